From an optimization exercise on the open Yosys and OpenROAD flow, aimed at a short achievable clock period and few clock cycles; shortcuts taken in it are not production practice.
RTL that was checked went through simulation tests only; none was proved equivalent to the original.
Runs are listed by start time; runs that overlapped did not see each other's results, and the first one shown may already differ from the original design.
Some runs may be left out. An edit can pass the tests and still lose a function that they never use.
No functional check of the RTL was part of runs 3 to 5.
The flow treats the clock pin as an ideal source, which a real chip does not have.
Power figures rest on the tool's default switching activity, not on a simulated workload.

**run.sh**
```bash
#!/bin/bash
# synth_recipe.tcl (not shown) runs the flow's synth.tcl, then flattens the netlist and writes it again
# the make line also repeats each setting of config.mk as NAME=value (left out here)
make -C /OpenROAD-flow-scripts/flow DESIGN_CONFIG=/design/flow/config.mk WORK_HOME=/design/flow/orfs CLKGATE_MAP_FILE= SYNTH_SCRIPT=/design/flow/synth_recipe.tcl finish
```
**config.mk**
```make
export PLATFORM = sky130hd
export DESIGN_NAME = SingleCycleProc
export DESIGN_NICKNAME = SingleCycleProc
export VERILOG_FILES = /design/flow/design.v
export SDC_FILE = /design/flow/constraint.sdc
export NUM_CORES = 4
export LEC_CHECK = 0
export CAP_MARGIN = 20
export CORE_MARGIN = 2
export CORE_UTILIZATION = 35
export PLACE_DENSITY = 0.5
export SETUP_SLACK_MARGIN = 1.0
export SLEW_MARGIN = 20
```
**constraint.sdc**
```tcl
create_clock -name core_clock -period 17.0 [get_ports {CLK}]
set_input_delay 3.4000 -clock core_clock [delete_from_list [all_inputs] [get_ports {CLK}]]
set_output_delay 3.4000 -clock core_clock [all_outputs]
set_load 0.01 [all_outputs]
```
**design.v**
```verilog
module SingleCycleControl(Reg2Loc, ALUSrc, MemToReg, RegWrite, MemRead, MemWrite, Branch, Uncondbranch, ALUOp, Opcode);
   input [10:0] Opcode;
   output 	Reg2Loc;
   output 	ALUSrc;
   output 	MemToReg;
   output 	RegWrite;
   output 	MemRead;
   output 	MemWrite;
   output 	Branch;
   output 	Uncondbranch;
   output [1:0] ALUOp;
   reg 		Reg2Loc, ALUSrc, MemToReg, RegWrite, MemRead, MemWrite, Branch, Uncondbranch;
   reg [1:0] 	ALUOp;
   always @ (*) begin
     casez(Opcode)
       11'b11111000010: begin
         Reg2Loc = 1'b0;
         Uncondbranch = 1'b0;
         Branch = 1'b0;
         MemRead = 1'b1;
         MemToReg = 1'b1;
         MemWrite = 1'b0;
         ALUSrc = 1'b1;
         RegWrite = 1'b1;
         ALUOp = 2'b00;
       end
       11'b11111000000: begin
         Reg2Loc = 1'b1;
         Uncondbranch = 1'b0;
         Branch = 1'b0;
         MemRead = 1'b0;
         MemToReg = 1'b0;
         MemWrite = 1'b1;
         ALUSrc = 1'b1;
         RegWrite = 1'b0;
         ALUOp = 2'b00;
       end
       11'b10001011000: begin
         Reg2Loc = 1'b0;
         Uncondbranch = 1'b0;
         Branch = 1'b0;
         MemRead = 1'b0;
         MemToReg = 1'b0;
         MemWrite = 1'b0;
         ALUSrc = 1'b0;
         RegWrite = 1'b1;
         ALUOp = 2'b10;
       end
       11'b11001011000: begin
         Reg2Loc = 1'b0;
         Uncondbranch = 1'b0;
         Branch = 1'b0;
         MemRead = 1'b0;
         MemToReg = 1'b0;
         MemWrite = 1'b0;
         ALUSrc = 1'b0;
         RegWrite = 1'b1;
         ALUOp = 2'b10;
       end
       11'b10001010000: begin
         Reg2Loc = 1'b0;
         Uncondbranch = 1'b0;
         Branch = 1'b0;
         MemRead = 1'b0;
         MemToReg = 1'b0;
         MemWrite = 1'b0;
         ALUSrc = 1'b0;
         RegWrite = 1'b1;
         ALUOp = 2'b10;
       end
       11'b10101010000: begin
         Reg2Loc = 1'b0;
         Uncondbranch = 1'b0;
         Branch = 1'b0;
         MemRead = 1'b0;
         MemToReg = 1'b0;
         MemWrite = 1'b0;
         ALUSrc = 1'b0;
         RegWrite = 1'b1;
         ALUOp = 2'b10;
       end
       11'b10110100???: begin
         Reg2Loc = 1'b1;
         Uncondbranch = 1'b0;
         Branch = 1'b1;
         MemRead = 1'b0;
         MemToReg = 1'b0;
         MemWrite = 1'b0;
         ALUSrc = 1'b0;
         RegWrite = 1'b0;
         ALUOp = 2'b01;
       end
       11'b000101?????: begin
         Reg2Loc = 1'b0;
         Uncondbranch = 1'b1;
         Branch = 1'b0;
         MemRead = 1'b0;
         MemToReg = 1'b0;
         MemWrite = 1'b0;
         ALUSrc = 1'b0;
         RegWrite = 1'b0;
         ALUOp = 2'b01;
       end
        default: begin
           Reg2Loc = 1'b0;
           Uncondbranch = 1'b0;
           ALUSrc = 1'b0;
           MemToReg = 1'b0;
           RegWrite = 1'b0;
           MemRead = 1'b0;
           MemWrite = 1'b0;
           Branch = 1'b0;
           ALUOp = 2'b00;
        end
      endcase
   end
endmodule
`timescale 1ns / 1ps
module ALUControl(ALUCtrl, ALUop, Opcode); 
  input [1:0] ALUop; 
  input [10:0] Opcode; 
  output reg [3:0] ALUCtrl; 
  always @(*) begin  
    ALUCtrl = 4'b0010;
    case(ALUop)
      2'b00: begin  
        ALUCtrl = 4'b0010;
      end
      2'b01: begin  
        ALUCtrl = 4'b0111;
      end
      2'b10: begin  
        if(Opcode == 11'b10001011000)
          ALUCtrl = 4'b0010;
        else if(Opcode == 11'b11001011000)
          ALUCtrl = 4'b0110;
        else if(Opcode == 11'b10001010000)
          ALUCtrl = 4'b0000;
        else if(Opcode == 11'b10101010000)
          ALUCtrl = 4'b0001;
      end
      default: ;
    endcase
  end
endmodule
`timescale 1ns / 1ps
module ALU(BusW, Zero, BusA, BusB, ALUCtrl);
  output  [63:0] BusW;
  input   [63:0] BusA, BusB;
  input   [3:0] ALUCtrl;
  output reg  Zero;
  reg     [63:0] BusW;
  always @(*) begin
    case(ALUCtrl)
      4'b0000: begin
        BusW = (BusA & BusB);
      end
      4'b0001: begin
        BusW = (BusA | BusB);
      end
      4'b0010: begin
        BusW = (BusA + BusB);
      end
      4'b0110: begin
        BusW = (BusA - BusB);
      end
      4'b0111: begin
        BusW = BusB;
      end
      default: begin
        BusW = 64'd0;
      end
    endcase
  end
  always@(*)
    begin
      if(BusW == 0)
        Zero = 1;
      else
        Zero = 0;
    end
endmodule
`timescale 1ns / 1ps
module NextPClogic(NextPC, CurrentPC, SignExtImm64, Branch, ALUZero, UCbranch); 
  input [63:0] CurrentPC, SignExtImm64; 
  input Branch, ALUZero, UCbranch; 
  output reg [63:0] NextPC;
  reg [63:0]SignExtImm64SL;
  always @ (*) begin
    SignExtImm64SL = SignExtImm64 << 2;
  	if(UCbranch)
  		NextPC = CurrentPC + SignExtImm64SL;
    else if(Branch && ALUZero)
    	NextPC = CurrentPC + SignExtImm64SL;
    else 
    	NextPC = CurrentPC + 4;
  end
endmodule
`timescale 1ns / 1ps
module SignExtender(BusImm, Imm32); 
  output reg [63:0] BusImm; 
  input [31:0] Imm32; 
  always @(*) begin
    if (Imm32[31:26] == 6'b000101)
      BusImm = {{38{Imm32[25]}}, Imm32[25:0]};
    else if (Imm32[31:24] == 8'b10110100)
      BusImm = {{45{Imm32[23]}}, Imm32[23:5]};
    else
      BusImm = {{55{Imm32[20]}}, Imm32[20:12]};
  end
endmodule
`timescale 1ns / 1ps
module RegisterFile(BusA, BusB, BusW, RA, RB, RW, RegWr, Clk);
  output [63:0] BusA;
  output [63:0] BusB;
  input [63:0] BusW;
  input [4:0]RW;
  input [4:0]RA;
  input [4:0]RB;
  input RegWr;
  input Clk;
  reg [63:0] registers [30:0];
  assign BusA = (RA == 5'd31) ? 64'd0 : registers[RA];
  assign BusB = (RB == 5'd31) ? 64'd0 : registers[RB];
  always@(posedge Clk) 
    begin
      if(RegWr) 
        if(RW != 5'd31) 
          registers[RW] <= BusW;
    end
endmodule
module SingleCycleProc(CLK, Reset_L, startPC, currentPC, instruction, dMemAddr, dMemWriteData, dMemWrite, dMemOut);
   input CLK;
   input Reset_L;
   input [63:0] startPC;
   output [63:0] currentPC;
   input [31:0] instruction;    
   output [63:0] dMemAddr;      
   output [63:0] dMemWriteData;
   output 	 dMemWrite;
   input [63:0]  dMemOut;       
   wire [63:0] 	 nextPC;
   reg [63:0] 	 currentPC;
   wire [31:0] 	 currentInstruction;
   wire [10:0] 	 opcode;
   wire [4:0] 	 rm,rn,rd;
   wire [5:0] 	 shamt;
   assign currentInstruction = instruction;
   assign {opcode, rm, shamt, rn, rd} = currentInstruction;
   wire [63:0] 	 busA, busB, busW;  
   wire [4:0] 	 rB;  
   wire 	 Reg2Loc, ALUSrc, MemToReg, RegWrite, MemRead, MemWrite, Branch, Uncondbranch;
   wire [1:0] 	 ALUOp;
   wire [3:0] 	 ALUCtrl;
   wire [63:0] 	 signExtImm64;
   wire [63:0] ALUImmRegChoice;
   wire [63:0] 	 ALUResult;
   wire 	 ALUZero;
   NextPClogic next(nextPC, currentPC, signExtImm64, Branch, ALUZero, Uncondbranch);
   always @ (posedge CLK) begin
      if(~Reset_L)
	      currentPC <= startPC;
      else
	      currentPC <= nextPC;
   end
   SingleCycleControl control(Reg2Loc, ALUSrc, MemToReg, RegWrite, MemRead, MemWrite, Branch, Uncondbranch, ALUOp, opcode);
   assign rB = Reg2Loc ? rd : rm;
   RegisterFile registers(busA, busB, busW, rn, rB, rd, RegWrite & Reset_L, CLK);
   SignExtender sgnext(signExtImm64, currentInstruction);
   ALUControl ALUCont(ALUCtrl, ALUOp, opcode);
   assign ALUImmRegChoice = ALUSrc ? signExtImm64 : busB;
   ALU mainALU(ALUResult, ALUZero, busA, ALUImmRegChoice, ALUCtrl);
   assign dMemAddr = ALUResult;
   assign dMemWriteData = busB;
   assign dMemWrite = MemWrite & Reset_L;
   assign busW = MemToReg ? dMemOut : ALUResult;
endmodule
```
==> impl_results.md, run 1 <==
* Status: complete, no violations
* Yosys top cell area share at 0.521
* Crit end category: output port
* Top post-synthesis cells by area: edfxtp_1 (52%), mux4_2 (12%), nand2_1 (3.5%)
* Synth Instances at 9410
* Final HPWL DP at 391000 µm
* Clk sinks at 2048
* Core Rows at 210
* Prevailing post-synth register cell: edfxtp_1
* Total grt overflow at 0
* Pleak at 46.9 nW
* Worst hold slack at 0.675 ns
* Slowest stage cell, crit path: or4_4
* Drt drc at 0
* Commonest non-fill, non-tap cell in the layout: edfxtp_1
* Vias in the first global route at 92072
* Pwr Total at 15.7 mW
* Via count at 98268
* Gr usage total at 0.345
* CTS H-tree lvls at 4
* CTS tree: done
* Core box area at 327000 µm²
* Routed length per instance at 40.6 µm
* Power per cell area at 115 nW/µm²
* Fillers at 30345
* Worst slew pin tran at 1.35 ns
* F_max at 62.9 MHz
* Unique masters post-synth at 118
* Most used cell, CP: buf_4
* Layout area overhead at 18.7%
* Post-synth top area cell: edfxtp_1
* Clock Pin Slew Worst Setup and Hold Paths at 0.05 ns
* GP Congestion at 0.975
* Crit path max fanout at 60
* Final setup vio count at 0
* Largest family of logic cells by synthesized area: multiplexers
* Hold_buf cts at 0
* Worst Hold Class: reg2reg
* FF+latch count, synth at 2048
* Syn Area/Cell at 12.2 µm²
* Fin crit period at 15.89 ns
* Final worst-path cycle share at 0.934
* CP required at 13.60 ns
* Layout cells sized above 1 at 0.203
* I/O Buffers at 354
* Starting Density at 0.351
* Nets at 10356
* Syn_nets at 9707
* Hold Vio Cnt, Final at 0
* Die ar. at 332000 µm²
* Synthesized-area fraction occupied by adder cells at 0.0155
* Total CTS buffers at 227
* Post-Route WL at 593000 µm
* Ports at 355
* Die H at 576 µm
* Syn. warnings at 7
* Most frequent cells in the layout: edfxtp_1 (1986), nand2_1 (1075), buf_4 (747), mux4_2 (597), o21ai_0 (535)
* Initial antenna violation count at 78
* Clock Path Buffers at 4
* Post-synthesis compound-gate area fraction at 0.137
* Max_cap viols at 0
* Post-synth ARST share at 0
* Worst-Skew Late Latency at 0.97 ns
* First-pass GRT wire length at 792000 µm
* Cell Area, Synth at 115000 µm²
* Mux contribution to synthesized area at 0.153
* Worst endpoint data arrival time at 12.49 ns
* Post-synthesis simple-gate area fraction at 0.113
* Vias per inst at 6.72
* RSZ-0062 raised after global routing: true
* Pre-Repair DR Iteration Count at 8
* CP Launch Type: primary input
* EDFF count, synth at 1986
* Final Max Slew Viols at 0
* Die Span X at 576 µm
* Clk root buf: clkbuf_16
* Largest net degree at the start of global routing at 114
* Detailed Route Iter0 Violations at 17350
* Clk_skew at 0.127 ns
* Kind of critical path: in2out
* Post-Synth XOR/XNOR Area at 0.0168
* Detail Route Antenna Nets at 0
* Sequential area share after synthesis at 0.531
* Slowest stage delay, CP at 0.59 ns
* Maximum vdd drop at 92.1 µV
* Max-slew headroom at 0.0954
==> sequential cells by signal, indices dropped and copies added, names as in the netlist <==
register             cells
registers.registers   1984
currentPC               64
==> area by class of cell <==
| type | instances | area, µm² | area share |
|---|---|---|---|
| antenna | 27 | 67.6 | 0.000497 |
| clock buffer | 275 | 5890 | 0.0433 |
| clock inverter | 145 | 1620 | 0.0119 |
| inverter | 94 | 359 | 0.00264 |
| multi-input combinational | 6516 | 51200 | 0.377 |
| sequential | 2048 | 60900 | 0.448 |
| tap | 4346 | 5440 | 0.0400 |
| timing repair buffer | 1172 | 10500 | 0.0769 |
==> per-layer routing <==
layer,track usage,vias to the layer above,wire [µm]
met5,0.00100,-,365
met4,0.175,52,35300
met3,0.123,1577,85100
met2,0.505,7928,251000
met1,0.451,50175,222000
li1,-,38536,-
==> path summary, 6_finish.rpt <==
check,depth (start not counted),endpoint,start,slack (ns)
setup / recovery,39,dMemAddr[58],instruction[24],1.11
hold / removal,2,currentPC[30]$_DFF_P_,currentPC[30]$_DFF_P_,0.67
setup reg to reg,42,currentPC[43]$_DFF_P_,registers.registers[28][1]$_DFFE_PP_,6.90
hold reg to reg,2,currentPC[30]$_DFF_P_,currentPC[30]$_DFF_P_,0.67
==> critical path, delay by kind of cell <==
family          cells  cell delay, ns
buf+inv            13            3.07
xor+xnor            1            0.17
compound gates     14            2.86
simple gates       10            2.60
fa+ha+maj           1            0.31
==> synthesized netlist by cell type, types with 133 or more instances <==
library cell / instances
a211oi_1: 295
edfxtp_1: 1986
clkbuf_1: 413
nor2_1: 578
a21oi_1: 409
a31oi_1: 138
buf_2: 165
mux2i_1: 369
nand2_1: 1082
nand3_1: 447
and3_1: 216
mux4_2: 597
ha_1: 133
o21ai_0: 549
xnor2_1: 140
==> power breakdown <==
| group | switching (mW) | leakage (nW) | internal [mW] |
|---|---|---|---|
| Sequential | 0.0298 | 18.4 | 6.37 |
| Clock | 2.18 | 3.67 | 2.95 |
| Combinational | 2.89 | 24.8 | 1.25 |
| Total | 5.10 | 46.9 | 10.6 |
==> metrics by stage <==
stage                     TNS (ns)  utilization  setup slack [ns]  area (µm²)  cells
after global placement      -0.244        0.389            -0.244      127000  14119
after CTS                        0        0.413             0.728      135000  14556
after floorplan                  0            -              2.39      115000   9410
after detailed placement         0        0.389            0.0445      127000  14119
after global routing             0        0.416             0.892      136000  14598
final                            0        0.416              1.11      136000  14623
==> cell families (layout without fill, tap and decap cells) <==
group,after synthesis,in the layout
XOR/XNOR,220,220
multiplexers,996,996
buffers and inverters,848,1686
other,0,27
adder cells (fa/ha/maj),142,142
AND/OR/NAND/NOR,2814,2814
flip-flops,2048,2048
AO/OA/AOI/OAI,2342,2344
==> timing repair <==
item,in CTS,in global routing
buffers inserted,13,35
setup endpoints to repair,20,17
cloned,4,4
gates resized for setup,31,108
pin swaps,14,30
Testbench counts, summed over its fixed seeds: cycles 51,124.
==> run 2: changes to the inputs <==
==> design.v (replaced) <==
module SingleCycleControl(IsLd, IsSt, IsAdd, IsSub, IsAnd, IsOrr, IsCBZ, IsB, Opcode);
   input [10:0] Opcode;
   output IsLd, IsSt, IsAdd, IsSub, IsAnd, IsOrr, IsCBZ, IsB;
   assign IsLd  = Opcode == 11'b11111000010;
   assign IsSt  = Opcode == 11'b11111000000;
   assign IsAdd = Opcode == 11'b10001011000;
   assign IsSub = Opcode == 11'b11001011000;
   assign IsAnd = Opcode == 11'b10001010000;
   assign IsOrr = Opcode == 11'b10101010000;
   assign IsCBZ = Opcode[10:3] == 8'b10110100;
   assign IsB   = Opcode[10:5] == 6'b000101;
endmodule
`timescale 1ns / 1ps
module ALUControl(ALUCtrl, ALUop, Opcode); 
  input [1:0] ALUop; 
  input [10:0] Opcode; 
  output reg [3:0] ALUCtrl; 
  always @(*) begin  
    ALUCtrl = 4'b0010;
    case(ALUop)
      2'b00: begin  
        ALUCtrl = 4'b0010;
      end
      2'b01: begin  
        ALUCtrl = 4'b0111;
      end
      2'b10: begin  
        if(Opcode == 11'b10001011000)
          ALUCtrl = 4'b0010;
        else if(Opcode == 11'b11001011000)
          ALUCtrl = 4'b0110;
        else if(Opcode == 11'b10001010000)
          ALUCtrl = 4'b0000;
        else if(Opcode == 11'b10101010000)
          ALUCtrl = 4'b0001;
      end
      default: ;
    endcase
  end
endmodule
`timescale 1ns / 1ps
module ALU(BusW, Zero, BusA, BusB, Cin, Logic, OrSel);
  output [63:0] BusW;
  output        Zero;
  input  [63:0] BusA, BusB;
  input         Cin;      
  input         Logic;    
  input         OrSel;    
  wire [63:0] sum  = BusA + BusB + {63'd0, Cin};
  wire [63:0] land = BusA & BusB;
  wire [63:0] lor  = BusA | BusB;
  assign BusW = Logic ? (OrSel ? lor : land) : sum;
  wire [63:0] p = BusA ^ BusB;
  wire [63:0] c = {BusA[62:0] | BusB[62:0], Cin};
  wire sumZero  = ~|(p ^ c);
  assign Zero = Logic ? (OrSel ? ~|lor : ~|land) : sumZero;
endmodule
`timescale 1ns / 1ps
module NextPClogic(BTarget, CTarget, PCPlus4, CurrentPC, Instr);
  output [63:0] BTarget, CTarget, PCPlus4;
  input  [63:0] CurrentPC;
  input  [31:0] Instr;
  assign PCPlus4 = CurrentPC + 64'd4;
  wire [28:0] blo = {1'b0, CurrentPC[27:0]} + {1'b0, Instr[25:0], 2'b00};
  wire [35:0] bhi  = CurrentPC[63:28];
  wire [35:0] bhi1 = bhi + 36'd1;
  wire [35:0] bhim = bhi - 36'd1;
  wire bs = Instr[25];
  assign BTarget = {(bs == blo[28]) ? bhi : (blo[28] ? bhi1 : bhim), blo[27:0]};
  wire [21:0] clo = {1'b0, CurrentPC[20:0]} + {1'b0, Instr[23:5], 2'b00};
  wire [42:0] chi  = CurrentPC[63:21];
  wire [42:0] chi1 = chi + 43'd1;
  wire [42:0] chim = chi - 43'd1;
  wire cs = Instr[23];
  assign CTarget = {(cs == clo[21]) ? chi : (clo[21] ? chi1 : chim), clo[20:0]};
endmodule
`timescale 1ns / 1ps
module SignExtender(BusImm, Imm32); 
  output reg [63:0] BusImm; 
  input [31:0] Imm32; 
  always @(*) begin
    if (Imm32[31:26] == 6'b000101)
      BusImm = {{38{Imm32[25]}}, Imm32[25:0]};
    else if (Imm32[31:24] == 8'b10110100)
      BusImm = {{45{Imm32[23]}}, Imm32[23:5]};
    else
      BusImm = {{55{Imm32[20]}}, Imm32[20:12]};
  end
endmodule
`timescale 1ns / 1ps
module RegisterFile(BusA, BusB, BusC, ZeroC, BusW, ZeroW, RA, RB, RC, RW, RegWr, Clk);
  output [63:0] BusA;
  output [63:0] BusB;
  output [63:0] BusC;
  output        ZeroC;
  input  [63:0] BusW;
  input         ZeroW;
  input  [4:0]  RA;
  input  [4:0]  RB;
  input  [4:0]  RC;
  input  [4:0]  RW;
  input         RegWr;
  input         Clk;
  reg [63:0] registers [30:0];
  reg [30:0] zflags;
  assign BusA  = (RA == 5'd31) ? 64'd0 : registers[RA];
  assign BusB  = (RB == 5'd31) ? 64'd0 : registers[RB];
  assign BusC  = (RC == 5'd31) ? 64'd0 : registers[RC];
  assign ZeroC = (RC == 5'd31) ? 1'b1  : zflags[RC];
  always @(posedge Clk)
    if (RegWr && RW != 5'd31) begin
      registers[RW] <= BusW;
      zflags[RW]    <= ZeroW;
    end
endmodule
module SingleCycleProc(CLK, Reset_L, startPC, currentPC, instruction, dMemAddr, dMemWriteData, dMemWrite, dMemOut);
   input CLK;
   input Reset_L;
   input [63:0] startPC;
   output [63:0] currentPC;
   input [31:0] instruction;    
   output [63:0] dMemAddr;      
   output [63:0] dMemWriteData;
   output 	 dMemWrite;
   input [63:0]  dMemOut;       
   reg [63:0] pcF;
   reg        xValid;           
   reg        xWr;              
   reg        xLd, xSt;
   reg        xCin, xLogic, xOr;
   reg [4:0]  xRd;
   reg [63:0] xA, xB, xSD;      
   assign currentPC = pcF;
   wire [4:0] rm = instruction[20:16];
   wire [4:0] rn = instruction[9:5];
   wire [4:0] rt = instruction[4:0];
   wire isLd, isSt, isAdd, isSub, isAnd, isOrr, isCBZ, isB;
   SingleCycleControl control(isLd, isSt, isAdd, isSub, isAnd, isOrr, isCBZ, isB, instruction[31:21]);
   wire isR = isAdd | isSub | isAnd | isOrr;
   wire [63:0] aluRes;
   wire        aluZero;
   ALU mainALU(aluRes, aluZero, xA, xB, xCin, xLogic, xOr);
   wire [63:0] wData = xLd ? dMemOut : aluRes;
   wire        wZero = xLd ? ~|dMemOut : aluZero;
   wire        wEn   = xValid & xWr & Reset_L;
   assign dMemAddr      = aluRes;
   assign dMemWriteData = xSD;
   assign dMemWrite     = xValid & xSt & Reset_L;
   wire [63:0] rfA, rfB, rfC;
   wire        rfCZero;
   RegisterFile registers(rfA, rfB, rfC, rfCZero, wData, wZero, rn, rm, rt, xRd, wEn, CLK);
   wire fwd  = xValid & xWr;
   wire fwdA = fwd & (xRd == rn);
   wire fwdB = fwd & (xRd == rm);
   wire fwdC = fwd & (xRd == rt);
   wire [63:0] valA = fwdA ? wData : rfA;
   wire [63:0] valB = fwdB ? wData : rfB;
   wire [63:0] valC = fwdC ? wData : rfC;
   wire        zeroC = fwdC ? wZero : rfCZero;
   wire [63:0] bTarget, cTarget, pcPlus4;
   NextPClogic next(bTarget, cTarget, pcPlus4, pcF, instruction);
   wire cbzTaken = isCBZ & zeroC;
   wire [63:0] nextPC = isB ? bTarget : (cbzTaken ? cTarget : pcPlus4);
   wire capture = (pcF == startPC);
   wire runF    = Reset_L | capture;
   wire [63:0] dImm = {{55{instruction[20]}}, instruction[20:12]};
   always @(posedge CLK) begin
      pcF    <= runF ? nextPC : startPC;
      xValid <= runF;
      xWr    <= (isR | isLd) & (rt != 5'd31);
      xLd    <= isLd;
      xSt    <= isSt;
      xCin   <= isSub;
      xLogic <= isAnd | isOrr;
      xOr    <= isOrr;
      xRd    <= rt;
      xA     <= valA;
      xB     <= (isLd | isSt) ? dImm : (isSub ? ~valB : valB);
      xSD    <= valC;
   end
endmodule
--- a/config.mk
+++ b/config.mk
@@ -7,2 +7,3 @@
 export LEC_CHECK = 0
+export ABC_CLOCK_PERIOD_IN_PS = 4000
 export CAP_MARGIN = 20
==> run 2 against run 1 <==
Effect of this change: largest power group unchanged; hold slack got worse by 0.095 ns; non-clock buffer count shrank 537; total power up 12%; sequential share of layout area down 2.2 points; sequential cell count increased by 235; synthesized cell count is 0.92% lower; worst setup slack better by 6.0 ns; combinational power up 5.3%; sequential power up about 10%; critical path depth fell by 15; largest cell class is now multi-input gates; fmax is 60% higher.
==> impl_results.md, run 2 <==
* Routed length per instance at 37.4 µm
* Layout area overhead at 14.2%
* Pleak at 51.7 nW
* Fin crit period at 9.91 ns
* Register with the most flip-flops: registers.registers
* Via count at 96635
* Layout cells sized above 1 at 0.252
* Die Span X at 628 µm
* FF/Latch Area at 66300 µm²
* GP Congestion at 0.952
* Prevailing post-synth register cell: edfxtp_1
* Vias in the first global route at 94332
* Max_cap viols at 0
* Worst Hold Class: reg2reg
* Cell breakdown of the critical path: buf_8 -> ha_1 -> fa_1 -> a211o_1 -> a211oi_1 -> nor3_1 -> o21ai_0 -> o211ai_1 -> a41oi_1 -> o21ai_0 -> a31oi_4 -> buf_4 -> ha_1 -> nor2b_1 -> o21ai_1 -> a21oi_1 -> o31ai_1 -> o22ai_1 -> o221ai_1 -> o211ai_1 -> o41ai_1 -> o21ai_0 -> xor2_1 -> a221o_1
* Commonest non-fill, non-tap cell in the layout: edfxtp_1
* Detail Route Antenna Nets at 0
* Die H at 628 µm
* R2r worst-path depth at 23
* Max-slew headroom at 0.107
* CP startpoint: instruction[0]
* Detailed Route Iter0 Violations at 13969
* EDFF count, synth at 2060
* Total grt overflow at 0
* Drt drc at 0
* Post-Route Setup TNS at 0 ns
* Most frequent cells in the layout: edfxtp_1 (2060), mux4_2 (1580), nand2_1 (592), mux2i_1 (585), o21ai_0 (484)
* Worst-Skew Late Latency at 0.98 ns
* Fillers at 35602
* Syn_nets at 9744
* Unique masters post-synth at 95
* Max FFs per register at 1984
* Cell Area, Synth at 136000 µm²
* Hold_buf cts at 0
* R2r setup slk at 9.33 ns
* RSZ-0062 raised after global routing: false
* First-pass GRT wire length at 768000 µm
* Pre-Repair DR Iteration Count at 8
* Setup bufs post-CTS at 0
* FF+latch count, synth at 2283
* Multi-input logic area at 66300 µm²
* Clk_skew at 0.124 ns
* Sequential area share after synthesis at 0.486
* Clock Pin Slew Worst Setup and Hold Paths at 0.06 ns
* Total CTS buffers at 282
* Ports at 355
* Final setup vio count at 0
* Syn Area/Cell at 14.6 µm²
* F_max at 101 MHz
* CP required at 17.64 ns
* Syn. warnings at 2
* CTS H-tree lvls at 5
* Worst hold start: registers.zflags[29]$_DFFE_PP_
* Slowest stage cell, crit path: o31ai_1
* R2R Path End: pcF[62]$_DFFE_PP_
* Clock Path Buffers at 4
* CTS tree: done
* Worst endpoint data arrival time at 10.55 ns
* Clk root buf: clkbuf_16
* Nets at 9934
* Inst Count DP at 14424
* Core box area at 389000 µm²
* Post-synth ARST share at 0
* Final HPWL DP at 355000 µm
* Maximum vdd drop at 92.8 µV
* Crit path max fanout at 37
* Die ar. at 395000 µm²
* Post-Route WL at 559000 µm
* Vias per inst at 6.47
* Worst slew pin tran at 1.30 ns
* Final worst-path cycle share at 0.583
* Clk sinks at 2283
* Initial antenna violation count at 31
* Commonest cells post-synth: edfxtp_1 (2060), mux4_2 (1580), mux2i_1 (604)
* Starting Density at 0.351
* Status: complete, no violations
* Slowest stage delay, CP at 0.76 ns
* Count leader, synth: edfxtp_1
* Yosys top cell area share at 0.454
* Final cell count without fillers at 14945
* Final Max Slew Viols at 0
* Post-synth top area cell: edfxtp_1
* Largest net degree at the start of global routing at 116
* Crit end category: flip-flop
* I/O Buffers at 354
* Gr usage total at 0.275
* Kind of critical path: in2reg
* Cell depth of the worst min-delay path at 2
* Power per cell area at 113 nW/µm²
* Hold Path Sink: registers.zflags[29]$_DFFE_PP_
* Synth Instances at 9323
* CP Launch Type: primary input
* Hold Vio Cnt, Final at 0
* Most used cell, CP: o21ai_0
* Core Rows at 229
* Critical R2R Launch: pcF[2]$_DFF_P_
* Post-CTS sizing at 0
* Top post-synthesis cells by area: edfxtp_1 (45%), mux4_2 (26%), mux2i_1 (4.4%)
==> run 2: cell count changes after synthesis, sizes merged, moves of 103 or more <==
cell    previous run  this run
ha               133       253
o22ai             77       203
a22oi            131         8
inv               91       330
a31oi            138        35
nand3            447        91
mux2i            369       604
nor2             580       320
mux4             598      1580
nand2           1086       595
and3             217        25
a211oi           302       115
dfxtp             62       223
==> run 2: critical path, delay by kind of cell <==
| kind | cells | cell delay (ns) |
|---|---|---|
| adder cells (fa/ha/maj) | 3 | 1.09 |
| buffers and inverters | 2 | 0.62 |
| XOR/XNOR | 1 | 0.17 |
| AND/OR/NAND/NOR | 2 | 0.32 |
| AO/OA/AOI/OAI | 16 | 4.85 |
==> run 2: final cells by class <==
cell class                 count  area share
clock inverter               146      0.0103
tap                         5197      0.0418
multi-input combinational   5981       0.426
inverter                     330     0.00801
sequential                  2283       0.426
timing repair buffer         635      0.0379
antenna                       19    0.000305
clock buffer                 354      0.0493
==> run 2: logic make-up (layout without fill, tap and decap cells) <==
logic type,count (synthesis),after routing,share of synthesized area
other cells,0,19,0
flops,2283,2283,0.486
fa+ha+maj,259,259,0.0241
mux,2229,2229,0.309
compound gates,1729,1729,0.0799
simple gates,1411,1411,0.0474
xor+xnor,353,353,0.0228
buf+inv,1059,1465,0.0303
==> run 2: where the power goes <==
group	total (mW)	switching, mW	internal (mW)
Sequential	7.05	0.110	6.94
Clock	6.20	2.55	3.65
Combinational	4.36	2.96	1.39
Total	17.6	5.62	12.0
==> run 2: per-stage QoR <==
| step | power (mW) | worst slack (ns) | util | hold WS, ns | area, µm² |
|---|---|---|---|---|---|
| after CTS | 17.6 | 7.16 | 0.400 | 0.583 | 156000 |
| after global routing | 18.1 | 6.71 | 0.401 | 0.596 | 156000 |
| final | 17.6 | 7.09 | 0.401 | 0.579 | 156000 |
| after detailed placement | 11.4 | 6.20 | 0.376 | 0.569 | 146000 |
| after floorplan | 9.42 | 7.22 | - | 0.537 | 136000 |
| after global placement | 11.4 | 6.07 | 0.376 | 0.557 | 146000 |
==> run 2: worst max path at each step <==
stage / end
after CTS: pcF[62]$_DFFE_PP_
after floorplan: pcF[28]$_DFFE_PP_
after global placement: pcF[62]$_DFFE_PP_
after global routing: pcF[62]$_DFFE_PP_
final: pcF[62]$_DFFE_PP_
after detailed placement: pcF[62]$_DFFE_PP_
==> run 2: layer usage <==
layer | track usage | share of wire | wire length (µm) | vias up
li1 | - | - | - | 38721
met1 | 0.380 | 0.41 | 227000 | 51124
met2 | 0.422 | 0.45 | 251000 | 5776
met3 | 0.0668 | 0.10 | 58500 | 1008
met4 | 0.0969 | 0.040 | 22400 | 6
met5 | 0 | 0.000063 | 35 | -
Testbench counts for the RTL of run 2, summed over its fixed seeds: cycles 51,124.
==> run 3: changes to the inputs <==
--- a/design.v
+++ b/design.v
@@ -65,4 +65,4 @@
   wire [35:0] bhi  = CurrentPC[63:28];
-  wire [35:0] bhi1 = bhi + 36'd1;
-  wire [35:0] bhim = bhi - 36'd1;
+  wire [35:0] bhi1, bhim;
+  IncDec #(36) bid(bhi1, bhim, bhi);
   wire bs = Instr[25];
@@ -71,6 +71,23 @@
   wire [42:0] chi  = CurrentPC[63:21];
-  wire [42:0] chi1 = chi + 43'd1;
-  wire [42:0] chim = chi - 43'd1;
+  wire [42:0] chi1, chim;
+  IncDec #(43) cid(chi1, chim, chi);
   wire cs = Instr[23];
   assign CTarget = {(cs == clo[21]) ? chi : (clo[21] ? chi1 : chim), clo[20:0]};
+endmodule
+module IncDec(Inc, Dec, X);
+  parameter W = 8;
+  output [W-1:0] Inc, Dec;
+  input  [W-1:0] X;
+  genvar i;
+  generate
+    for (i = 0; i < W; i = i + 1) begin : g_bit
+      if (i == 0) begin : b0
+        assign Inc[0] = ~X[0];
+        assign Dec[0] = ~X[0];
+      end else begin : bn
+        assign Inc[i] = X[i] ^ (&X[i-1:0]);
+        assign Dec[i] = X[i] ^ ~(|X[i-1:0]);
+      end
+    end
+  endgenerate
 endmodule
@@ -132,2 +149,9 @@
    reg [63:0] xA, xB, xSD;      
+   reg [8:0]  xImm;             
+   reg        btbV;             
+   reg [61:0] btbPC, btbTgt;
+   reg        cbzV;             
+   reg [61:0] cbzPC, cbzPC1;    
+   reg [61:0] cbzTgt;
+   reg [4:0]  cbzRt;
    assign currentPC = pcF;
@@ -145,3 +169,7 @@
    wire        wEn   = xValid & xWr & Reset_L;
-   assign dMemAddr      = aluRes;
+   wire [9:0]  aLo = {1'b0, xA[8:0]} + {1'b0, xImm};
+   wire [54:0] aHi = xA[63:9];
+   wire [54:0] aHiInc, aHiDec;
+   IncDec #(55) aid(aHiInc, aHiDec, aHi);
+   assign dMemAddr      = {(xImm[8] == aLo[9]) ? aHi : (aLo[9] ? aHiInc : aHiDec), aLo[8:0]};
    assign dMemWriteData = xSD;
@@ -162,6 +190,15 @@
    wire cbzTaken = isCBZ & zeroC;
-   wire [63:0] nextPC = isB ? bTarget : (cbzTaken ? cTarget : pcPlus4);
+   wire btbHit = Reset_L & btbV & (pcPlus4[63:2] == btbPC);
+   wire [63:0] fallPC = btbHit ? {btbTgt, 2'b00} : pcPlus4;
+   wire cHit = Reset_L & cbzV & (pcPlus4[63:2] == cbzPC) & isR & (rt == cbzRt);
+   wire [61:0] cFall = (btbV & (btbPC == cbzPC1)) ? btbTgt : cbzPC1;
+   wire [63:0] fzC = {valA[62:0] | valB[62:0], 1'b0};
+   wire fZero = isSub ? (valA == valB) :
+                isAnd ? ~|(valA & valB) :
+                isOrr ? ~|(valA | valB) :
+                        ~|(valA ^ valB ^ fzC);
+   wire [63:0] cNext = {(fZero ? cbzTgt : cFall), 2'b00};
+   wire [63:0] nextPC = isB ? bTarget : (cbzTaken ? cTarget : (cHit ? cNext : fallPC));
    wire capture = (pcF == startPC);
    wire runF    = Reset_L | capture;
-   wire [63:0] dImm = {{55{instruction[20]}}, instruction[20:12]};
    always @(posedge CLK) begin
@@ -177,4 +214,21 @@
       xA     <= valA;
-      xB     <= (isLd | isSt) ? dImm : (isSub ? ~valB : valB);
+      xB     <= isSub ? ~valB : valB;
+      xImm   <= instruction[20:12];
       xSD    <= valC;
+      if (!Reset_L)
+        cbzV <= 1'b0;
+      else if (isCBZ & (rt != 5'd31)) begin
+        cbzV   <= 1'b1;
+        cbzPC  <= pcF[63:2];
+        cbzPC1 <= pcPlus4[63:2];
+        cbzTgt <= cTarget[63:2];
+        cbzRt  <= rt;
+      end
+      if (!Reset_L)
+        btbV <= 1'b0;
+      else if (isB) begin
+        btbV   <= 1'b1;
+        btbPC  <= pcF[63:2];
+        btbTgt <= bTarget[63:2];
+      end
    end
==> flow/run.sh (new file) <==
#!/bin/bash
# The standard layout (standard.sh, unchanged synthesis and steps),
# with ORFS's repair_timing asked for a larger setup margin, so that the
# resizer keeps working on paths well inside the design's clock period.
# The clock period and constraints are the design's own (constraint.sdc).
set -euo pipefail
bash standard.sh SETUP_SLACK_MARGIN=10.5 finish > standard_flow.log 2>&1
==> standard.sh (new file) <==
#!/bin/bash
# synth_recipe.tcl (not shown) runs the flow's synth.tcl, then flattens the netlist and writes it again
# the make line also repeats each setting of config.mk as NAME=value (left out here)
make -C /OpenROAD-flow-scripts/flow DESIGN_CONFIG=/design/flow/config.mk WORK_HOME=/design/flow/orfs CLKGATE_MAP_FILE= SYNTH_SCRIPT=/design/flow/synth_recipe.tcl "${@:-finish}"
--- a/config.mk
+++ b/config.mk
@@ -12,3 +12,2 @@
 export PLACE_DENSITY = 0.5
-export SETUP_SLACK_MARGIN = 1.0
 export SLEW_MARGIN = 20
removed: run.sh
==> run 3 against run 2 <==
Effect of this change: critical path depth fell by 11; global-route usage rose by 5.2 points; wire length rose by 35%; die area rose by 14%; largest power group unchanged; utilization rose by 2.4 points; non-clock buffer count rose by 461; final area rose by 21%; clock power rose by 12%; combinational power rose by 15%; fmax rose by 22%; first-iteration DRC count rose by 30%.
==> impl_results.md, run 3 <==
* Clock Path Buffers at 4
* Hold_buf cts at 0
* Vias in the first global route at 113506
* Kind of critical path: reg2out
* Prevailing post-synth register cell: edfxtp_1
* Largest net degree at the start of global routing at 84
* Worst slew pin tran at 1.24 ns
* Via count at 116795
* Logic pwr share at 0.252
* Hold Vio Cnt, Final at 0
* Cell Area, Synth at 155000 µm²
* Die ar. at 449000 µm²
* I/O Buffers at 354
* Final worst-path cycle share at 0.480
* Yosys top cell area share at 0.450
* Internal power at 13.4 mW
* Initial antenna violation count at 60
* EDFF count, synth at 2332
* Most used cell, CP: or3_4
* Register with the most flip-flops: registers.registers
* Core box area at 442000 µm²
* R2r worst-path depth at 29
* Cell breakdown of the critical path: or3_4 -> nand2b_4 -> or3_4 -> or4_4 -> or3_4 -> or3_4 -> or4_4 -> nor3_4 -> nand3_1 -> nor2_1 -> a41oi_1 -> xnor2_1 -> buf_2
* Unique masters post-synth at 107
* Total grt overflow at 0
* Synth Instances at 10767
* Max-slew headroom at 0.174
* Pwr Total at 19.9 mW
* FF+latch count, synth at 2609
* Crit path max fanout at 3
* Layout cells sized above 1 at 0.319
* Count leader, synth: edfxtp_1
* RSZ-0062 raised after global routing: true
* Routed length per instance at 43.0 µm
* Fin crit period at 8.15 ns
* Top post-synthesis cells by area: edfxtp_1 (45%), mux4_2 (25%), dfxtp_1 (3.6%)
* Sequential area share after synthesis at 0.486
* Die H at 670 µm
* Clk_skew at 0.0945 ns
* Switch share at 0.328
* Post-synth top area cell: edfxtp_1
* GP Congestion at 0.979
* Most frequent cells in the layout: edfxtp_1 (2332), mux4_2 (1719), nand2_1 (606), buf_4 (446), o21ai_0 (414)
* Max_cap viols at 0
* Starting Density at 0.352
* Commonest non-fill, non-tap cell in the layout: edfxtp_1
* Clock share of power at 0.349
* Post-Route Setup TNS at 0 ns
* Detailed Route Iter0 Violations at 18180
* Nets at 11848
* Syn. warnings at 2
* Worst endpoint data arrival time at 4.75 ns
* Total CTS buffers at 315
* Final setup vio count at 0
* Worst hold slack at 0.453 ns
* CP Launch Type: flip-flop
* First-pass GRT wire length at 1010000 µm
* Vias per inst at 6.65
* Detail Route Antenna Nets at 0
* Power per cell area at 106 nW/µm²
* Clk root buf: clkbuf_16
* Pleak at 63.5 nW
* CTS tree: done
* Critical R2R Launch: xA[18]$_DFF_P_
* F_max at 123 MHz
* Core Rows at 244
* Post-synth ARST share at 0
* Clk sinks at 2609
* Ports at 355
* Syn_nets at 11249
* Slowest stage delay, CP at 0.51 ns
* Crit end category: output port
* Final HPWL DP at 468000 µm
* Max FFs per register at 1984
* CP required at 13.60 ns
* R2r setup slk at 9.09 ns
* Worst Hold Class: reg2reg
* Sequential share of power at 0.399
* Die Span X at 670 µm
* Hold Path Sink: cbzV$_SDFFE_PN0P_
* Maximum vdd drop at 78.7 µV
* Worst-Skew Late Latency at 1.02 ns
* Status: complete, no violations
* Gr usage total at 0.327
* R2R Path End: pcF[36]$_DFF_P_
* CTS H-tree lvls at 5
* Sw Pwr at 6.53 mW
* Worst hold start: cbzV$_SDFFE_PN0P_
* Slowest stage cell, crit path: or4_4
* Clock Pin Slew Worst Setup and Hold Paths at 0.09 ns
* Post-Route WL at 756000 µm
* Drt drc at 0
* Pre-Repair DR Iteration Count at 6
* Layout area overhead at 20.9%
* Syn Area/Cell at 14.4 µm²
* Fillers at 39773
* Commonest cells post-synth: edfxtp_1 (2332), mux4_2 (1719), nand2_1 (617)
* Cell depth of the worst min-delay path at 1
* Final Max Slew Viols at 0
-- run 3: changes by cell type after synthesis, sizes merged, moves of 73 or more --
cell    before   now
xnor2      237   404
mux2i      604   461
inv        330   432
mux4      1580  1719
nor4        59   174
o21ai      540   467
o221ai     102    20
o22ai      203    92
xor2       115   264
a211oi     115    34
edfxtp    2060  2332
nand4       88   193
-- run 3: how the worst max path moves through the flow --
stage,start,end,slack [ns]
floorplan,instruction[5],pcF[53]$_DFF_P_,9.39
global placement,instruction[6],pcF[44]$_DFF_P_,5.25
detailed placement,instruction[6],pcF[44]$_DFF_P_,5.33
CTS,xA[27]$_DFF_P_,dMemAddr[44],8.80
global route,xA[41]$_DFF_P_,dMemAddr[63],8.80
finish,xA[41]$_DFF_P_,dMemAddr[63],8.85
-- run 3: kinds of logic (layout without fill, tap and decap cells) --
group	Yosys count	in the layout	share of synthesized area
flops	2609	2609	0.486
compound gates	1605	1607	0.0667
buf+inv	1262	2113	0.0311
other cells	0	44	0
mux	2274	2274	0.286
simple gates	2018	2022	0.0652
xor+xnor	678	678	0.0392
fa+ha+maj	321	321	0.0261
-- run 3: per-stage QoR --
| step | cells | setup WS, ns | utilization | cell area [µm²] |
|---|---|---|---|---|
| 4_1_cts | 17471 | 8.80 | 0.422 | 186000 |
| 2_1_floorplan | 10767 | 9.39 | - | 157000 |
| 5_1_grt | 17560 | 8.80 | 0.425 | 188000 |
| 3_3_place_gp | 16549 | 5.25 | 0.378 | 167000 |
| 6_report | 17572 | 8.85 | 0.425 | 188000 |
| 3_5_place_dp | 16555 | 5.33 | 0.378 | 167000 |
-- run 3: critical path, delay by kind of cell, from the launching register on --
kind	cells	cell delay (ns)
buffers and inverters	1	0.18
and+or+nand+nor	10	2.86
xor gates and xnor gates	1	0.27
DFF	1	0.37
AOI/OAI and AO/OA	1	0.06
-- run 3: layout make-up --
cell class,instances,area [µm²],share of cell area
tap,5904,7390,0.0393
sequential,2609,75600,0.402
clock buffer,416,8620,0.0459
antenna,44,110,0.000586
timing repair buffer,1096,13600,0.0725
clock inverter,159,1720,0.00917
inverter,433,1690,0.00898
multi-input combinational,6902,79100,0.421
timing repair inverter,9,45.0,0.000240
-- run 3: timing repair --
action / in CTS / in global routing
gates cloned: 112 / 5
pin swaps: 106 / 92
resized for setup: 975 / 249
setup buffers: 229 / 51
endpoints found under the setup margin: 1129 / 297
-- run 3: routing by layer --
metal / up-vias / track usage / wire [µm]
met2: 8456 / 0.492 / 330000
li1: 44991 / - / -
met5: - / 0 / 309
met4: 30 / 0.161 / 46300
met1: 61662 / 0.435 / 289000
met3: 1656 / 0.0925 / 91000
-- run 3: power by group through the flow --
stage                     logic (mW)  registers, mW  clock network [mW]
after floorplan                 2.31           8.02                   0
after global placement          4.34           8.08                   0
after detailed placement        4.38           8.09                   0
after CTS                       4.79           7.95                7.02
after global routing            5.18           7.96                7.27
final                           5.02           7.96                6.95
==> run 4: changes to the inputs <==
--- a/design.v
+++ b/design.v
@@ -80,11 +80,24 @@
   input  [W-1:0] X;
-  genvar i;
+  wire [W-1:0] ones, zeros;
+  PrefixAnd #(W) po(ones, X);
+  PrefixAnd #(W) pz(zeros, ~X);
+  assign Inc = X ^ {ones[W-2:0], 1'b1};
+  assign Dec = X ^ {zeros[W-2:0], 1'b1};
+endmodule
+module PrefixAnd(P, X);
+  parameter W = 8;
+  localparam L = $clog2(W);
+  output [W-1:0] P;
+  input  [W-1:0] X;
+  wire [(L+1)*W-1:0] s;
+  assign s[W-1:0] = X;
+  genvar l, i;
   generate
-    for (i = 0; i < W; i = i + 1) begin : g_bit
-      if (i == 0) begin : b0
-        assign Inc[0] = ~X[0];
-        assign Dec[0] = ~X[0];
-      end else begin : bn
-        assign Inc[i] = X[i] ^ (&X[i-1:0]);
-        assign Dec[i] = X[i] ^ ~(|X[i-1:0]);
+    for (l = 0; l < L; l = l + 1) begin : g_lvl
+      for (i = 0; i < W; i = i + 1) begin : g_bit
+        if (i >= (1 << l)) begin : g_and
+          assign s[(l+1)*W+i] = s[l*W+i] & s[l*W+i-(1<<l)];
+        end else begin : g_pass
+          assign s[(l+1)*W+i] = s[l*W+i];
+        end
       end
@@ -92,2 +105,3 @@
   endgenerate
+  assign P = s[(L+1)*W-1:L*W];
 endmodule
==> flow/run.sh (replaced) <==
#!/bin/bash
# The standard layout (standard.sh: unchanged synthesis and steps,
# the design's clock period and constraints in constraint.sdc), with two
# repair settings changed:
#  - MATCH_CELL_FOOTPRINT 0: the resizer may swap a cell for one with another
#    footprint (the port buffers ORFS inserts are clkdlybuf4s50_1 cells,
#    which otherwise can only be resized within their own footprint).
set -euo pipefail
bash standard.sh SETUP_SLACK_MARGIN=10.5 MATCH_CELL_FOOTPRINT=0 finish > standard_flow.log 2>&1
==> run 4 against run 3 <==
Effect of this change: first-iteration DRC count is 8.5% lower; fmax is 6.7% lower; via count about the same; clock skew decreased by 0.0084 ns; critical path depth rose by 2; final area increased by 1.7%; wire length down 0.31%; area after synthesis is 0.16% higher; final cell count grew 0.31%; die area increased by 0.16%; combinational power increased by 7.2%; critical endpoint unchanged.
==> impl_results.md, run 4 <==
* Crit path max fanout at 5
* Post-synth top area cell: edfxtp_1
* F_max at 114 MHz
* Total grt overflow at 0
* Routed length per instance at 42.8 µm
* Yosys top cell area share at 0.450
* Final setup vio count at 0
* Layout cells sized above 1 at 0.343
* Post-synth ARST share at 0
* Die Span X at 671 µm
* Worst Hold Class: reg2reg
* Sequential area share after synthesis at 0.485
* Top post-synthesis cells by area: edfxtp_1 (45%), mux4_2 (25%), dfxtp_1 (3.6%)
* Core Rows at 244
* Clk_skew at 0.0862 ns
* Critical R2R Launch: xA[1]$_DFF_P_
* Power per cell area at 107 nW/µm²
* R2R Path End: pcF[55]$_DFF_P_
* Cell depth of the worst min-delay path at 1
* Worst hold start: cbzV$_SDFFE_PN0P_
* Via count at 116684
* I/O Buffers at 354
* Prevailing post-synth register cell: edfxtp_1
* Count leader, synth: edfxtp_1
* CTS tree: done
* Clk sinks at 2609
* Worst hold slack at 0.456 ns
* Die ar. at 450000 µm²
* Fin crit period at 8.74 ns
* Final Max Slew Viols at 0
* Gr usage total at 0.322
* Initial antenna violation count at 43
* Nets at 11925
* Clock Path Buffers at 4
* Commonest cells post-synth: edfxtp_1 (2332), mux4_2 (1736), nand2_1 (566)
* Crit end category: output port
* CP required at 13.60 ns
* Synth Instances at 10758
* R2r worst-path depth at 35
* Register with the most flip-flops: registers.registers
* Worst endpoint data arrival time at 5.34 ns
* R2r setup slk at 9.03 ns
* Final worst-path cycle share at 0.514
* Clock Pin Slew Worst Setup and Hold Paths at 0.06 ns
* FF+latch count, synth at 2609
* Final HPWL DP at 465000 µm
* Commonest non-fill, non-tap cell in the layout: edfxtp_1
* Pre-Repair DR Iteration Count at 6
* RSZ-0062 raised after global routing: true
* Hold Path Sink: cbzV$_SDFFE_PN0P_
* Hold Vio Cnt, Final at 0
* Mux contribution to synthesized area at 0.288
* Maximum vdd drop at 80.4 µV
* Largest net degree at the start of global routing at 144
* Vias per inst at 6.62
* Cell Area, Synth at 156000 µm²
* Vias in the first global route at 114235
* Core box area at 442000 µm²
* Syn_nets at 11240
* Fillers at 39362
* CP Launch Type: flip-flop
* Post-Route Setup TNS at 0 ns
* Layout area overhead at 22.7%
* Post-Route WL at 754000 µm
* Met2 usage at 0.488
* Most Crowded Layer GR: met2
* EDFF count, synth at 2332
* Max-slew headroom at 0.152
* Largest family of logic cells by synthesized area: multiplexers
* Drt drc at 0
* Total CTS buffers at 321
* Post-synthesis compound-gate area fraction at 0.0628
* Post-Synth XOR/XNOR Area at 0.0391
* Worst slew pin tran at 1.27 ns
* Max_cap viols at 0
* Grt met1 use at 0.429
* Pleak at 63.4 nW
* Clk root buf: clkbuf_16
* Synthesized-area fraction occupied by adder cells at 0.0260
* Met3 Use GR at 0.0733
* Worst-Skew Late Latency at 1.01 ns
* Most frequent cells in the layout: edfxtp_1 (2332), mux4_2 (1736), nand2_1 (520), mux2i_1 (452), clkbuf_16 (429)
* Ports at 355
* Detailed Route Iter0 Violations at 16640
* CTS H-tree lvls at 5
* Die H at 671 µm
* GP Congestion at 0.981
* Starting Density at 0.352
* Syn. warnings at 2
* Status: complete, no violations
* Unique masters post-synth at 107
* Max FFs per register at 1984
* Kind of critical path: reg2out
* Post-synthesis simple-gate area fraction at 0.0666
* First-pass GRT wire length at 1000000 µm
* Detail Route Antenna Nets at 0
* Syn Area/Cell at 14.5 µm²
-- run 4: cell count changes in the layout (fill, tap and decap cells not counted), moves of 41 or more --
cell,delta
nor2_1,+70
mux2_2,-51
buf_4,-48
buf_16,-41
mux2i_1,+58
buf_6,+85
clkbuf_16,+103
nand2_1,-86
a21o_1,-41
xor2_1,-77
bufbuf_16,-51
o21ai_0,-66
o21ai_2,+47
-- run 4: worst max path at each step --
stage                    startpoint         endpoint  slack [ns]
finish               xA[22]$_DFF_P_     dMemAddr[63]        8.26
CTS                  xA[29]$_DFF_P_     dMemAddr[61]        8.27
global route         xA[31]$_DFF_P_     dMemAddr[63]        8.20
detailed placement   instruction[5]  pcF[31]$_DFF_P_        5.42
floorplan           instruction[16]  pcF[35]$_DFF_P_        9.40
global placement     instruction[5]  pcF[31]$_DFF_P_        5.45
-- run 4: critical path, stage by stage (launching register included) --
cell and delay [ns]:
dfxtp_1 0.74, nand3_1 0.26, nor4_4 0.34, buf_6 0.18, nand4_1 0.13, or4_4 0.63, nor4b_4 0.30, nand4_1 0.14
buf_6 0.16, or4_4 0.47, buf_6 0.16, buf_6 0.11, nor3_4 0.14, o21ai_4 0.10, xnor2_4 0.32, buf_6 0.16
-- run 4: area by class of cell --
class | count | area, µm² | area share
multi-input cells | 6899 | 81000 | 0.424
well taps | 5904 | 7390 | 0.0387
inverters | 424 | 1700 | 0.00887
flip-flops and latches | 2609 | 75600 | 0.396
repair buffers | 1169 | 14500 | 0.0760
diodes | 25 | 62.6 | 0.000327
repair inverters | 19 | 95.1 | 0.000498
clock inverters | 187 | 1970 | 0.0103
clock buffers | 390 | 8640 | 0.0453
-- run 4: metrics by stage --
step / utilization / area (µm²) / power, mW / worst slack, ns / std cells
floorplan: - / 158000 / 10.5 / 9.40 / 10758
global placement: 0.378 / 167000 / 12.6 / 5.45 / 16539
detailed placement: 0.379 / 167000 / 12.7 / 5.42 / 16541
CTS: 0.423 / 187000 / 20.3 / 8.27 / 17436
global route: 0.432 / 191000 / 21.0 / 8.20 / 17617
finish: 0.432 / 191000 / 20.5 / 8.26 / 17626
-- run 4: what timing repair did --
item	in CTS	in global routing
setup endpoints to repair	1032	311
resized for setup	1139	549
pin swaps	120	194
hold buffers	0	0
cloned	119	34
setup buffers	199	131
-- run 4: routing by layer --
layer / wire length, µm / part of all wire
met4: 50300 / 0.067
met5: 322 / 0.00043
met2: 334000 / 0.44
met1: 290000 / 0.38
met3: 79400 / 0.11
-- run 4: cells by family after synthesis --
logic type	Yosys count
multiplexers	2309
flip-flops	2609
buffers and inverters	1250
AO/OA/AOI/OAI	1550
AND/OR/NAND/NOR	2058
XOR/XNOR	662
adder cells (fa/ha/maj)	320
-- run 4: where the power goes --
part           internal (mW)  switching (mW)
clock network           4.13            2.99
logic                   1.74            3.64
registers               7.87           0.155
total                   13.7            6.78
==> run 5: changes to the inputs <==
--- a/design.v
+++ b/design.v
@@ -163,3 +163,3 @@
    reg [63:0] xA, xB, xSD;      
-   reg [8:0]  xImm;             
+   reg [63:0] xAddr;            
    reg        btbV;             
@@ -183,7 +183,3 @@
    wire        wEn   = xValid & xWr & Reset_L;
-   wire [9:0]  aLo = {1'b0, xA[8:0]} + {1'b0, xImm};
-   wire [54:0] aHi = xA[63:9];
-   wire [54:0] aHiInc, aHiDec;
-   IncDec #(55) aid(aHiInc, aHiDec, aHi);
-   assign dMemAddr      = {(xImm[8] == aLo[9]) ? aHi : (aLo[9] ? aHiInc : aHiDec), aLo[8:0]};
+   assign dMemAddr      = xAddr;
    assign dMemWriteData = xSD;
@@ -201,2 +197,8 @@
    wire        zeroC = fwdC ? wZero : rfCZero;
+   wire [8:0]  imm9 = instruction[20:12];
+   wire [9:0]  aLo  = {1'b0, valA[8:0]} + {1'b0, imm9};
+   wire [54:0] aHi  = valA[63:9];
+   wire [54:0] aHiInc, aHiDec;
+   IncDec #(55) aid(aHiInc, aHiDec, aHi);
+   wire [63:0] addrF = {(imm9[8] == aLo[9]) ? aHi : (aLo[9] ? aHiInc : aHiDec), aLo[8:0]};
    wire [63:0] bTarget, cTarget, pcPlus4;
@@ -208,13 +210,15 @@
    wire [61:0] cFall = (btbV & (btbPC == cbzPC1)) ? btbTgt : cbzPC1;
-   wire [63:0] fzC = {valA[62:0] | valB[62:0], 1'b0};
-   wire fZero = isSub ? (valA == valB) :
-                isAnd ? ~|(valA & valB) :
-                isOrr ? ~|(valA | valB) :
-                        ~|(valA ^ valB ^ fzC);
-   wire [63:0] cNext = {(fZero ? cbzTgt : cFall), 2'b00};
-   wire [63:0] nextPC = isB ? bTarget : (cbzTaken ? cTarget : (cHit ? cNext : fallPC));
+   wire [63:0] fzX = valA ^ valB;
+   wire [63:0] fzC = {valA[62:0] | valB[62:0], 1'b0} & {64{isAdd}};
+   wire [63:0] fzT = (isAdd | isSub) ? (fzX ^ fzC) :
+                     isAnd ? (valA & valB) : (valA | valB);
+   wire fZero = ~|fzT;
+   wire foldTaken = cHit & fZero;
    wire capture = (pcF == startPC);
    wire runF    = Reset_L | capture;
+   wire [63:0] seqPC  = cHit ? {cFall, 2'b00} : fallPC;
+   wire [63:0] nextPC = isB ? bTarget : (cbzTaken ? cTarget : seqPC);
+   wire [63:0] pcD    = foldTaken ? {cbzTgt, 2'b00} : (runF ? nextPC : startPC);
    always @(posedge CLK) begin
-      pcF    <= runF ? nextPC : startPC;
+      pcF    <= pcD;
       xValid <= runF;
@@ -229,3 +233,3 @@
       xB     <= isSub ? ~valB : valB;
-      xImm   <= instruction[20:12];
+      xAddr  <= addrF;
       xSD    <= valC;
==> run 5 against run 4 <==
Effect of this change: register-to-register slack got worse by 0.10 ns; clock skew grew 0.019 ns; via count is 7.5% higher; worst setup slack improved by 0.44 ns; sequential share of layout area increased by 0.49 points; global-route usage grew 1.7 points; count of clock-buffer cells in the layout up 24; combinational power down 5.4%; die area up 2.3%; area after synthesis rose by 2.3%; critical path type is now in2reg; highest routed layer unchanged.
==> impl_results.md, run 5 <==
* Top post-synthesis cells by area: edfxtp_1 (44%), mux4_2 (22%), dfxtp_1 (4.2%)
* Worst Hold Class: reg2reg
* Drt drc at 0
* Maximum vdd drop at 95.4 µV
* Number of cells on the critical path at 20
* Critical R2R Launch: xB[13]$_DFF_P_
* Clk_skew at 0.105 ns
* CTS H-tree lvls at 5
* Cell Area, Synth at 159000 µm²
* Prevailing post-synth register cell: edfxtp_1
* Sequential share of power at 0.394
* Yosys top cell area share at 0.439
* Detail Route Antenna Nets at 0
* Placement Cell Area at 171000 µm²
* Crit path max fanout at 39
* Pwr Total at 20.4 mW
* Clk sinks at 2664
* Nets at 12759
* Clock share of power at 0.357
* RSZ-0062 raised after global routing: true
* Most used cell, CP: nor2_1
* Final HPWL DP at 516000 µm
* Crit path to: pcF[15]$_DFF_P_
* Worst-Skew Late Latency at 1.01 ns
* Slowest stage delay, CP at 0.55 ns
* Clock Path Buffers at 4
* Slowest stage cell, crit path: a221oi_4
* Fin crit period at 8.30 ns
* Hold Vio Cnt, Final at 0
* Total CTS buffers at 321
* Switch share at 0.328
* Critical path buffers and inverters at 7
* Layout area overhead at 20.1%
* Syn. warnings at 2
* Ports at 355
* R2r worst-path depth at 25
* Status: complete, no violations
* GP Congestion at 1.03
* Vias in the first global route at 118890
* Count leader, synth: edfxtp_1
* Logic pwr share at 0.249
* Sw Pwr at 6.69 mW
* Final instance area at 191000 µm²
* R2r setup slk at 8.93 ns
* Die ar. at 461000 µm²
* Syn Area/Cell at 13.7 µm²
* Kind of critical path: in2reg
* Clock Pin Slew Worst Setup and Hold Paths at 0.06 ns
* Worst endpoint data arrival time at 9.15 ns
* Max-slew headroom at 0.0860
* Die H at 679 µm
* Post-synth ARST share at 0
* Post-synth top area cell: edfxtp_1
* R2R Path End: pcF[15]$_DFF_P_
* Power per cell area at 107 nW/µm²
* Synth Instances at 11656
* CP startpoint: instruction[7]
* Internal power at 13.7 mW
* Register with the most flip-flops: registers.registers
* Max_cap viols at 0
* Hold_buf cts at 0
* Detailed Route Iter0 Violations at 20618
* I/O Buffers at 354
* Clk root buf: clkbuf_16
* Worst slew pin tran at 1.37 ns
* Vias per inst at 6.76
* FF+latch count, synth at 2664
* Sequential area share after synthesis at 0.481
* Post-Route Setup TNS at 0 ns
* Largest net degree at the start of global routing at 138
* Most frequent cells in the layout: edfxtp_1 (2330), mux4_2 (1551), nand2_1 (715), mux2i_1 (513), nor2_1 (489)
* First-pass GRT wire length at 1070000 µm
* Commonest cells post-synth: edfxtp_1 (2330), mux4_2 (1551), nand2_1 (748)
* Syn_nets at 12139
* Unique masters post-synth at 127
* CTS tree: done
* Die Span X at 679 µm
* Cell family with most CP delay: buffers and inverters
* Crit end category: flip-flop
* Core box area at 453000 µm²
* Cell breakdown of the critical path: buf_16 -> inv_6 -> buf_4 -> mux2i_1 -> o21ai_0 -> a221oi_4 -> nor2_1 -> nor2_1 -> inv_1 -> ha_1 -> nor4_1 -> nand2_1 -> o21a_1 -> nor2_1 -> o21ai_1 -> a211oi_4 -> clkbuf_16 -> buf_12 -> inv_16 -> mux2_4
* CP required at 17.85 ns
* Gr usage total at 0.339
* Layout cells sized above 1 at 0.287
* EDFF count, synth at 2330
* Final worst-path cycle share at 0.488
* Total grt overflow at 0
* Starting Density at 0.352
* Core Rows at 247
* Max FFs per register at 1984
* F_max at 120 MHz
* Pleak at 64.6 nW
* Routed length per instance at 43.8 µm
* Commonest non-fill, non-tap cell in the layout: edfxtp_1
* Final Max Slew Viols at 0
* Pre-Repair DR Iteration Count at 8
* Via count at 125400
* Post-Route WL at 813000 µm
* Final setup vio count at 0
* CP Launch Type: primary input
* Initial antenna violation count at 67
## run 5: how the worst min path moves through the flow
| stage | start | to | slack, ns | cells past startpoint |
|---|---|---|---|---|
| global route | cbzTgt[4]$_DFFE_PP_ | pcF[6]$_DFF_P_ | 0.46 | 2 |
| CTS | cbzTgt[53]$_DFFE_PP_ | pcF[55]$_DFF_P_ | 0.43 | 2 |
| finish | cbzTgt[29]$_DFFE_PP_ | pcF[31]$_DFF_P_ | 0.45 | 2 |
| detailed placement | cbzTgt[24]$_DFFE_PP_ | pcF[26]$_DFF_P_ | 0.44 | 2 |
| floorplan | cbzTgt[45]$_DFFE_PP_ | pcF[47]$_DFF_P_ | 0.42 | 2 |
| global placement | cbzTgt[54]$_DFFE_PP_ | pcF[56]$_DFF_P_ | 0.43 | 2 |
## run 5: repair_timing
item	CTS	global route
setup endpoints to repair	981	243
pin swaps	62	129
gates cloned	80	17
gates resized for setup	631	407
buffers inserted	132	156
## run 5: through the flow
step	instances	setup slack, ns	hold WS, ns	util
global route	18547	8.81	0.461	0.422
CTS	18341	8.80	0.431	0.414
global placement	17533	4.77	0.427	0.377
detailed placement	17539	4.81	0.436	0.378
floorplan	11656	7.96	0.418	-
finish	18561	8.70	0.451	0.422
## run 5: logic make-up (layout without fill, tap and decap cells)
family / count (synthesis) / count (layout) / synth area share
AOI/OAI and AO/OA: 2098 / 2100 / 0.0865
other: 0 / 42 / 0
xor gates and xnor gates: 627 / 627 / 0.0353
adders and majority gates: 321 / 321 / 0.0254
DFF: 2664 / 2664 / 0.481
and+or+nand+nor: 2458 / 2458 / 0.0773
buffers and inverters: 1307 / 2192 / 0.0344
muxes: 2181 / 2181 / 0.260
## run 5: metal layers
layer  wire length (µm)  vias up  global-route usage
met2             350000     9675               0.501
li1                   -    48299                   -
met4              47900       28               0.167
met3             104000     1766               0.102
met1             310000    65632               0.454
met5                189        -                   0
## run 5: cell type report
type,instances,area (µm²)
clock buffer,414,8850
sequential,2664,76700
inverter,441,1770
tap,5976,7480
multi-input combinational,7687,80700
clock inverter,176,2080
timing repair inverter,14,113
antenna,42,105
fill,40871,262000
timing repair buffer,1147,13500
## run 5: power groups by stage
stage / Combinational (mW) / Sequential (mW) / Clock (mW)
final: 5.09 / 8.03 / 7.28
after global routing: 5.23 / 8.03 / 7.59
after CTS: 4.74 / 8.02 / 7.34
after detailed placement: 4.49 / 8.16 / 0
after global placement: 4.45 / 8.16 / 0
after floorplan: 2.33 / 8.12 / 0
## run 5: tightest hold or removal path, delay by kind of cell, from the launching register on
kind | cells | cell delay, ns
DFF | 1 | 0.33
and+or+nand+nor | 1 | 0.06
AOI/OAI and AO/OA | 1 | 0.04
==> run 6: changes to the inputs <==
--- a/design.v
+++ b/design.v
@@ -88,3 +88,3 @@
   parameter W = 8;
-  localparam L = $clog2(W);
+  localparam L = (W > 64) ? 7 : (W > 32) ? 6 : (W > 16) ? 5 : (W > 8) ? 4 : (W > 4) ? 3 : (W > 2) ? 2 : 1;
   output [W-1:0] P;
@@ -158,4 +158,6 @@
    reg        xValid;           
+   reg        xFold;            
    reg        xWr;              
-   reg        xLd, xSt;
+   reg        xLd;
+   reg        xStore;           
    reg        xCin, xLogic, xOr;
@@ -163,3 +165,6 @@
    reg [63:0] xA, xB, xSD;      
-   reg [63:0] xAddr;            
+   reg [8:0]  xALo;             
+   reg [54:0] xAHi;             
+   reg [54:0] xAOnes, xAZeros;
+   reg        xAInc, xADec;     
    reg        btbV;             
@@ -183,5 +188,6 @@
    wire        wEn   = xValid & xWr & Reset_L;
-   assign dMemAddr      = xAddr;
+   assign dMemAddr = {xAHi ^ (({xAOnes[53:0], 1'b1} & {55{xAInc}}) |
+                              ({xAZeros[53:0], 1'b1} & {55{xADec}})), xALo};
    assign dMemWriteData = xSD;
-   assign dMemWrite     = xValid & xSt & Reset_L;
+   assign dMemWrite     = xStore & Reset_L;
    wire [63:0] rfA, rfB, rfC;
@@ -200,5 +206,7 @@
    wire [54:0] aHi  = valA[63:9];
-   wire [54:0] aHiInc, aHiDec;
-   IncDec #(55) aid(aHiInc, aHiDec, aHi);
-   wire [63:0] addrF = {(imm9[8] == aLo[9]) ? aHi : (aLo[9] ? aHiInc : aHiDec), aLo[8:0]};
+   wire [54:0] aOnes, aZeros;
+   PrefixAnd #(55) apo(aOnes, aHi);
+   PrefixAnd #(55) apz(aZeros, ~aHi);
+   wire aInc = aLo[9] & ~imm9[8];    
+   wire aDec = ~aLo[9] & imm9[8];    
    wire [63:0] bTarget, cTarget, pcPlus4;
@@ -210,8 +218,3 @@
    wire [61:0] cFall = (btbV & (btbPC == cbzPC1)) ? btbTgt : cbzPC1;
-   wire [63:0] fzX = valA ^ valB;
-   wire [63:0] fzC = {valA[62:0] | valB[62:0], 1'b0} & {64{isAdd}};
-   wire [63:0] fzT = (isAdd | isSub) ? (fzX ^ fzC) :
-                     isAnd ? (valA & valB) : (valA | valB);
-   wire fZero = ~|fzT;
-   wire foldTaken = cHit & fZero;
+   wire foldMiss = Reset_L & xValid & xFold & aluZero;
    wire capture = (pcF == startPC);
@@ -220,9 +223,10 @@
    wire [63:0] nextPC = isB ? bTarget : (cbzTaken ? cTarget : seqPC);
-   wire [63:0] pcD    = foldTaken ? {cbzTgt, 2'b00} : (runF ? nextPC : startPC);
+   wire [63:0] pcD    = foldMiss ? {cbzTgt, 2'b00} : (runF ? nextPC : startPC);
    always @(posedge CLK) begin
       pcF    <= pcD;
-      xValid <= runF;
+      xValid <= runF & ~foldMiss;
+      xFold  <= cHit;
       xWr    <= (isR | isLd) & (rt != 5'd31);
       xLd    <= isLd;
-      xSt    <= isSt;
+      xStore <= runF & ~foldMiss & isSt;
       xCin   <= isSub;
@@ -233,3 +237,8 @@
       xB     <= isSub ? ~valB : valB;
-      xAddr  <= addrF;
+      xALo    <= aLo[8:0];
+      xAHi    <= aHi;
+      xAOnes  <= aOnes;
+      xAZeros <= aZeros;
+      xAInc   <= aInc;
+      xADec   <= aDec;
       xSD    <= valC;
==> flow/run.sh (replaced) <==
#!/bin/bash
# The standard layout (standard.sh: unchanged synthesis and steps,
# the design's clock period and constraints in constraint.sdc), with these
# changes to how the layout is optimised:
#  - MATCH_CELL_FOOTPRINT 0: the resizer may swap a cell for one with another
#    footprint (the port buffers ORFS inserts are clkdlybuf4s50_1 cells,
#    which otherwise can only be resized within their own footprint);
#  - POST_CTS_TCL flow/eco.tcl: after CTS, the AND gate that drives
#    dMemWrite's output buffer takes Reset_L straight from its input buffer
#    (see eco.tcl).
# Each tool's full output is in the ORFS logs under orfs/logs; make's own
# output goes to standard_flow.log.
set -euo pipefail
bash standard.sh SETUP_SLACK_MARGIN=10.5 MATCH_CELL_FOOTPRINT=0 POST_CTS_TCL="$PWD/flow/eco.tcl" finish > standard_flow.log 2>&1
==> flow/eco.tcl (new file) <==
# Run by ORFS at the end of CTS (POST_CTS_TCL). The Reset_L -> dMemWrite
# path (input buffer, the AND gate that blocks stores during reset, output
# buffer) is the design's critical path; ORFS's buffer tree for Reset_L's
# fanout puts extra buffers in it. This connects the AND gate's Reset_L
# input straight to Reset_L's input buffer. The logic is unchanged: only
# buffers are bypassed.
proc eco_reset_path {} {
  set block [ord::get_db_block]
  set rnet [$block findNet Reset_L]
  if {$rnet eq "NULL"} { puts "ECO: no Reset_L net"; return }
  set inbuf ""
  foreach it [$rnet getITerms] { if {[$it isInputSignal]} { set inbuf [$it getInst] } }
  if {$inbuf eq ""} { puts "ECO: no Reset_L input buffer"; return }
  set rbuf_net ""
  foreach it [$inbuf getITerms] { if {[$it isOutputSignal]} { set rbuf_net [$it getNet] } }
  if {$rbuf_net eq "" || $rbuf_net eq "NULL"} { puts "ECO: input buffer has no output net"; return }
  set onet [$block findNet dMemWrite]
  if {$onet eq "NULL"} { puts "ECO: no dMemWrite net"; return }
  set obuf ""
  foreach it [$onet getITerms] { if {[$it isOutputSignal]} { set obuf [$it getInst] } }
  if {$obuf eq ""} { puts "ECO: no dMemWrite output buffer"; return }
  set gnet ""
  foreach it [$obuf getITerms] { if {[$it isInputSignal]} { set gnet [$it getNet] } }
  if {$gnet eq "" || $gnet eq "NULL"} { puts "ECO: output buffer has no input net"; return }
  set gate ""
  foreach it [$gnet getITerms] { if {[$it isOutputSignal]} { set gate [$it getInst] } }
  if {$gate eq ""} { puts "ECO: no gate before the output buffer"; return }
  puts "ECO: inbuf [$inbuf getName] ([[$inbuf getMaster] getName]); gate [$gate getName] ([[$gate getMaster] getName]); obuf [$obuf getName]"
  foreach it [$gate getITerms] {
    if {![$it isInputSignal]} continue
    set n [$it getNet]
    set hops 0
    while {$n ne "" && $n ne "NULL" && [$n getName] ne [$rbuf_net getName] && $hops < 6} {
      set drv ""
      foreach d [$n getITerms] { if {[$d isOutputSignal]} { set drv [$d getInst] } }
      if {$drv eq ""} break
      set m [[$drv getMaster] getName]
      if {![regexp {__(buf|clkbuf)_[0-9]+$} $m]} break
      set nn ""
      foreach d [$drv getITerms] { if {[$d isInputSignal]} { set nn [$d getNet] } }
      set n $nn
      incr hops
    }
    if {$n ne "" && $n ne "NULL" && [$n getName] eq [$rbuf_net getName] && $hops > 0} {
      puts "ECO: reconnect [$gate getName]/[[$it getMTerm] getName] from [[$it getNet] getName] to [$rbuf_net getName] ($hops buffers skipped)"
      $it disconnect
      $it connect $rbuf_net
    }
  }
}
eco_reset_path
==> run 6 against run 5 <==
Effect of this change: critical path depth is 17 lower; critical path type is now in2out; via count down 2.5%; utilization decreased by 0.60 points; total power shrank 2.8%; largest power group unchanged; fmax up 16%; first-iteration DRC count is 3.1% lower; wire length shrank 2.9%; die area decreased by 1.5%; sequential power up 1%; final area shrank 3.0%; count of clock-buffer cells in the layout increased by 2.
==> impl_results.md, run 6 <==
* Status: complete, no violations
* Die H at 673 µm
* Detailed Route Iter0 Violations at 19979
* Commonest non-fill, non-tap cell in the layout: edfxtp_1
* Final worst-path cycle share at 0.421
* Crit end category: output port
* Layout area overhead at 18.2%
* Clock share of power at 0.367
* Top post-synthesis cells by area: edfxtp_1 (45%), mux4_2 (22%), dfxtp_1 (5.0%)
* Post-Route Setup TNS at 0 ns
* Largest net degree at the start of global routing at 146
* Clock Pin Slew Worst Setup and Hold Paths at 0.06 ns
* Number of cells on the critical path at 3
* Cell breakdown of the critical path: buf_8 -> and2_4 -> buf_6
* Most frequent cells in the layout: edfxtp_1 (2330), mux4_2 (1503), nand2_1 (726), mux2i_1 (563), buf_4 (447)
* Worst slew pin tran at 1.31 ns
* Maximum vdd drop at 77.7 µV
* Cell depth of the worst min-delay path at 1
* Unique masters post-synth at 108
* Max-slew headroom at 0.106
* Crit path max fanout at 2
* CP required at 13.60 ns
* Vias per inst at 6.79
* Worst endpoint data arrival time at 3.76 ns
* Total grt overflow at 0
* Final setup vio count at 0
* Pre-Repair DR Iteration Count at 7
* Critical path buffers and inverters at 2
* Sw Pwr at 6.33 mW
* Core Rows at 245
* EDFF count, synth at 2330
* Register with the most flip-flops: registers.registers
* Prevailing post-synth register cell: edfxtp_1
* Clk sinks at 2719
* I/O Buffers at 354
* F_max at 140 MHz
* Hold Vio Cnt, Final at 0
* Gr usage total at 0.335
* Largest family of logic cells by synthesized area: multiplexers
* Routed length per instance at 43.8 µm
* Switch share at 0.319
* Layout cells sized above 1 at 0.273
* Internal power at 13.5 mW
* Post-synthesis compound-gate area fraction at 0.0917
* Max_cap viols at 0
* Worst hold slack at 0.469 ns
* Power per cell area at 107 nW/µm²
* FF+latch count, synth at 2719
* RSZ-0062 raised after global routing: true
* Syn_nets at 11658
* Synthesized-area fraction occupied by adder cells at 0.0156
* Post-synth ARST share at 0
* Detail Route Antenna Nets at 0
* Cell family with most CP delay: buffers and inverters
* Die Span X at 673 µm
* Nets at 12115
* Worst-Skew Late Latency at 1.03 ns
* First-pass GRT wire length at 1040000 µm
* Yosys top cell area share at 0.446
* Post-synth top area cell: edfxtp_1
* CP Launch Type: primary input
* Max FFs per register at 1984
* Final Max Slew Viols at 0
* Kind of critical path: in2out
* GP Congestion at 1.02
* Core box area at 446000 µm²
* Fin crit period at 7.16 ns
* Logic pwr share at 0.224
* Clk_skew at 0.125 ns
* Post-Route WL at 789000 µm
* Pleak at 62.1 nW
* Mux contribution to synthesized area at 0.256
* Sequential share of power at 0.409
* Ports at 355
* Initial antenna violation count at 75
* Die ar. at 454000 µm²
* Post-Synth XOR/XNOR Area at 0.0343
* CTS tree: done
* Syn Area/Cell at 13.9 µm²
* Top Registers: registers.registers: 1984 flops, xB: 64 flops, xSD: 64 flops
* Commonest cells post-synth: edfxtp_1 (2330), mux4_2 (1503), nand2_1 (751)
* R2r worst-path depth at 16
* Post-synthesis simple-gate area fraction at 0.0748
* Via count at 122281
* Vias in the first global route at 116958
* Fin worst setup slack at 9.84 ns
* Drt drc at 0
* Synth Instances at 11304
* Syn. warnings at 2
* Worst Hold Class: reg2reg
* Final HPWL DP at 508000 µm
* Starting Density at 0.352
* Cell Area, Synth at 157000 µm²
* DP Worst Slack at 7.06 ns
* Slowest stage cell, crit path: and2_4
* Sequential area share after synthesis at 0.496
* Count leader, synth: edfxtp_1
* Slowest stage delay, CP at 0.13 ns
## run 6: cell count changes in the layout (fill, tap and decap cells not counted), moves of 73 or more
cell and delta:
nor2_1 -101, inv_1 -73, o221ai_1 +133, xnor2_1 -103, a22oi_1 +94, ha_1 -116
## run 6: path summary, 6_finish.rpt
check,to,from,slack (ns)
worst max-delay path,dMemWrite,Reset_L,9.84
worst min-delay path,pcF[3]$_DFF_P_,cbzTgt[1]$_DFFE_PP_,0.47
worst max register to register,pcF[56]$_DFF_P_,pcF[25]$_DFF_P_,10.38
worst min register to register,pcF[3]$_DFF_P_,cbzTgt[1]$_DFFE_PP_,0.47
## run 6: area by class of cell
type	instances	area [µm²]
diodes	43	108
multi-input cells	7341	77100
clock buffers	416	8960
repair buffers	1012	10800
fillers	40605	260000
repair inverters	1	5.00
flip-flops and latches	2719	77800
inverters	358	1400
clock inverters	182	1930
well taps	5928	7420
## run 6: worst reg2reg max path: cells and delay by family (launching register included)
family,cells,cell delay (ns)
and+or+nand+nor,10,4.48
DFF,1,0.31
buffers and inverters,4,1.19
AOI/OAI and AO/OA,2,0.55
## run 6: stage by stage
stage               area (µm²)  std cells  total power [mW]  utilization
finish                  185000      18000              19.8        0.416
global route            185000      17972              20.3        0.416
detailed placement      169000      17140              12.3        0.379
global placement        169000      17134              12.3        0.378
floorplan               158000      11304              10.3            -
## run 6: cells by family after synthesis
logic type	after synthesis
adder cells (fa/ha/maj)	192
AND/OR/NAND/NOR	2312
AO/OA/AOI/OAI	2143
buffers and inverters	1248
XOR/XNOR	569
multiplexers	2121
flip-flops	2719
## run 6: power by group through the flow
stage	Combinational [mW]	Sequential [mW]	Clock, mW
6_report	4.44	8.11	7.28
5_1_grt	4.54	8.11	7.60
3_5_place_dp	4.09	8.24	0
3_3_place_gp	4.04	8.24	0
2_1_floorplan	2.11	8.19	0
## run 6: per-layer routing
layer / GRT usage / vias to the layer above / wire, µm
li1: - / 46995 / -
met1: 0.448 / 64002 / 302000
met2: 0.492 / 9378 / 338000
met3: 0.103 / 1886 / 99900
met4: 0.170 / 20 / 48000
met5: 0 / - / 133
Testbench counts for the RTL of run 6, summed over its fixed seeds: cycles 47,632.
==> run 7: changes to the inputs <==
--- a/design.v
+++ b/design.v
@@ -121,3 +121,3 @@
 `timescale 1ns / 1ps
-module RegisterFile(BusA, BusB, BusC, ZeroC, BusW, ZeroW, RA, RB, RC, RW, RegWr, Clk);
+module RegisterFile(BusA, BusB, BusC, ZeroC, OneA, OneB, BusW, ZeroW, OneW, RA, RB, RC, RW, RegWr, Clk);
   output [63:0] BusA;
@@ -126,4 +126,6 @@
   output        ZeroC;
+  output        OneA, OneB;
   input  [63:0] BusW;
   input         ZeroW;
+  input         OneW;
   input  [4:0]  RA;
@@ -136,2 +138,3 @@
   reg [30:0] zflags;
+  reg [30:0] oflags;
   assign BusA  = (RA == 5'd31) ? 64'd0 : registers[RA];
@@ -140,2 +143,4 @@
   assign ZeroC = (RC == 5'd31) ? 1'b1  : zflags[RC];
+  assign OneA  = (RA == 5'd31) ? 1'b0  : oflags[RA];
+  assign OneB  = (RB == 5'd31) ? 1'b0  : oflags[RB];
   always @(posedge Clk)
@@ -144,2 +149,3 @@
       zflags[RW]    <= ZeroW;
+      oflags[RW]    <= OneW;
     end
@@ -187,2 +193,3 @@
    wire        wZero = xLd ? ~|dMemOut : aluZero;
+   wire        wOne  = xLd ? (dMemOut == 64'd1) : (aluRes == 64'd1);
    wire        wEn   = xValid & xWr & Reset_L;
@@ -194,3 +201,4 @@
    wire        rfCZero;
-   RegisterFile registers(rfA, rfB, rfC, rfCZero, wData, wZero, rn, rm, rt, xRd, wEn, CLK);
+   wire        rfOneA, rfOneB;
+   RegisterFile registers(rfA, rfB, rfC, rfCZero, rfOneA, rfOneB, wData, wZero, wOne, rn, rm, rt, xRd, wEn, CLK);
    wire fwd  = xValid & xWr;
@@ -203,2 +211,4 @@
    wire        zeroC = fwdC ? wZero : rfCZero;
+   wire        oneA  = fwdA ? wOne : rfOneA;
+   wire        oneB  = fwdB ? wOne : rfOneB;
    wire [8:0]  imm9 = instruction[20:12];
@@ -218,3 +228,5 @@
    wire [61:0] cFall = (btbV & (btbPC == cbzPC1)) ? btbTgt : cbzPC1;
-   wire foldMiss = Reset_L & xValid & xFold & aluZero;
+   wire subKnown  = isSub & (oneA | oneB);
+   wire foldTaken = cHit & isSub & oneA & oneB;
+   wire foldMiss  = Reset_L & xValid & xFold & aluZero;
    wire capture = (pcF == startPC);
@@ -223,3 +235,3 @@
    wire [63:0] nextPC = isB ? bTarget : (cbzTaken ? cTarget : seqPC);
-   wire [63:0] pcD    = foldMiss ? {cbzTgt, 2'b00} : (runF ? nextPC : startPC);
+   wire [63:0] pcD    = (foldMiss | foldTaken) ? {cbzTgt, 2'b00} : (runF ? nextPC : startPC);
    always @(posedge CLK) begin
@@ -227,3 +239,3 @@
       xValid <= runF & ~foldMiss;
-      xFold  <= cHit;
+      xFold  <= cHit & ~subKnown;
       xWr    <= (isR | isLd) & (rt != 5'd31);
==> run 7 against run 6 <==
Effect of this change: still clean; critical path depth unchanged; area after synthesis grew 0.24%; wire length is 2.8% lower; combinational power rose by 9.7%; die area increased by 0.24%; final cell count up 0.73%; clock skew is 0.021 ns lower; via count is 0.46% lower; worst setup slack got worse by 0.015 ns; register-to-register slack improved by 0.07 ns.
==> impl_results.md, run 7 <==
* Final Max Slew Viols at 0
* Vias per inst at 6.71
* FF+latch count, synth at 2750
* Cell breakdown of the critical path: buf_16 -> and2_4 -> buf_6
* Worst Hold Class: reg2reg
* R2R Path End: pcF[13]$_DFF_P_
* Clk_skew at 0.104 ns
* Detailed Route Iter0 Violations at 19522
* Post-synth ARST share at 0
* Status: complete, no violations
* I/O Buffers at 354
* R2r worst-path depth at 17
* Die Span X at 674 µm
* CP Launch Type: primary input
* Synth Instances at 11363
* Post-Route Setup TNS at 0 ns
* Syn_nets at 11717
* Core box area at 448000 µm²
* Fin worst setup slack at 9.83 ns
* Clk sinks at 2750
* CTS tree: done
* GP Congestion at 0.974
* Hold Path Sink: cbzV$_SDFFE_PN0P_
* Unique masters post-synth at 110
* Cell depth of the worst min-delay path at 1
* Total grt overflow at 0
* Hold Vio Cnt, Final at 0
* Slowest stage cell, crit path: and2_4
* Final cell count without fillers at 18131
* Worst endpoint data arrival time at 3.77 ns
* Worst hold slack at 0.459 ns
* Pre-Repair DR Iteration Count at 6
* Most frequent cells in the layout: edfxtp_1 (2361), mux4_2 (1427), mux2i_1 (744), nand2_1 (719), o21ai_0 (493)
* F_max at 139 MHz
* Commonest non-fill, non-tap cell in the layout: edfxtp_1
* Sequential area share after synthesis at 0.500
* Pleak at 62.6 nW
* DP Worst Slack at 6.44 ns
* Clock Pin Slew Worst Setup and Hold Paths at 0.06 ns
* Vias in the first global route at 116673
* Max_cap viols at 0
* Max FFs per register at 1984
* Fin crit period at 7.17 ns
* Final HPWL DP at 470000 µm
* Final worst-path cycle share at 0.422
* Nets at 12225
* Initial antenna violation count at 65
* Maximum vdd drop at 75.2 µV
* CP required at 13.60 ns
* Syn Area/Cell at 13.8 µm²
* Power per cell area at 110 nW/µm²
* Worst-Skew Late Latency at 1.01 ns
* Yosys top cell area share at 0.451
* Max-slew headroom at 0.0922
* Final setup vio count at 0
* Syn. warnings at 2
* Worst hold start: cbzV$_SDFFE_PN0P_
* Top post-synthesis cells by area: edfxtp_1 (45%), mux4_2 (20%), dfxtp_1 (5.0%)
* R2r setup slk at 10.45 ns
* Routed length per instance at 42.3 µm
* Starting Density at 0.351
* Cell Area, Synth at 157000 µm²
* Crit end category: output port
* Critical R2R Launch: pcF[25]$_DFF_P_
* RSZ-0062 raised after global routing: true
* Layout cells sized above 1 at 0.270
* Core Rows at 246
* Top Registers: registers.registers: 1984 flops, xB: 64 flops, xSD: 64 flops
* Layout area overhead at 18.8%
* Via count at 121723
* Crit path max fanout at 3
* Worst slew pin tran at 1.36 ns
* Die ar. at 455000 µm²
* Inst Count DP at 17201
* Slowest stage delay, CP at 0.15 ns
* Die H at 674 µm
* Prevailing post-synth register cell: edfxtp_1
* First-pass GRT wire length at 1020000 µm
* Commonest cells post-synth: edfxtp_1 (2361), mux4_2 (1427), mux2i_1 (764)
* Gr usage total at 0.325
* Fillers at 40799
* Drt drc at 0
* Post-synth top area cell: edfxtp_1
* Count leader, synth: edfxtp_1
* Ports at 355
* EDFF count, synth at 2361
* Kind of critical path: in2out
* Largest net degree at the start of global routing at 73
* Post-Route WL at 767000 µm
* Register with the most flip-flops: registers.registers
* Detail Route Antenna Nets at 0
[run 7: metal layers]
metal,share of wire,wire length (µm),GRT usage
met4,0.062,47300,0.166
met5,0.00045,342,0
met3,0.12,95800,0.0948
met2,0.44,335000,0.487
met1,0.38,288000,0.428
[run 7: kinds of logic (layout without fill, tap and decap cells)]
family,after synthesis,after routing,share of synthesized area
flops,2750,2750,0.500
mux,2298,2298,0.261
simple gates,2138,2142,0.0664
compound gates,2100,2103,0.0883
buf+inv,1279,2047,0.0344
xor+xnor,605,605,0.0340
fa+ha+maj,193,193,0.0156
other cells,0,41,0
[run 7: cell type report]
class                   instances  area, µm²  share of cell area
repair inverters               17       97.6            0.000522
inverters                     388       1610             0.00861
clock buffers                 409       9010              0.0482
diodes                         41        103            0.000549
well taps                    5952       7450              0.0399
repair buffers               1042      11800              0.0629
flip-flops and latches       2750      78700               0.421
clock inverters               191       1970              0.0105
multi-input cells            7341      76100               0.407
[run 7: where the power goes]
| group | switching [mW] | internal [mW] | total (mW) |
|---|---|---|---|
| clock network | 3.11 | 4.25 | 7.36 |
| logic | 3.44 | 1.43 | 4.87 |
| registers | 0.102 | 8.12 | 8.23 |
| total | 6.65 | 13.8 | 20.5 |
[run 7: per-stage QoR]
stage / util / instance area [µm²] / total power [mW]
detailed placement: 0.377 / 169000 / 12.7
floorplan: - / 158000 / 10.5
global route: 0.417 / 187000 / 20.9
global placement: 0.376 / 169000 / 12.6
finish: 0.417 / 187000 / 20.5
[run 7: worst max-delay path by stage]
| stage | from | to | slack, ns | cells after the start |
|---|---|---|---|---|
| final | Reset_L | dMemWrite | 9.83 | 3 |
| after global routing | Reset_L | dMemWrite | 9.83 | 3 |
| after detailed placement | instruction[5] | xAZeros[53]$_DFF_P_ | 6.44 | 15 |
| after global placement | instruction[5] | xAZeros[53]$_DFF_P_ | 6.51 | 15 |
| after floorplan | instruction[5] | xADec$_DFF_P_ | 8.72 | 31 |
[run 7: critical path: cells and delay by family]
kind | cells | cell delay (ns)
buf+inv | 2 | 0.22
simple gates | 1 | 0.15
Testbench counts for the RTL of run 7, summed over its fixed seeds: cycles 46,746.
==> run 8: changes to the inputs <==
--- a/design.v
+++ b/design.v
@@ -121,3 +121,3 @@
 `timescale 1ns / 1ps
-module RegisterFile(BusA, BusB, BusC, ZeroC, OneA, OneB, BusW, ZeroW, OneW, RA, RB, RC, RW, RegWr, Clk);
+module RegisterFile(BusA, BusB, BusC, ZeroC, BusW, ZeroW, RA, RB, RC, RW, RegWr, Clk);
   output [63:0] BusA;
@@ -126,6 +126,4 @@
   output        ZeroC;
-  output        OneA, OneB;
   input  [63:0] BusW;
   input         ZeroW;
-  input         OneW;
   input  [4:0]  RA;
@@ -138,3 +136,2 @@
   reg [30:0] zflags;
-  reg [30:0] oflags;
   assign BusA  = (RA == 5'd31) ? 64'd0 : registers[RA];
@@ -143,4 +140,2 @@
   assign ZeroC = (RC == 5'd31) ? 1'b1  : zflags[RC];
-  assign OneA  = (RA == 5'd31) ? 1'b0  : oflags[RA];
-  assign OneB  = (RB == 5'd31) ? 1'b0  : oflags[RB];
   always @(posedge Clk)
@@ -149,3 +144,2 @@
       zflags[RW]    <= ZeroW;
-      oflags[RW]    <= OneW;
     end
@@ -164,3 +158,2 @@
    reg        xValid;           
-   reg        xFold;            
    reg        xWr;              
@@ -175,8 +168,2 @@
    reg        xAInc, xADec;     
-   reg        btbV;             
-   reg [61:0] btbPC, btbTgt;
-   reg        cbzV;             
-   reg [61:0] cbzPC, cbzPC1;    
-   reg [61:0] cbzTgt;
-   reg [4:0]  cbzRt;
    assign currentPC = pcF;
@@ -193,3 +180,2 @@
    wire        wZero = xLd ? ~|dMemOut : aluZero;
-   wire        wOne  = xLd ? (dMemOut == 64'd1) : (aluRes == 64'd1);
    wire        wEn   = xValid & xWr & Reset_L;
@@ -201,4 +187,3 @@
    wire        rfCZero;
-   wire        rfOneA, rfOneB;
-   RegisterFile registers(rfA, rfB, rfC, rfCZero, rfOneA, rfOneB, wData, wZero, wOne, rn, rm, rt, xRd, wEn, CLK);
+   RegisterFile registers(rfA, rfB, rfC, rfCZero, wData, wZero, rn, rm, rt, xRd, wEn, CLK);
    wire fwd  = xValid & xWr;
@@ -211,4 +196,2 @@
    wire        zeroC = fwdC ? wZero : rfCZero;
-   wire        oneA  = fwdA ? wOne : rfOneA;
-   wire        oneB  = fwdB ? wOne : rfOneB;
    wire [8:0]  imm9 = instruction[20:12];
@@ -224,21 +207,12 @@
    wire cbzTaken = isCBZ & zeroC;
-   wire btbHit = Reset_L & btbV & (pcPlus4[63:2] == btbPC);
-   wire [63:0] fallPC = btbHit ? {btbTgt, 2'b00} : pcPlus4;
-   wire cHit = Reset_L & cbzV & (pcPlus4[63:2] == cbzPC) & isR & (rt == cbzRt);
-   wire [61:0] cFall = (btbV & (btbPC == cbzPC1)) ? btbTgt : cbzPC1;
-   wire subKnown  = isSub & (oneA | oneB);
-   wire foldTaken = cHit & isSub & oneA & oneB;
-   wire foldMiss  = Reset_L & xValid & xFold & aluZero;
    wire capture = (pcF == startPC);
    wire runF    = Reset_L | capture;
-   wire [63:0] seqPC  = cHit ? {cFall, 2'b00} : fallPC;
-   wire [63:0] nextPC = isB ? bTarget : (cbzTaken ? cTarget : seqPC);
-   wire [63:0] pcD    = (foldMiss | foldTaken) ? {cbzTgt, 2'b00} : (runF ? nextPC : startPC);
+   wire [63:0] nextPC = isB ? bTarget : (cbzTaken ? cTarget : pcPlus4);
+   wire [63:0] pcD    = runF ? nextPC : startPC;
    always @(posedge CLK) begin
       pcF    <= pcD;
-      xValid <= runF & ~foldMiss;
-      xFold  <= cHit & ~subKnown;
+      xValid <= runF;
       xWr    <= (isR | isLd) & (rt != 5'd31);
       xLd    <= isLd;
-      xStore <= runF & ~foldMiss & isSt;
+      xStore <= runF & isSt;
       xCin   <= isSub;
@@ -256,18 +230,2 @@
       xSD    <= valC;
-      if (!Reset_L)
-        cbzV <= 1'b0;
-      else if (isCBZ & (rt != 5'd31)) begin
-        cbzV   <= 1'b1;
-        cbzPC  <= pcF[63:2];
-        cbzPC1 <= pcPlus4[63:2];
-        cbzTgt <= cTarget[63:2];
-        cbzRt  <= rt;
-      end
-      if (!Reset_L)
-        btbV <= 1'b0;
-      else if (isB) begin
-        btbV   <= 1'b1;
-        btbPC  <= pcF[63:2];
-        btbTgt <= bTarget[63:2];
-      end
    end
==> run 8 against run 7 <==
Effect of this change: sequential share of layout area about the same; final cell count decreased by 14%; register-to-register slack got worse by 0.06 ns; largest power group unchanged; worst setup slack improved by 0.0038 ns; utilization decreased by 0.52 points; hold slack improved by 0.092 ns; non-clock buffer count decreased by 245; count of clock-buffer cells in the layout decreased by 34; wire length decreased by 18%; fmax about the same; die area decreased by 11%; critical path depth unchanged.
==> impl_results.md, run 8 <==
* CP Launch Type: primary input
* Final HPWL DP at 384000 µm
* Ports at 355
* Pre-Repair DR Iteration Count at 7
* Via count at 103885
* Most frequent cells in the layout: edfxtp_1 (2060), mux4_2 (1516), nand2_1 (633), mux2i_1 (560), o21ai_0 (412)
* Worst-Skew Late Latency at 0.98 ns
* Unique masters post-synth at 106
* Sequential area share after synthesis at 0.494
* Sw Pwr at 5.46 mW
* Fillers at 35893
* Crit path max fanout at 3
* Final instance area at 163000 µm²
* Yosys top cell area share at 0.445
* Max-slew headroom at 0.161
* Hold Vio Cnt, Final at 0
* Largest net degree at the start of global routing at 114
* Cell Area, Synth at 139000 µm²
* Post-synth ARST share at 0
* R2r worst-path depth at 15
* Kind of critical path: in2out
* CTS tree: done
* Fin crit period at 7.17 ns
* Placement Cell Area at 149000 µm²
* Final Max Slew Viols at 0
* Worst slew pin tran at 1.24 ns
* Vias in the first global route at 99840
* Multi-input logic area at 67700 µm²
* Vias per inst at 6.69
* First-pass GRT wire length at 850000 µm
* Worst hold slack at 0.550 ns
* Internal power at 12.0 mW
* Syn Area/Cell at 14.3 µm²
* Pleak at 54.7 nW
* Sequential share of power at 0.419
* Clk sinks at 2401
* Final worst-path cycle share at 0.422
* Maximum vdd drop at 72.1 µV
* Gr usage total at 0.305
* Clock share of power at 0.361
* Die ar. at 402000 µm²
* Drt drc at 0
* I/O Buffers at 354
* Core Rows at 231
* Layout cells sized above 1 at 0.271
* Switch share at 0.313
* Layout area overhead at 17.1%
* FF+latch count, synth at 2401
* CP required at 13.60 ns
* Top post-synthesis cells by area: edfxtp_1 (44%), mux4_2 (25%), dfxtp_1 (4.9%)
* Clk_skew at 0.0789 ns
* Commonest non-fill, non-tap cell in the layout: edfxtp_1
* Crit end category: output port
* Detailed Route Iter0 Violations at 15696
* Starting Density at 0.351
* Nets at 10380
* Commonest cells post-synth: edfxtp_1 (2060), mux4_2 (1516), nand2_1 (645)
* Count leader, synth: edfxtp_1
* Power per cell area at 107 nW/µm²
* Post-Route Setup TNS at 0 ns
* Prevailing post-synth register cell: edfxtp_1
* Syn. warnings at 2
* Status: complete, no violations
* Clock Pin Slew Worst Setup and Hold Paths at 0.05 ns
* Finished Core Util at 0.412
* Die H at 634 µm
* Syn_nets at 10064
* Cell depth of the worst min-delay path at 2
* Max_cap viols at 0
* Core box area at 396000 µm²
* Detail Route Antenna Nets at 0
* Initial antenna violation count at 54
* Max FFs per register at 1984
* F_max at 140 MHz
* Final setup vio count at 0
* Logic pwr share at 0.220
* Register with the most flip-flops: registers.registers
* Worst endpoint data arrival time at 3.77 ns
* Synth Instances at 9710
* Routed length per instance at 40.6 µm
* Post-Route WL at 630000 µm
* FF/Latch Area at 68700 µm²
* Worst Hold Class: reg2reg
* Die Span X at 634 µm
* EDFF count, synth at 2060
* Total grt overflow at 0
* GP Congestion at 1.00
* Post-synth top area cell: edfxtp_1
* RSZ-0062 raised after global routing: true
-- run 8: changes by cell type in the layout (fill, tap and decap cells not counted), sizes merged, moves of 98 or more --
cell / before / now
o21ai: 542 / 439
nand2: 744 / 646
edfxtp: 2361 / 2060
o211ai: 192 / 85
mux2i: 764 / 573
a22oi: 221 / 80
xnor2: 383 / 216
buf: 645 / 420
-- run 8: critical path, stage by stage --
cell    delay, ns
buf_12       0.11
and2_4       0.15
buf_6        0.11
-- run 8: power groups by stage --
stage	clock network (mW)	logic [mW]	registers, mW
2_1_floorplan	0	2.01	7.33
3_3_place_gp	0	3.53	7.41
3_5_place_dp	0	3.57	7.42
5_1_grt	6.59	3.98	7.30
6_report	6.28	3.84	7.30
-- run 8: cells by family (layout without fill, tap and decap cells) --
logic type / count (synthesis) / after routing / share of synthesized area
AO/OA/AOI/OAI: 1725 / 1725 / 0.0800
XOR/XNOR: 371 / 371 / 0.0234
adder cells (fa/ha/maj): 192 / 192 / 0.0175
buffers and inverters: 1084 / 1634 / 0.0321
flip-flops: 2401 / 2401 / 0.494
multiplexers: 2144 / 2144 / 0.291
other: 0 / 21 / 0
AND/OR/NAND/NOR: 1793 / 1796 / 0.0620
-- run 8: worst paths after layout --
kind,slack (ns),startpoint,end
hold reg to reg,0.55,registers.zflags[19]$_DFFE_PP_,registers.zflags[19]$_DFFE_PP_
setup reg to reg,10.39,xAHi[1]$_DFF_P_,xAZeros[45]$_DFF_P_
hold / removal,0.55,registers.zflags[19]$_DFFE_PP_,registers.zflags[19]$_DFFE_PP_
setup / recovery,9.83,Reset_L,dMemWrite
-- run 8: through the flow --
step / power, mW / cells / worst slack [ns]
final: 17.4 / 15526 / 9.83
after global placement: 10.9 / 14794 / 7.03
after detailed placement: 11.0 / 14796 / 6.98
after floorplan: 9.34 / 9710 / 9.46
after global routing: 17.9 / 15512 / 9.82
-- run 8: routing by layer --
metal  global-route usage  share of wire  vias up
met3               0.0729           0.11     1448
li1                     -              -    40352
met1                0.413           0.39    54501
met5                    0        0.00054        -
met2                0.461           0.44     7532
met4                0.143          0.055       52
-- run 8: layout make-up --
| class | count | area share |
|---|---|---|
| Multi-Input combinational cell | 6228 | 0.416 |
| Clock inverter | 153 | 0.00941 |
| Sequential cell | 2401 | 0.422 |
| Inverter | 305 | 0.00744 |
| Antenna cell | 21 | 0.000323 |
| Clock buffer | 375 | 0.0482 |
| Timing Repair Buffer | 797 | 0.0568 |
| Timing Repair inverter | 4 | 0.000161 |
| Tap cell | 5242 | 0.0403 |
Testbench counts for the RTL of run 8, summed over its fixed seeds: cycles 51,124.

re-timing with driven ports:
How much do the figures lean on ideal ports? The routed layouts below were timed once more, with nothing changed but the port constraints.
Step 1 sets driving cells, clkbuf_16 on the clock port and buf_2 on the other inputs (assumed; they add their load-dependent delay and slew).
Step 2 moves the port delays by t, midway between the first and last clock arrival at a register: inputs arrive t later, outputs are due t later. That takes back most of the time a late clock gives input paths.
a / b / c = no drivers / after step 1 / after step 2; a / b = the first two.
run | t (ns) | slack for setup (ns) | latest minus earliest clock arrival (ns) | worst data-port slew with drivers (ns)
run 1 | 1.017 | 1.114 / 1.092 / 1.092 | 0.127 / 0.126 | 0.12
run 2 | 1.028 | 7.089 / 7.152 / 6.123 | 0.125 / 0.125 | 0.17
run 3 | 1.087 | 8.848 / 8.436 / 7.348 | 0.095 / 0.095 | 0.77
run 4 | 1.079 | 8.260 / 8.147 / 7.536 | 0.089 / 0.088 | 0.49
run 5 | 1.093 | 8.700 / 8.426 / 7.333 | 0.121 / 0.121 | 0.63
run 6 | 1.093 | 9.844 / 9.805 / 8.971 | 0.129 / 0.129 | 0.55
run 7 | 1.073 | 9.829 / 9.768 / 8.830 | 0.104 / 0.105 | 0.48
run 8 | 1.046 | 9.833 / 9.780 / 8.830 | 0.079 / 0.079 | 0.47
After both steps every run listed still meets setup and hold. For run 3, which loses most, drivers alone change the setup slack by -0.412 ns; drivers and shift together by -1.500 ns.
